Source: an optimization exercise on an open RTL-to-GDS flow (aim: small area). Production flows keep margins and buffers that such runs may drop.
Function was checked by simulation only, so behaviour that the tests miss may differ from the original.
Runs are listed by start time; runs that overlapped did not see each other's results, and the first one shown may already differ from the original design.
The series may have gaps, and a smaller design here may also do less where the tests do not look.
No driver is modelled on the clock port, so clocking that relies on it looks cheaper here than on a real chip.

[flow/run.sh]
#!/bin/bash
# synth_recipe.tcl (not shown) runs the flow's synth.tcl, then flattens the netlist and writes it again
# the make line also repeats each setting of config.mk as NAME=value (left out here)
make -C /OpenROAD-flow-scripts/flow DESIGN_CONFIG=/design/flow/config.mk WORK_HOME=/design/flow/orfs CLKGATE_MAP_FILE= SYNTH_SCRIPT=/design/flow/synth_recipe.tcl finish
[flow/config.mk]
export PLATFORM = sky130hd
export DESIGN_NAME = uart_top
export DESIGN_NICKNAME = uart_top
export VERILOG_FILES = /design/flow/design.v
export SDC_FILE = /design/flow/constraint.sdc
export NUM_CORES = 4
export LEC_CHECK = 0
export CAP_MARGIN = 20
export CORE_MARGIN = 2
export CORE_UTILIZATION = 40
export SLEW_MARGIN = 20
[flow/constraint.sdc]
create_clock -name core_clock -period 20.0 [get_ports {clk}]
set_input_delay 4.0000 -clock core_clock [delete_from_list [all_inputs] [get_ports {clk}]]
set_output_delay 4.0000 -clock core_clock [all_outputs]
set_load 0.01 [all_outputs]
[flow/design.v]
 module clk_gen(
    input  logic clk, rst,
    input  logic [16:0] i_baud,
    output logic o_tx_tick, o_rx_tick
);
int tx_max, rx_max;
int tx_cnt, rx_cnt;
logic rx_clk, tx_clk;
always @(posedge clk) begin
    if(rst) begin
        tx_max <= 0;
        rx_max <= 0;
    end else begin
        case (i_baud)
            4800: begin 
                tx_max <= 14'd10416;  
                rx_max <= 11'd651;   
            end
            9600: begin  
                tx_max <= 14'd5208;
                rx_max <= 11'd325;
            end
            14400: begin 
                tx_max <= 14'd3472;
                rx_max <= 11'd217;
            end
            19200: begin
                tx_max <= 14'd2604;
                rx_max <= 11'd163;
            end
            38400: begin
                tx_max <= 14'd1302;
                rx_max <= 11'd81;
            end
            57600: begin 
                tx_max <= 14'd868;
                rx_max <= 11'd54;
            end
            default: begin 
                tx_max <= 14'd5208;  
                rx_max <= 11'd325;
            end 
        endcase
    end
end
always @(posedge clk) begin
    if (rst) begin
        tx_cnt <= 0;
        tx_clk <= 0;
    end else begin
        if (tx_cnt <= tx_max / 2) begin
            tx_cnt <= tx_cnt + 1;
        end else begin
            tx_cnt <= 0;
            tx_clk <= ~tx_clk;
        end
    end
end
always@(posedge clk) begin
    if (rst) begin
        rx_cnt <= 0;
        rx_clk <= 0;
    end else begin
        if(rx_cnt < rx_max / 2) begin 
            rx_cnt <= rx_cnt + 1;
        end else begin
            rx_cnt <= 0;
            rx_clk <= ~rx_clk;
        end
    end
end
assign o_tx_tick = !rst && !tx_clk && !(tx_cnt <= tx_max / 2);
assign o_rx_tick = !rst && !rx_clk && !(rx_cnt < rx_max / 2);
endmodule
 module uart_tx(
    input  logic clk, rst, i_tx_tick, i_tx_str, 
    input  logic [7:0] i_tx_data,
    input  logic [3:0] i_len,    
    input  logic i_parity_ty,      
    input  logic i_parity_en,
    input  logic i_stop2,    
    output logic o_tx, o_tx_done, o_tx_er
 );
 logic [7:0] tx_reg;
 logic parity_bit;
 integer cnt;
 typedef enum logic [2:0] {idle, start_bit, send_data, send_parity, stop1_bit, stop2_bit, done} state_ty;
 state_ty state, next_state;
 always@(posedge clk) begin
    if (rst) begin
        parity_bit <= 1'b0;
    end else if (i_tx_tick) begin
    if(i_parity_ty == 1'b1) begin    
        case(i_len)
            4'd5 : parity_bit <= ^(tx_reg[4:0]); 
            4'd6 : parity_bit <= ^(tx_reg[5:0]);
            4'd7 : parity_bit <= ^(tx_reg[6:0]);
            4'd8 : parity_bit <= ^(tx_reg[7:0]);
            default : parity_bit <= 1'b0;
        endcase
    end else begin   
        case(i_len)
            4'd5 : parity_bit <= ~^(tx_reg[4:0]); 
            4'd6 : parity_bit <= ~^(tx_reg[5:0]);
            4'd7 : parity_bit <= ~^(tx_reg[6:0]);
            4'd8 : parity_bit <= ~^(tx_reg[7:0]);
            default : parity_bit <= 1'b0; 
        endcase
    end
    end
 end
 always@(posedge clk) begin
    if (rst)
        state <= idle;
    else if (i_tx_tick)
        state <= next_state;
 end
 always@(posedge clk) begin
    if (rst)
        tx_reg <= {(8){1'b0}};
    else if (i_tx_tick) begin
        if (state == idle)
            tx_reg <= {(8){1'b0}};
        else if (state == start_bit)
            tx_reg <= i_tx_data;
    end
 end
 always@(*) begin
    o_tx_done = 1'b0;
    o_tx = 1'b1;
    o_tx_er =  1'b0;
    next_state = idle;
    case(state)
        idle: begin
            if(i_tx_str) 
                next_state = start_bit;
            else
                next_state = idle;
        end
        start_bit: begin
            o_tx = 1'b0;     
            next_state = send_data;
        end
        send_data: begin
            if (cnt < i_len - 1) begin
                next_state = send_data;
                o_tx = tx_reg[cnt];
            end else if (i_parity_en) begin
                o_tx = tx_reg[cnt];
                next_state = send_parity;
            end else begin
                o_tx = tx_reg[cnt];
                next_state = stop1_bit;
            end
        end
        send_parity: begin
            o_tx = parity_bit;
            next_state = stop1_bit;
        end
        stop1_bit: begin
            o_tx = 1'b1;
            if(i_stop2) 
                next_state = stop2_bit;
            else 
                next_state = done;
        end
        stop2_bit: begin
            o_tx = 1'b1;
            next_state = done;
        end
        done: begin
            o_tx_done = 1'b1;
            next_state = idle;
        end
        default: next_state = idle;
    endcase
 end
 always@(posedge clk) begin
    if (rst)
        cnt <= 0;
    else if (i_tx_tick) begin
    case(state)
        idle: cnt <= 0;
        start_bit: cnt <= 0;
        send_data: cnt <= cnt + 1;
        send_parity: cnt <= 0;
        stop1_bit: cnt <= 0;
        stop2_bit: cnt <= 0;
        done: cnt <= 0;
        default: cnt <= 0;
    endcase
    end
 end
 endmodule
module uart_rx(
    input  logic clk, rst, i_rx_tick, i_rx, i_rx_str,
    input  logic [3:0] i_len,
    input  logic i_parity_ty, i_parity_en,
    input  logic i_stop2,
    output logic [7:0] o_rx,
    output logic o_rx_done, 
    output logic o_rx_er     
);
logic parity;
logic rx_er;
logic [7:0] data_temp;
int cnt, bit_cnt;
typedef enum bit [2:0] {idle, start_bit, recv_data, check_parity, check_stop1, check_stop2, done} state_ty;
state_ty state, next_state;
always@(posedge clk) begin     
    if(rst)
        state <= idle;
    else if (i_rx_tick)
        state <= next_state; 
end
always@(*) begin
    if(i_parity_ty)
        parity = ^data_temp;
    else 
        parity = ~^data_temp;
end
always@(*) begin         
    next_state = state;
    case(state)
        idle: begin
            if(i_rx_str &&  !i_rx)
                next_state = start_bit;
            else
                next_state = idle;
        end
        start_bit: begin
            if (cnt == 7 && i_rx) begin      
                next_state = idle;
            end else if (cnt == 15) begin
                next_state = recv_data;
            end else begin
                next_state = start_bit;
            end
        end
        recv_data: begin
            if (cnt == 15 && bit_cnt == (i_len - 1)) begin
                if(i_parity_en)
                    next_state = check_parity;
                else 
                    next_state = check_stop1;
            end else begin
                next_state = recv_data;
            end                
        end
        check_parity: begin
            if (cnt == 15) begin
                next_state = check_stop1;
            end else begin
                next_state = check_parity;
            end
        end
        check_stop1: begin
            if (cnt == 15) begin
                if(i_stop2)
                    next_state = check_stop2;
                else 
                    next_state = done; 
            end else begin
                next_state = check_stop1;
            end
        end
        check_stop2: begin
            if (cnt == 15) begin
                next_state = done;
            end else begin
                next_state = check_stop2;
            end
        end
        done: begin
            next_state = idle;
        end
        default: next_state = idle;
    endcase
end
always@(posedge clk) begin
    if (rst) begin
        data_temp <= 8'h00;
        o_rx <= 8'h01;
        rx_er <= 1'b0;
    end else if (i_rx_tick) begin
        case(state)
            idle: begin
                data_temp <= 8'h00;
                o_rx <= 8'h01;
                rx_er <= 1'b0;
            end
            recv_data: begin
                if(cnt == 7) begin
                    data_temp <= {i_rx, data_temp[7:1]};
                end else if (cnt == 15 && bit_cnt == (i_len - 1)) begin
                    case(i_len)
                        4'd5: o_rx <= data_temp[7:3];
                        4'd6: o_rx <= data_temp[7:2];
                        4'd7: o_rx <= data_temp[7:1];
                        4'd8: o_rx <= data_temp[7:0];
                        default: o_rx <= 8'h00;
                    endcase
                end
            end
            check_parity: begin
                if(cnt == 7 && i_rx != parity)
                    rx_er <= 1'b1;   
            end
            check_stop1: begin
                if(cnt == 7 && i_rx != 1'b1)
                    rx_er <= 1'b1;   
            end
            check_stop2: begin
                if(cnt == 7 && i_rx != 1'b1)
                    rx_er <= 1'b1;   
            end
            default: ;
        endcase
    end
end
assign o_rx_done = (state == done);
assign o_rx_er = rx_er;
always@(posedge clk) begin
    if (rst) begin
        cnt <= 0;
        bit_cnt <= 0;
    end else if (i_rx_tick) begin
    case(state)
        idle: begin
            cnt <= 0;
            bit_cnt <= 0;
        end
        start_bit: begin
            if(cnt < 15) 
                cnt <= cnt + 1;
            else 
                cnt <= 0;
        end
        recv_data: begin
            if(cnt < 15) begin
                cnt <= cnt + 1;
            end else begin 
                cnt <= 0;
                bit_cnt <= bit_cnt + 1;
            end
        end
        check_parity:  begin
            if(cnt < 15) 
                cnt <= cnt + 1;
            else 
                cnt <= 0;
        end
        check_stop1:  begin
            if(cnt < 15) 
                cnt <= cnt + 1;
            else 
                cnt <= 0;
        end
        check_stop2:  begin
            if(cnt < 15) 
                cnt <= cnt + 1;
            else 
                cnt <= 0;
        end
        done: begin
            cnt <= 0;
            bit_cnt <= 0;
        end
        default: begin
            cnt <= 0;
            bit_cnt <= 0;
        end
    endcase
    end
end
endmodule
 module uart_top(
    input  logic clk, rst,
    input  logic [7:0] i_tx_data,
    input  logic [3:0] i_len,
    input  logic [16:0] i_baud,  
    input  logic i_tx_str, i_rx_str, 
    input  logic i_parity_ty, i_parity_en, i_stop2,
    input  logic i_rx,
    output logic o_tx,
    output logic o_tx_done, o_rx_done,
    output logic o_tx_er, o_rx_er,
    output logic [7:0] o_rx 
 );
 logic tx_tick, rx_tick;
 clk_gen c_gen (clk, rst, i_baud, tx_tick, rx_tick);
 uart_tx u_tx (clk, rst, tx_tick, i_tx_str, i_tx_data, i_len, i_parity_ty, i_parity_en, i_stop2, o_tx, o_tx_done, o_tx_er);
 uart_rx u_rx (clk, rst, rx_tick, i_rx, i_rx_str, i_len, i_parity_ty, i_parity_en, i_stop2, o_rx, o_rx_done, o_rx_er);
 endmodule
==> flow_summary_export.csv, run 1 <==
group,metric,value,unit
synthesis,synth_commonest_cells,"207 x dfxtp_1, 165 x nor2_1, 123 x a21oi_1",
synthesis,synth_seq_cells,207,
synthesis,synth_compound_area_frac,0.146,
run,max-cap-violations,0,
floorplanning,die_h,173,um
final_layout,layout-drive-gt1-share,0.0609,
setup_path,required,20.41,ns
synthesis,yosys.area_share.simple,0.291,
synthesis,synth_top_family_by_area,"simple AND/OR/NAND/NOR gates",
global_routing,grt_max_degree,49,
final_layout,fin_nets,1544,
synthesis,yosys.area.top_type,"dfxtp_1",
synthesis,ys_async_sr_fraction,0,
timing,setup_viol_count_final,0,
setup_path,slowest_stage,"a2111oi_0",
clock_network,clock_latency,0.52,ns
synthesis,synth.distinct_cells,75,
final_layout,n_antenna_cell,0,
synthesis,ys_seq_area_frac,0.362,
drt,first_pass_iters,5,
placed_design,hpwlAfterDp,19.2,mm
clock_network,cts_setup_buffers,0,
run_status,status,"no timing/DRC/antenna violations",
synthesis,synth.top_cell.area_share,0.362,
timing,final.min_clock_period,7.59,ns
global_routing,antenna_found_initial,0,
synthesis,synth_edf_count,0,
synthesis,synth_most_common_cell,"dfxtp_1",
final_layout,area_growth,14.6,%
synthesis,synth-main-ff-cell,"dfxtp_1",
drt,routed_wl,27.4,mm
timing,relSlewSlack,0.284,
timing,timing.final.crit_share,0.380,
setup_path,cp_max_fo,30,
final_layout,layoutNonFillerInstCount,1839,
clock_network,cts_tree,"done",
drt,post_drt_wl_per_cell,14.9,um
synthesis,synthesis.nets,1518,
timing,fmax,132,MHz
drt,met2WireLength,12.4,mm
floorplanning,num_rows,61,
floorplanning,die_area,30000,um2
timing,hold_viol_final,0,
drt,drt-vias-per-instance,5.48,
timing,drv_slew,0,
hold_path,worst_hold_path_type,"reg2reg",
clock_network,clockBufferDepth,3,
drt,top_layer,"met4",
synthesis,ys_top_cells_by_area,"dfxtp_1 36%, ha_1 6.8%, nor2_1 5.4%, a21oi_1 5.4%, xnor2_1 4.7%",
synthesis,synth.avg_cell_area,8.07,um2
setup_path,reg2reg_slack,16.75,ns
placed_design,io_buffers,48,
global_routing,grt_pass1_vias,9372,
clock_network,cts_buffers,25,
timing,finalClockSkew,0.0125,ns
floorplanning,core,28000,um2
clock_network,ctsHoldBuffers,0,
floorplanning,start_util,0.409,
drt,wl_met3,1.14,mm
timing,finalSetupTns,0,ns
setup_path,r2r-start,"u_rx.bit_cnt[5]",
final_layout,fin_area,13100,um2
final_layout,final.fill_count,2771,
setup_path,cp-startpoint,"i_len[0]",
drt,vias,10100,
floorplanning,die_w,173,um
global_routing,grt_overflow,0,
final_layout,seqCellArea,4140,um2
floorplanning,boundaryPins,50,
drt,drtIter0Drc,692,
setup_path,reg2reg_depth,7,
hold_path,hold-path-cell-count,1,
synthesis,syn_inst,1419,
setup_path,worstSetupStartpointType,"primary input",
drt,drtAntennaViolNets,0,
synthesis,synthMuxAreaShare,0.00754,
setup_path,cp.arrival,8.00,ns
synthesis,synth.cell_area,11500,um2
clock_network,root_buffer,"clkbuf_16",
drt,wl_met1,13.6,mm
timing,worst_slew_pin_slew,1.07,ns
clock_network,clkTransAtPathRegs,0.06,ns
setup_path,r2r-end,"u_rx.o_rx[0]",
global_routing,grt_first_pass_wirelength,46.2,mm
setup_path,cpPeakStageDelay,0.81,ns
synthesis,yosys.area_share.xor_xnor,0.0861,
hold_path,hold_start,"c_gen.rx_cnt[0]",
clock_network,clock-sinks,207,
hold_path,worstHoldEndpoint,"c_gen.rx_cnt[0]",
placed_design,placement.cell_area,12200,um2
clock_network,cts.htree.levels,1,
synthesis,ys_warn_count,3,
setup_path,crit_family,"compound AO/OA/AOI/OAI gates",
timing,rsz0062_at_grt,"no",
setup_path,crit_type,"in2reg",
setup_path,cp.buffers_inverters,2,
drt,drc,0,
clock_network,cts_resized,0,
global_routing,grtUsageTotal,0.179,
setup_path,crit_chain,"clkdlybuf4s50_1 > inv_1 > ha_1 > or3b_2 > ha_1 > and4_1 > o21ai_0 > a21oi_1 > o311ai_0 > a2111oi_0 > o21ai_0 > o311a_1",
final_layout,multiInputGateArea,6880,um2
setup_path,end_kind,"register",
placed_design,dp.cells,1796,
synthesis,synth_fa_ha_area_frac,0.0677,
placed_design,gp_congestion,0.837,
## final cells by class
| cell class | count | share of cell area |
|---|---|---|
| Timing Repair Buffer | 59 | 0.0425 |
| Multi-Input combinational cell | 1101 | 0.524 |
| Sequential cell | 207 | 0.316 |
| Clock inverter | 9 | 0.0116 |
| Inverter | 51 | 0.0146 |
| Tap cell | 378 | 0.0360 |
| Clock buffer | 34 | 0.0556 |
## worst max path at each step
stage / endpoint / cells past startpoint
2_1_floorplan: u_tx.state[1] / 11
3_3_place_gp: u_rx.o_rx[0] / 10
3_5_place_dp: u_rx.o_rx[0] / 10
4_1_cts: u_rx.o_rx[0] / 10
5_1_grt: u_tx.state[1] / 12
6_report: u_tx.state[1] / 12
## per-layer routing
layer  track usage  up-vias
met5             0        -
li1              -     5150
met1         0.254     4727
met3        0.0224       22
met4        0.0385        0
met2         0.293      186
## through the flow
stage	setup WS, ns	hold WS (ns)	utilization
6_report	12.41	0.466	0.469
5_1_grt	12.08	0.491	0.469
4_1_cts	12.19	0.468	0.469
3_5_place_dp	11.65	0.452	0.437
3_3_place_gp	11.84	0.446	0.437
2_1_floorplan	12.99	0.425	-
## layout by cell type (no fill, tap or decap), types with 4 or more instances in the layout
cell,synthesis,final
nand3b_1,10,10
nand4_1,53,53
nor2b_1,6,6
a31oi_1,7,7
xor2_1,49,49
nand2_1,98,98
o22ai_1,4,4
nand3_1,82,82
and3b_1,5,5
bufinv_16,0,4
nor3_1,20,20
ha_1,62,62
dfxtp_1,207,207
clkbuf_16,0,25
a21o_1,5,5
inv_1,51,51
or4_1,12,12
clkbuf_8,0,7
or3_1,47,47
o2111ai_1,5,5
a21oi_1,123,122
nand2_2,5,5
nand2b_1,17,16
a22oi_1,11,11
and3_1,28,28
xnor2_1,61,61
o211ai_1,4,4
or2_1,5,5
o21ai_1,13,13
or2_2,6,6
and4_1,8,8
o21ai_2,5,6
nor4_1,36,36
buf_4,1,11
o31ai_1,8,8
nor2_1,165,165
and2_1,13,13
o21a_1,5,5
o21ai_0,69,68
clkdlybuf4s50_1,0,47
## kinds of logic after synthesis
group           count (synthesis)
buf+inv                       111
xor+xnor                      111
compound gates                284
mux                             6
fa+ha+maj                      62
other cells                     1
flops                         207
simple gates                  637
## worst register-to-register path, delay by kind of cell, from the launching register on
| family | cells | cell delay, ns |
|---|---|---|
| simple gates | 4 | 1.11 |
| flops | 1 | 0.42 |
| compound gates | 3 | 1.59 |
Power of run 1 is not shown: the default activity estimate is doubtful for this run.
==> run 2: changes to the inputs <==
==> flow/design.v (replaced) <==
module clk_gen(
    input  logic clk, rst,
    input  logic [16:0] i_baud,
    output logic o_tx_tick, o_rx_tick
);
logic b48, b14, b19, b38, b57;
assign b48 = (i_baud == 17'd4800);
assign b14 = (i_baud == 17'd14400);
assign b19 = (i_baud == 17'd19200);
assign b38 = (i_baud == 17'd38400);
assign b57 = (i_baud == 17'd57600);
logic [12:0] tx_rl;
logic [8:0]  rx_rl;
always_comb begin
    if (b48)      begin tx_rl = 13'd5209; rx_rl = 9'd325; end
    else if (b14) begin tx_rl = 13'd1737; rx_rl = 9'd108; end
    else if (b19) begin tx_rl = 13'd1303; rx_rl = 9'd81;  end
    else if (b38) begin tx_rl = 13'd652;  rx_rl = 9'd40;  end
    else if (b57) begin tx_rl = 13'd435;  rx_rl = 9'd27;  end
    else          begin tx_rl = 13'd2605; rx_rl = 9'd162; end
end
logic [12:0] tx_cnt;
logic [8:0]  rx_cnt;
logic tx_ph, rx_ph;
logic tx_tc, rx_tc;
assign tx_tc = (tx_cnt == 13'd0);
assign rx_tc = (rx_cnt == 9'd0);
always_ff @(posedge clk) begin
    if (rst || tx_tc) tx_cnt <= tx_rl;
    else              tx_cnt <= tx_cnt - 13'd1;
    if (rst)          tx_ph <= 1'b0;
    else if (tx_tc)   tx_ph <= ~tx_ph;
end
always_ff @(posedge clk) begin
    if (rst)        rx_cnt <= 9'd0;
    else if (rx_tc) rx_cnt <= rx_rl;
    else            rx_cnt <= rx_cnt - 9'd1;
    if (rst)        rx_ph <= 1'b0;
    else if (rx_tc) rx_ph <= ~rx_ph;
end
assign o_tx_tick = tx_tc & ~tx_ph;
assign o_rx_tick = rx_tc & ~rx_ph;
endmodule
module uart_tx(
    input  logic clk, rst, i_tx_tick, i_tx_str,
    input  logic [7:0] i_tx_data,
    input  logic [3:0] i_len,
    input  logic i_parity_ty,
    input  logic i_parity_en,
    input  logic i_stop2,
    output logic o_tx, o_tx_done, o_tx_er
);
localparam logic [3:0] IDLE = 4'b0000, START = 4'b0001, PAR = 4'b0010,
                       STOP1 = 4'b0011, STOP2 = 4'b0100, DONE = 4'b0101;
logic [3:0] st, nx;
logic [7:0] tx_reg;
logic par;
logic last;
assign last = st[2] & (st[1:0] + 2'd1 == i_len[1:0]);
always_comb begin
    nx = st;
    o_tx = 1'b1;
    if (st[3]) begin
        o_tx = tx_reg[st[2:0]];
        if (last) nx = i_parity_en ? PAR : STOP1;
        else      nx = st + 4'd1;
    end else begin
        case (st)
            IDLE:  nx = i_tx_str ? START : IDLE;
            START: begin o_tx = 1'b0; nx = 4'b1000; end
            PAR:   begin o_tx = par; nx = STOP1; end
            STOP1: nx = i_stop2 ? STOP2 : DONE;
            STOP2: nx = DONE;
            default: nx = IDLE;
        endcase
    end
end
assign o_tx_done = (st == DONE);
assign o_tx_er = 1'b0;
always_ff @(posedge clk) begin
    if (rst)            st <= IDLE;
    else if (i_tx_tick) st <= nx;
end
always_ff @(posedge clk) begin
    if (i_tx_tick) begin
        if (st == START) tx_reg <= i_tx_data;
        if (st[3]) par <= par ^ o_tx;
        else       par <= ~i_parity_ty;
    end
end
endmodule
module uart_rx(
    input  logic clk, rst, i_rx_tick, i_rx, i_rx_str,
    input  logic [3:0] i_len,
    input  logic i_parity_ty, i_parity_en,
    input  logic i_stop2,
    output logic [7:0] o_rx,
    output logic o_rx_done,
    output logic o_rx_er
);
localparam logic [3:0] IDLE = 4'b0000, START = 4'b0001, PAR = 4'b0010,
                       STOP1 = 4'b0011, STOP2 = 4'b0100, DONE = 4'b0101;
logic [3:0] st, nx;
logic [3:0] cnt;
logic [7:0] dt;
logic acc;
logic mid, fin;
assign mid = (cnt == 4'd7);
assign fin = (cnt == 4'd15);
always_comb begin
    nx = st;
    if (st[3]) begin
        if (fin) begin
            if (st[2:0] == 3'd7) nx = i_parity_en ? PAR : STOP1;
            else                 nx = st + 4'd1;
        end
    end else begin
        case (st)
            IDLE:  nx = (i_rx_str && !i_rx) ? START : IDLE;
            START: if (mid && i_rx) nx = IDLE;
                   else if (fin) nx = {2'b10, i_len[1] ^ i_len[0], i_len[0]};
            PAR:   if (fin) nx = STOP1;
            STOP1: if (fin) nx = i_stop2 ? STOP2 : DONE;
            STOP2: if (fin) nx = DONE;
            default: nx = IDLE;
        endcase
    end
end
always_ff @(posedge clk) begin
    if (rst)            st <= IDLE;
    else if (i_rx_tick) st <= nx;
end
always_ff @(posedge clk) begin
    if (i_rx_tick) begin
        if (st == IDLE) cnt <= 4'd0;
        else            cnt <= cnt + 4'd1;
    end
end
always_ff @(posedge clk) begin
    if (i_rx_tick && mid && st[3]) begin
        dt[3:0] <= dt[4:1];
        dt[4] <= (i_len[1:0] == 2'b01) ? i_rx : dt[5];
        dt[5] <= (i_len[1:0] == 2'b10) ? i_rx : dt[6];
        dt[6] <= (i_len[1:0] == 2'b11) ? i_rx : dt[7];
        dt[7] <= (i_len[1:0] == 2'b00) ? i_rx : 1'b0;
    end
end
always_ff @(posedge clk) begin
    if (i_rx_tick) begin
        if (st == IDLE) acc <= ~i_parity_ty;
        else if (mid) begin
            if (st[3])         acc <= i_parity_en & (acc ^ i_rx);
            else if (st == PAR) acc <= acc ^ i_rx;
            else if (st == STOP1 || st == STOP2) acc <= acc | ~i_rx;
        end
    end
end
assign o_rx = dt;
assign o_rx_done = (st == DONE);
assign o_rx_er = acc;
endmodule
 module uart_top(
    input  logic clk, rst,
    input  logic [7:0] i_tx_data,
    input  logic [3:0] i_len,
    input  logic [16:0] i_baud,  
    input  logic i_tx_str, i_rx_str, 
    input  logic i_parity_ty, i_parity_en, i_stop2,
    input  logic i_rx,
    output logic o_tx,
    output logic o_tx_done, o_rx_done,
    output logic o_tx_er, o_rx_er,
    output logic [7:0] o_rx 
 );
 logic tx_tick, rx_tick;
 clk_gen c_gen (clk, rst, i_baud, tx_tick, rx_tick);
 uart_tx u_tx (clk, rst, tx_tick, i_tx_str, i_tx_data, i_len, i_parity_ty, i_parity_en, i_stop2, o_tx, o_tx_done, o_tx_er);
 uart_rx u_rx (clk, rst, rx_tick, i_rx, i_rx_str, i_len, i_parity_ty, i_parity_en, i_stop2, o_rx, o_rx_done, o_rx_er);
 endmodule
==> flow_summary_export.csv, run 2 <==
group,metric,value,unit
clock_network,clock-sinks,54,
floorplanning,num_rows,31,
timing,setup_ws,13.76,ns
clock_network,cts.htree.levels,2,
timing,fmax,160,MHz
timing,worst_slew_pin_slew,0.888,ns
setup_path,cp.arrival,2.24,ns
global_routing,antenna_found_initial,0,
clock_network,cts_buffers,5,
timing,relSlewSlack,0.407,
placed_design,gp_congestion,0.804,
drt,drt-vias-per-instance,5.31,
floorplanning,boundaryPins,50,
synthesis,yosys.area.top_type,"edfxtp_1",
timing,timing.final.crit_share,0.312,
setup_path,r2r-end,"u_tx.tx_reg[1]",
synthesis,synthesis.nets,371,
final_layout,reg_top3,"c_gen.tx_cnt x13, c_gen.rx_cnt x9",
final_layout,layout_common_cells,"46 x clkdlybuf4s50_1, 32 x dfxtp_1, 26 x nor2_1, 25 x nand2_1",
synthesis,synth.top_cell.area_share,0.217,
timing,hold_viol_final,0,
setup_path,r2r-start,"c_gen.tx_cnt[0]",
timing,finalClockSkew,0.00740,ns
drt,routed_wl,6.06,mm
global_routing,grt_overflow,0,
synthesis,synth_seq_cells,54,
placed_design,placement.cell_area,3600,um2
drt,drc,0,
timing,drv_slew,0,
hold_path,hold-path-cell-count,2,
final_layout,fin_nets,416,
setup_path,reg2reg_slack,17.12,ns
synthesis,synth_most_common_cell,"dfxtp_1",
clock_network,clkTransAtPathRegs,0.09,ns
run_status,status,"no timing/DRC/antenna violations",
drt,vias,2455,
setup_path,crit_family,"multiplexers",
final_layout,largest_register_ffs,13,
timing,finalSetupTns,0,ns
synthesis,synth_edf_count,22,
final_layout,n_antenna_cell,0,
setup_path,cp-startpoint,"u_tx.st[0]",
setup_path,cp_max_fo,8,
drt,drtIter0Drc,96,
global_routing,grt_max_degree,22,
final_layout,fin_area,3690,um2
setup_path,crit_chain,"mux4_2 > mux2i_1 > a21oi_1 > clkdlybuf4s50_1",
setup_path,slowest_stage,"dfxtp_1",
clock_network,clockBufferDepth,2,
drt,first_pass_iters,4,
setup_path,cp_num_cells,4,
clock_network,cts_resized,0,
synthesis,synth.cell_area,3050,um2
global_routing,grt_pass1_vias,2290,
clock_network,cts_setup_buffers,0,
final_layout,regMostFlops,"c_gen.tx_cnt",
synthesis,synth.avg_cell_area,9.61,um2
floorplanning,core,7330,um2
placed_design,dp_slack,13.99,ns
timing,setup_viol_count_final,0,
synthesis,synth.distinct_cells,57,
floorplanning,die_h,91.3,um
placed_design,io_buffers,46,
synthesis,ys_warn_count,3,
timing,hold_ws,0.458,ns
drt,post_drt_wl_per_cell,13.1,um
floorplanning,die_area,8330,um2
synthesis,syn_inst,317,
timing,rsz0062_at_grt,"no",
synthesis,synth-main-ff-cell,"dfxtp_1",
setup_path,reg2reg_depth,6,
setup_path,cp-endpoint,"o_tx",
run,max-cap-violations,0,
timing,final.min_clock_period,6.24,ns
synthesis,synth_commonest_cells,"32 x dfxtp_1, 26 x nor2_1, 25 x nand2_1",
synthesis,ys_top_cells_by_area,"edfxtp_1 22%, dfxtp_1 21%, ha_1 7.0%, xnor2_1 3.7%, a21oi_1 3.6%",
clock_network,clock_latency,0.30,ns
synthesis,ys_seq_area_frac,0.427,
final_layout,area_growth,21.3,%
setup_path,cp.buffers_inverters,1,
global_routing,grt_first_pass_wirelength,10.2,mm
floorplanning,start_util,0.415,
floorplanning,die_w,91.3,um
drt,drtAntennaViolNets,0,
setup_path,cpPeakStageDelay,0.56,ns
setup_path,end_kind,"output port",
clock_network,cts_tree,"done",
synthesis,ys_async_sr_fraction,0,
clock_network,root_buffer,"clkbuf_8",
clock_network,ctsHoldBuffers,0,
final_layout,layout-drive-gt1-share,0.0661,
setup_path,worstSetupStartpointType,"register",
setup_path,crit_type,"reg2out",
hold_path,worst_hold_path_type,"reg2reg",
placed_design,hpwlAfterDp,4.62,mm
setup_path,required,16.00,ns
global_routing,grtUsageTotal,0.147,
final_layout,final_common_cell,"clkdlybuf4s50_1",
run 2: cells by family after synthesis:
kind of cell / count (synthesis) / synth area share
simple gates: 119 / 0.225
buf+inv: 26 / 0.0333
other cells: 1 / 0.00123
mux: 10 / 0.0423
flops: 54 / 0.427
fa+ha+maj: 17 / 0.0698
xor+xnor: 18 / 0.0518
compound gates: 72 / 0.150
run 2: worst min-delay path by stage:
stage / start / to
2_1_floorplan: c_gen.rx_ph / c_gen.rx_ph
3_3_place_gp: c_gen.rx_ph / c_gen.rx_ph
3_5_place_dp: u_rx.dt[4] / u_rx.dt[3]
4_1_cts: c_gen.rx_ph / c_gen.rx_ph
5_1_grt: u_rx.dt[3] / u_rx.dt[2]
6_report: c_gen.rx_ph / c_gen.rx_ph
run 2: routing by layer:
metal / up-vias / global-route usage / routed length [um]
li1: 1257 / - / -
met1: 1140 / 0.193 / 2910
met2: 54 / 0.253 / 2870
met3: 4 / 0.0249 / 228
met4: 0 / 0.0341 / 51
met5: - / 0 / 0
run 2: worst register-to-register path, cell delays in order (launching register included):
cell and delay, ns:
dfxtp_1 0.37, inv_1 0.08, ha_1 0.22, nor3b_1 0.34
nand2_2 0.14, or4b_4 0.58, nor4b_2 0.80
run 2: cell type report:
cell class | count | area [um2]
well taps | 99 | 124
flip-flops and latches | 54 | 1300
fillers | 696 | 3640
inverters | 17 | 63.8
clock buffers | 6 | 82.6
multi-input cells | 237 | 1640
clock inverters | 2 | 12.5
repair buffers | 47 | 468
run 2: per-stage QoR:
step / std cells / util
3_5_place_dp: 454 / 0.491
6_report: 462 / 0.504
5_1_grt: 462 / 0.504
4_1_cts: 462 / 0.504
2_1_floorplan: 317 / -
3_3_place_gp: 454 / 0.491
Power of run 2 is not shown: the default activity estimate is doubtful for this run.
==> run 3: changes to the inputs <==
--- a/flow/design.v
+++ b/flow/design.v
@@ -10,31 +10,30 @@
 assign b38 = (i_baud == 17'd38400);
 assign b57 = (i_baud == 17'd57600);
 logic [12:0] tx_rl;
-logic [8:0]  rx_rl;
+logic [8:0] rx_rl;
 always_comb begin
-    if (b48)      begin tx_rl = 13'd5209; rx_rl = 9'd325; end
-    else if (b14) begin tx_rl = 13'd1737; rx_rl = 9'd108; end
-    else if (b19) begin tx_rl = 13'd1303; rx_rl = 9'd81;  end
-    else if (b38) begin tx_rl = 13'd652;  rx_rl = 9'd40;  end
-    else if (b57) begin tx_rl = 13'd435;  rx_rl = 9'd27;  end
-    else          begin tx_rl = 13'd2605; rx_rl = 9'd162; end
+    if (b48) begin tx_rl = 13'd7305; rx_rl = 9'd300; end
+    else if (b14) begin tx_rl = 13'd2776; rx_rl = 9'd395; end
+    else if (b19) begin tx_rl = 13'd4497; rx_rl = 9'd315; end
+    else if (b38) begin tx_rl = 13'd2399; rx_rl = 9'd142; end
+    else if (b57) begin tx_rl = 13'd4219; rx_rl = 9'd213; end
+    else begin tx_rl = 13'd2935; rx_rl = 9'd493; end
 end
-logic [12:0] tx_cnt;
-logic [8:0]  rx_cnt;
-logic tx_ph, rx_ph;
-logic tx_tc, rx_tc;
-assign tx_tc = (tx_cnt == 13'd0);
-assign rx_tc = (rx_cnt == 9'd0);
+logic [12:0] tx_s;
+logic [8:0] rx_s;
+logic tx_ph, rx_ph, tx_tc, rx_tc;
+assign tx_tc = (tx_s == 13'd1);
+assign rx_tc = (rx_s == 9'd1);
 always_ff @(posedge clk) begin
-    if (rst || tx_tc) tx_cnt <= tx_rl;
-    else              tx_cnt <= tx_cnt - 13'd1;
+    if (rst || tx_tc) tx_s <= tx_rl;
+    else              tx_s <= {tx_s[11:0], tx_s[0] ^ tx_s[2] ^ tx_s[3] ^ tx_s[12]};
     if (rst)          tx_ph <= 1'b0;
     else if (tx_tc)   tx_ph <= ~tx_ph;
 end
 always_ff @(posedge clk) begin
-    if (rst)        rx_cnt <= 9'd0;
-    else if (rx_tc) rx_cnt <= rx_rl;
-    else            rx_cnt <= rx_cnt - 9'd1;
+    if (rst)        rx_s <= 9'd1;
+    else if (rx_tc) rx_s <= rx_rl;
+    else            rx_s <= {rx_s[7:0], rx_s[4] ^ rx_s[8]};
     if (rst)        rx_ph <= 1'b0;
     else if (rx_tc) rx_ph <= ~rx_ph;
 end
==> flow_summary_export.csv, run 3 <==
group,metric,value,unit
run_status,status,"no timing/DRC/antenna violations",
floorplanning,num_rows,30,
timing,setup_viol_count_final,0,
synthesis,synth.top_cell.area_share,0.232,
synthesis,ys_top_cells_by_area,"edfxtp_1 23%, dfxtp_1 22%, ha_1 6.6%, nor2_1 4.1%, a21oi_1 3.3%",
timing,hold_viol_final,0,
synthesis,synth_seq_cells,54,
timing,worst_slew_pin_slew,0.734,ns
placed_design,placement.cell_area,3410,um2
clock_network,clock-sinks,54,
global_routing,grtUsageTotal,0.159,
final_layout,largest_register_ffs,13,
floorplanning,die_h,88.4,um
global_routing,grt_first_pass_wirelength,9.78,mm
clock_network,cts.htree.levels,2,
drt,post_drt_wl_per_cell,13.4,um
synthesis,ys_seq_area_frac,0.457,
floorplanning,start_util,0.417,
synthesis,synth.cell_area,2850,um2
setup_path,cp-startpoint,"u_tx.st[0]",
setup_path,crit_chain,"inv_1 > ha_1 > a2111oi_0 > a21oi_1 > clkdlybuf4s50_1",
synthesis,synth-main-ff-cell,"dfxtp_1",
synthesis,synth.distinct_cells,55,
synthesis,ys_async_sr_fraction,0,
drt,drtAntennaViolNets,0,
clock_network,cts_setup_buffers,0,
final_layout,reg_top3,"c_gen.tx_s x13, c_gen.rx_s x9",
floorplanning,die_w,88.4,um
drt,drt-vias-per-instance,5.22,
setup_path,required,16.00,ns
final_layout,seqCellArea,1300,um2
setup_path,end_kind,"output port",
synthesis,synthesis.nets,342,
drt,vias,2262,
synthesis,synth.avg_cell_area,9.82,um2
placed_design,io_buffers,46,
final_layout,layout_common_cells,"46 x clkdlybuf4s50_1, 32 x dfxtp_1, 31 x nor2_1, 22 x edfxtp_1, 19 x a21oi_1",
final_layout,layoutNonFillerInstCount,433,
timing,hold_ws,0.456,ns
clock_network,clkTransAtPathRegs,0.10,ns
final_layout,fin_nets,388,
final_layout,layout-drive-gt1-share,0.0712,
synthesis,synth_edf_count,22,
floorplanning,die_area,7810,um2
final_layout,multiInputGateArea,1450,um2
hold_path,hold-path-cell-count,0,
hold_path,worstHoldEndpoint,"u_rx.dt[3]",
timing,finalClockSkew,0.00904,ns
placed_design,dp.cells,425,
setup_path,cpPeakStageDelay,0.57,ns
clock_network,clock_latency,0.31,ns
timing,timing.final.crit_share,0.315,
clock_network,ctsHoldBuffers,0,
drt,routed_wl,5.81,mm
synthesis,synth_commonest_cells,"32 x dfxtp_1, 31 x nor2_1, 22 x edfxtp_1",
floorplanning,core,6830,um2
setup_path,r2r-start,"c_gen.tx_s[3]",
timing,final.min_clock_period,6.29,ns
clock_network,clockBufferDepth,2,
global_routing,antenna_found_initial,0,
timing,relSlewSlack,0.509,
drt,drtIter0Drc,96,
synthesis,synth_most_common_cell,"dfxtp_1",
clock_network,cts_buffers,5,
setup_path,worstSetupStartpointType,"register",
drt,first_pass_iters,4,
hold_path,hold_start,"u_rx.dt[4]",
timing,fmax,159,MHz
setup_path,r2r-end,"u_tx.tx_reg[7]",
final_layout,regMostFlops,"c_gen.tx_s",
clock_network,cts_resized,0,
synthesis,syn_inst,290,
setup_path,crit_family,"buffers and inverters",
timing,finalSetupTns,0,ns
clock_network,cts_tree,"done",
final_layout,area_growth,22.7,%
timing,drv_slew,0,
clock_network,root_buffer,"clkbuf_8",
placed_design,hpwlAfterDp,4.45,mm
setup_path,cp.buffers_inverters,2,
final_layout,final_common_cell,"clkdlybuf4s50_1",
global_routing,grt_overflow,0,
placed_design,gp_congestion,0.811,
synthesis,yosys.area.top_type,"edfxtp_1",
synthesis,ys_warn_count,3,
global_routing,grt_pass1_vias,2077,
setup_path,slowest_stage,"dfxtp_1",
final_layout,n_antenna_cell,0,
final_layout,fin_area,3500,um2
setup_path,reg2reg_slack,17.70,ns
setup_path,cp.arrival,2.29,ns
setup_path,reg2reg_depth,5,
setup_path,cp_max_fo,9,
timing,rsz0062_at_grt,"no",
hold_path,worst_hold_path_type,"reg2reg",
run,max-cap-violations,0,
final_layout,final.fill_count,661,
drt,drc,0,
setup_path,crit_type,"reg2out",
global_routing,grt_max_degree,19,
floorplanning,boundaryPins,50,
-- run 3: how the worst max path moves through the flow --
stage                          to  slack (ns)  cells past startpoint
floorplan                    o_tx       14.53                      4
global placement    c_gen.tx_s[2]       13.90                      4
detailed placement  c_gen.tx_s[2]       13.94                      4
CTS                          o_tx       13.70                      4
global route                 o_tx       13.48                      5
finish                       o_tx       13.71                      5
-- run 3: per-stage QoR --
| step | setup slack [ns] | util |
|---|---|---|
| 2_1_floorplan | 14.53 | - |
| 3_3_place_gp | 13.90 | 0.499 |
| 3_5_place_dp | 13.94 | 0.499 |
| 4_1_cts | 13.70 | 0.512 |
| 5_1_grt | 13.48 | 0.512 |
| 6_report | 13.71 | 0.512 |
-- run 3: routing by layer --
layer / vias up / GRT usage / wire length [um]
met1: 1056 / 0.211 / 2760
met3: 4 / 0.0299 / 220
met5: - / 0 / 0
met4: 0 / 0.0537 / 74
met2: 51 / 0.263 / 2750
li1: 1151 / - / -
-- run 3: cells by family (layout without fill, tap and decap cells) --
family,Yosys count,in the layout,synth area share
compound gates,65,65,0.147
flops,54,54,0.457
buf+inv,25,72,0.0347
fa+ha+maj,15,15,0.0659
xor+xnor,10,10,0.0307
mux,11,11,0.0492
other cells,1,1,0.00132
simple gates,109,109,0.214
-- run 3: area by class of cell --
class,count,share of cell area
well taps,96,0.0344
repair buffers,48,0.136
multi-input cells,211,0.414
clock buffers,5,0.0197
inverters,16,0.0172
flip-flops and latches,54,0.372
clock inverters,3,0.00608
-- run 3: worst reg2reg max path, delay by kind of cell, from the launching register on --
family                 cells  cell delay (ns)
buffers and inverters      1             0.23
and+or+nand+nor            4             1.44
DFF                        1             0.35
Power of run 3 is not shown: the default activity estimate is doubtful for this run.
==> run 4: changes to the inputs <==
--- a/flow/design.v
+++ b/flow/design.v
@@ -12,28 +12,28 @@
 logic [12:0] tx_rl;
 logic [8:0] rx_rl;
 always_comb begin
-    if (b48) begin tx_rl = 13'd7305; rx_rl = 9'd300; end
-    else if (b14) begin tx_rl = 13'd2776; rx_rl = 9'd395; end
-    else if (b19) begin tx_rl = 13'd4497; rx_rl = 9'd315; end
-    else if (b38) begin tx_rl = 13'd2399; rx_rl = 9'd142; end
-    else if (b57) begin tx_rl = 13'd4219; rx_rl = 9'd213; end
-    else begin tx_rl = 13'd2935; rx_rl = 9'd493; end
+    if (b48) begin tx_rl = 13'd1543; rx_rl = 9'd110; end
+    else if (b14) begin tx_rl = 13'd751; rx_rl = 9'd35; end
+    else if (b19) begin tx_rl = 13'd2146; rx_rl = 9'd113; end
+    else if (b38) begin tx_rl = 13'd3618; rx_rl = 9'd371; end
+    else if (b57) begin tx_rl = 13'd4863; rx_rl = 9'd56; end
+    else begin tx_rl = 13'd1711; rx_rl = 9'd98; end
 end
 logic [12:0] tx_s;
 logic [8:0] rx_s;
 logic tx_ph, rx_ph, tx_tc, rx_tc;
-assign tx_tc = (tx_s == 13'd1);
-assign rx_tc = (rx_s == 9'd1);
+assign tx_tc = (tx_s == 13'd4754);
+assign rx_tc = (rx_s == 9'd20);
 always_ff @(posedge clk) begin
     if (rst || tx_tc) tx_s <= tx_rl;
-    else              tx_s <= {tx_s[11:0], tx_s[0] ^ tx_s[2] ^ tx_s[3] ^ tx_s[12]};
+    else              tx_s <= {tx_s[11:0], tx_s[9] ^ tx_s[12]};
     if (rst)          tx_ph <= 1'b0;
     else if (tx_tc)   tx_ph <= ~tx_ph;
 end
 always_ff @(posedge clk) begin
-    if (rst)        rx_s <= 9'd1;
+    if (rst)        rx_s <= 9'd20;
     else if (rx_tc) rx_s <= rx_rl;
-    else            rx_s <= {rx_s[7:0], rx_s[4] ^ rx_s[8]};
+    else            rx_s <= {rx_s[7:0], rx_s[1] ^ rx_s[8]};
     if (rst)        rx_ph <= 1'b0;
     else if (rx_tc) rx_ph <= ~rx_ph;
 end
==> flow/flow/run.sh (new file) <==
#!/bin/bash
# The standard layout (standard.sh) with three changes that leave the
# registers exactly as the standard synthesis makes them:
#  - ABC maps the combinational logic with an area-oriented script
#    (flow/abc_area.script) instead of ORFS's speed script,
#  - Yosys does not pre-map adders to half/full-adder cells (ADDER_MAP_FILE
#    empty), so ABC sees all of the logic,
#  - the port buffers use the smallest buffer, sky130_fd_sc_hd__buf_1.
set -euo pipefail
W=$(pwd)
rm -rf "$W/scripts_area"
cp -r "$FLOW_HOME/scripts" "$W/scripts_area"
cp "$W/flow/abc_area.script" "$W/scripts_area/abc_speed.script"
export SCRIPTS_DIR="$W/scripts_area"
export BUFFER_PORTS_ARGS="-buffer_cell sky130_fd_sc_hd__buf_1"
bash standard.sh ADDER_MAP_FILE= finish > "$W/standard.log" 2>&1
==> flow/flow/abc_area.script (new file) <==
strash
fraig
dch -f
map -a
amap
strash
dch -f
map -a
amap
==> flow/standard.sh (new file) <==
#!/bin/bash
# synth_recipe.tcl (not shown) runs the flow's synth.tcl, then flattens the netlist and writes it again
# the make line also repeats each setting of config.mk as NAME=value (left out here)
make -C /OpenROAD-flow-scripts/flow DESIGN_CONFIG=/design/flow/config.mk WORK_HOME=/design/flow/orfs CLKGATE_MAP_FILE= SYNTH_SCRIPT=/design/flow/synth_recipe.tcl "${@:-finish}"
removed: flow/run.sh
==> flow_summary_export.csv, run 4 <==
group,metric,value,unit
clock_network,ctsHoldBuffers,0,
hold_path,worstHoldEndpoint,"u_rx.dt[3]",
final_layout,area_growth,17.1,%
floorplanning,core,5920,um2
run_status,status,"no timing/DRC/antenna violations",
clock_network,clkTransAtPathRegs,0.09,ns
global_routing,met3_usage,0.0424,
floorplanning,start_util,0.413,
synthesis,synth_seq_cells,54,
synthesis,yosys.area.top_type,"edfxtp_1",
setup_path,cp_max_fo,5,
synthesis,synth.cell_area,2440,um2
timing,timing.final.crit_share,0.302,
global_routing,busiest_layer,"met2",
timing,rsz0062_at_grt,"no",
synthesis,synth.top_cell.area_share,0.270,
setup_path,crit_chain,"buf_1 > or4_1 > or4_1 > nor4_1 > or2_0 > nor2_1 > nor2_1 > nor2_1",
timing,finalSetupTns,0,ns
clock_network,clockBufferDepth,2,
synthesis,synth_commonest_cells,"47 x nor2_1, 42 x clkinv_1, 32 x dfxtp_1",
synthesis,ys_async_sr_fraction,0,
synthesis,synth-main-ff-cell,"dfxtp_1",
final_layout,regMostFlops,"c_gen.tx_s",
setup_path,r2r-start,"c_gen.rx_s[1]",
timing,drv_slew,0,
synthesis,syn_inst,280,
global_routing,grt_pass1_vias,1947,
setup_path,reg2reg_depth,8,
global_routing,grtUsageTotal,0.162,
clock_network,clock-sinks,54,
timing,setup_viol_count_final,0,
setup_path,cp_common_cell,"nor2_1",
run,max-cap-violations,0,
setup_path,cpPeakStageDelay,0.69,ns
global_routing,antenna_found_initial,0,
clock_network,root_buffer,"clkbuf_8",
synthesis,ys_warn_count,3,
drt,drt-vias-per-instance,5.33,
timing,finalClockSkew,0.00274,ns
hold_path,hold-path-cell-count,0,
drt,post_drt_wl_per_cell,12.5,um
clock_network,cts_setup_buffers,0,
timing,hold_viol_final,0,
drt,drtIter0Drc,138,
synthesis,ys_seq_area_frac,0.532,
synthesis,synth.distinct_cells,34,
synthesis,synth_most_common_cell,"nor2_1",
final_layout,fin_nets,372,
placed_design,dp_slack,13.65,ns
synthesis,ys_top_cells_by_area,"edfxtp_1 27%, dfxtp_1 26%, nor2_1 7.2%, clkinv_1 6.4%, o21ai_0 4.9%",
global_routing,grt_max_degree,17,
setup_path,end_kind,"register",
timing,final.min_clock_period,6.04,ns
global_routing,met1_usage,0.218,
final_layout,reg_top3,"c_gen.tx_s x13, c_gen.rx_s x9",
drt,drc,0,
drt,routed_wl,5.14,mm
drt,vias,2191,
final_layout,n_antenna_cell,0,
clock_network,cts_tree,"done",
synthesis,synthesis.nets,317,
drt,first_pass_iters,4,
global_routing,grtUsageMet2,0.251,
placed_design,gp_congestion,0.881,
placed_design,hpwlAfterDp,3.84,mm
setup_path,r2r-end,"u_rx.dt[7]",
clock_network,cts_buffers,5,
floorplanning,num_rows,28,
timing,worst_slew_pin_slew,0.880,ns
clock_network,cts.htree.levels,2,
global_routing,grt_overflow,0,
setup_path,reg2reg_slack,17.20,ns
floorplanning,die_w,82.2,um
final_layout,final_common_cell,"nor2_1",
synthesis,synth_edf_count,22,
hold_path,worst_hold_path_type,"reg2reg",
setup_path,required,20.18,ns
clock_network,cts_resized,0,
synthesis,synth.avg_cell_area,8.73,um2
setup_path,cp.arrival,6.22,ns
timing,fmax,166,MHz
floorplanning,boundaryPins,50,
timing,hold_ws,0.463,ns
final_layout,largest_register_ffs,13,
setup_path,crit_type,"in2reg",
drt,drtAntennaViolNets,0,
floorplanning,die_h,82.2,um
placed_design,io_buffers,46,
final_layout,layout-drive-gt1-share,0.0327,
clock_network,clock_latency,0.31,ns
floorplanning,die_area,6750,um2
hold_path,hold_start,"u_rx.dt[4]",
timing,relSlewSlack,0.408,
setup_path,worstSetupStartpointType,"primary input",
global_routing,grt_first_pass_wirelength,8.54,mm
setup_path,slowest_stage,"nor4_1",
timing,setup_ws,13.96,ns
setup_path,cp-startpoint,"i_baud[1]",
final_layout,layout_common_cells,"47 x nor2_1, 46 x buf_1, 42 x clkinv_1, 32 x dfxtp_1, 24 x o21ai_0",
==> run 4: worst max-delay path by stage <==
stage / cells after the start / end / slack (ns)
final: 8 / c_gen.rx_s[6] / 13.96
after global routing: 7 / c_gen.tx_s[7] / 13.74
after CTS: 7 / c_gen.tx_s[7] / 13.98
after detailed placement: 7 / c_gen.tx_s[7] / 13.65
after global placement: 7 / c_gen.tx_s[7] / 13.67
after floorplan: 6 / c_gen.tx_s[3] / 14.04
==> run 4: metal layers <==
layer  vias to the layer above  routed length (um)
li1                       1113                   -
met1                      1014                2450
met5                         -                   0
met3                         9                 259
met4                         0                  86
met2                        55                2350
==> run 4: kinds of logic after synthesis <==
kind of cell | after synthesis | share of synthesized area
and+or+nand+nor | 117 | 0.231
AOI/OAI and AO/OA | 65 | 0.167
DFF | 54 | 0.532
buffers and inverters | 43 | 0.0676
other | 1 | 0.00153
==> run 4: cell type report <==
type / count / area, um2
clock buffers: 7 / 108
flip-flops and latches: 54 / 1300
inverters: 42 / 158
well taps: 75 / 93.8
clock inverters: 1 / 30.0
repair buffers: 49 / 195
fillers: 590 / 3060
multi-input cells: 183 / 978
==> run 4: through the flow <==
step           instances  utilization  area [um2]
5_1_grt              411        0.484        2860
4_1_cts              411        0.484        2860
3_5_place_dp         403        0.460        2730
2_1_floorplan        280            -        2440
6_report             411        0.484        2860
3_3_place_gp         403        0.460        2730
==> run 4: worst max-delay path: cells and delay by family <==
| family | cells | cell delay [ns] |
|---|---|---|
| simple gates | 7 | 2.15 |
| buf+inv | 1 | 0.07 |
Power of run 4 is not shown: the default activity estimate is doubtful for this run.
==> run 5: changes to the inputs <==
--- a/flow/flow/run.sh
+++ b/flow/flow/run.sh
@@ -13,4 +13,5 @@
 cp "$W/flow/abc_area.script" "$W/scripts_area/abc_speed.script"
 export SCRIPTS_DIR="$W/scripts_area"
 export BUFFER_PORTS_ARGS="-buffer_cell sky130_fd_sc_hd__buf_1"
+export CTS_ARGS="-sink_clustering_enable -repair_clock_nets -dont_use_dummy_load -sink_clustering_size 30 -sink_clustering_max_diameter 100 -buf_list sky130_fd_sc_hd__clkbuf_8"
 bash standard.sh ADDER_MAP_FILE= finish > "$W/standard.log" 2>&1
--- a/flow/config.mk
+++ b/flow/config.mk
@@ -8,4 +8,5 @@
 export CAP_MARGIN = 20
 export CORE_MARGIN = 2
 export CORE_UTILIZATION = 40
+export GPL_TIMING_DRIVEN = 0
 export SLEW_MARGIN = 20
==> flow_summary_export.csv, run 5 <==
group,metric,value,unit
run_status,status,"no timing/DRC/antenna violations",
clock_network,clockBufferDepth,2,
synthesis,synth_most_common_cell,"nor2_1",
setup_path,crit_family,"simple AND/OR/NAND/NOR gates",
clock_network,clkTransAtPathRegs,0.09,ns
drt,drtIter0Drc,125,
timing,fmax,165,MHz
timing,finalSetupTns,0,ns
final_layout,layoutNonFillerInstCount,408,
setup_path,reg2reg_depth,8,
final_layout,area_growth,15.0,%
drt,vias,2141,
drt,drt-vias-per-instance,5.25,
timing,worst_slew_pin_slew,0.760,ns
setup_path,r2r-end,"u_rx.dt[6]",
final_layout,final_common_cell,"nor2_1",
clock_network,cts_buffers,5,
setup_path,r2r-start,"c_gen.rx_s[1]",
final_layout,regMostFlops,"c_gen.tx_s",
placed_design,hpwlAfterDp,3.86,mm
setup_path,cp_common_cell,"or4_1",
setup_path,slowest_stage,"nor4_1",
placed_design,io_buffers,46,
setup_path,cp_num_cells,7,
timing,final.min_clock_period,6.04,ns
floorplanning,start_util,0.413,
clock_network,clock-sinks,54,
floorplanning,die_w,82.2,um
drt,drtAntennaViolNets,0,
setup_path,cp-endpoint,"c_gen.tx_s[7]",
setup_path,crit_chain,"buf_1 > or4_1 > or4_1 > nor4_1 > or3_1 > or2_0 > o21ai_0",
clock_network,ctsHoldBuffers,0,
timing,finalClockSkew,0.0160,ns
setup_path,required,20.18,ns
floorplanning,die_h,82.2,um
timing,setup_viol_count_final,0,
global_routing,antenna_found_initial,0,
global_routing,grt_first_pass_wirelength,8.31,mm
global_routing,grtUsageTotal,0.157,
synthesis,synth.avg_cell_area,8.73,um2
setup_path,end_kind,"register",
placed_design,gp_congestion,0.867,
synthesis,yosys.area.top_type,"edfxtp_1",
drt,routed_wl,5.00,mm
hold_path,worst_hold_path_type,"reg2reg",
synthesis,synth.distinct_cells,34,
synthesis,synth_seq_cells,54,
synthesis,ys_top_cells_by_area,"edfxtp_1 27%, dfxtp_1 26%, nor2_1 7.2%, clkinv_1 6.4%, o21ai_0 4.9%",
synthesis,ys_seq_area_frac,0.532,
global_routing,grt_overflow,0,
setup_path,worstSetupStartpointType,"primary input",
setup_path,cp_max_fo,6,
floorplanning,die_area,6750,um2
clock_network,cts_setup_buffers,0,
clock_network,cts.htree.levels,2,
global_routing,grt_pass1_vias,1928,
final_layout,layout_common_cells,"47 x nor2_1, 46 x buf_1, 42 x clkinv_1, 32 x dfxtp_1, 24 x o21ai_0",
final_layout,final.fill_count,584,
timing,timing.final.crit_share,0.302,
synthesis,ys_async_sr_fraction,0,
synthesis,syn_inst,280,
synthesis,synth_commonest_cells,"47 x nor2_1, 42 x clkinv_1, 32 x dfxtp_1",
drt,drc,0,
run,max-cap-violations,0,
synthesis,synthesis.nets,317,
final_layout,layout-drive-gt1-share,0.0330,
clock_network,clock_latency,0.30,ns
clock_network,cts_tree,"done",
clock_network,cts_resized,0,
drt,first_pass_iters,4,
timing,hold_viol_final,0,
timing,drv_slew,0,
final_layout,reg_top3,"c_gen.tx_s x13, c_gen.rx_s x9",
setup_path,cpPeakStageDelay,0.60,ns
timing,rsz0062_at_grt,"no",
floorplanning,core,5920,um2
setup_path,cp-startpoint,"i_baud[1]",
global_routing,grt_max_degree,17,
drt,post_drt_wl_per_cell,12.3,um
synthesis,synth-main-ff-cell,"dfxtp_1",
final_layout,fin_nets,372,
timing,relSlewSlack,0.489,
synthesis,synth.top_cell.area_share,0.270,
setup_path,crit_type,"in2reg",
clock_network,root_buffer,"clkbuf_8",
floorplanning,num_rows,28,
final_layout,largest_register_ffs,13,
setup_path,reg2reg_slack,17.03,ns
floorplanning,boundaryPins,50,
final_layout,n_antenna_cell,0,
placed_design,dp.cells,403,
synthesis,ys_warn_count,3,
setup_path,cp.arrival,6.22,ns
synthesis,synth_edf_count,22,
synthesis,synth.cell_area,2440,um2
setup_path,cp.buffers_inverters,1,
-- run 5: cell count changes in the layout (fill, tap and decap cells not counted), sizes merged --
| cell | before | now |
|---|---|---|
| clkbuf | 7 | 5 |
| bufinv | 1 | 0 |
-- run 5: how the worst min path moves through the flow --
| stage | cells after the start | endpoint | start | slack (ns) |
|---|---|---|---|---|
| after floorplan | 1 | c_gen.tx_s[1] | c_gen.tx_s[0] | 0.41 |
| after global placement | 0 | u_rx.dt[2] | u_rx.dt[3] | 0.43 |
| after detailed placement | 1 | c_gen.tx_s[1] | c_gen.tx_s[0] | 0.43 |
| after CTS | 2 | c_gen.rx_s[4] | c_gen.rx_s[3] | 0.45 |
| after global routing | 0 | u_rx.dt[0] | u_rx.dt[1] | 0.47 |
| final | 2 | c_gen.rx_s[4] | c_gen.rx_s[3] | 0.45 |
-- run 5: worst register-to-register path, stage by stage (launching register included) --
cell and delay [ns]:
dfxtp_1 0.32, nor2_1 0.10, nand4_1 0.10, nor4_1 0.53
clkinv_1 0.30, nor2_1 0.56, clkinv_1 0.22, nor4_2 0.25
buf_2 0.27
-- run 5: metrics by stage --
| step | instance area, um2 | setup slack [ns] | hold WS (ns) | util |
|---|---|---|---|---|
| 3_5_place_dp | 2740 | 13.64 | 0.433 | 0.463 |
| 4_1_cts | 2810 | 13.94 | 0.449 | 0.475 |
| 5_1_grt | 2810 | 13.71 | 0.469 | 0.475 |
| 3_3_place_gp | 2710 | 13.67 | 0.432 | 0.458 |
| 2_1_floorplan | 2440 | 14.04 | 0.413 | - |
| 6_report | 2810 | 13.96 | 0.447 | 0.475 |
-- run 5: area by class of cell --
| cell class | instances | area [um2] | share of cell area |
|---|---|---|---|
| buffer | 1 | 7.51 | 0.00267 |
| multi-input combinational | 183 | 997 | 0.355 |
| clock buffer | 5 | 68.8 | 0.0245 |
| inverter | 42 | 158 | 0.0561 |
| tap | 75 | 93.8 | 0.0334 |
| timing repair buffer | 48 | 185 | 0.0659 |
| sequential | 54 | 1300 | 0.463 |
-- run 5: cell families after synthesis --
kind of cell | Yosys count | synth area share
AND/OR/NAND/NOR | 117 | 0.231
AO/OA/AOI/OAI | 65 | 0.167
flip-flops | 54 | 0.532
buffers and inverters | 43 | 0.0676
other | 1 | 0.00153
-- run 5: routing by layer --
layer	vias to the layer above	track usage	routed length, um	share of wire
met5	-	0	0	0
met4	0	0.0633	74	0.015
met2	50	0.252	2290	0.46
met3	8	0.0370	215	0.043
li1	1118	-	-	-
met1	965	0.203	2420	0.48
Power of run 5 is not shown: the default activity estimate is doubtful for this run.
==> run 6: changes to the inputs <==
--- a/flow/flow/run.sh
+++ b/flow/flow/run.sh
@@ -13,5 +13,5 @@
 cp "$W/flow/abc_area.script" "$W/scripts_area/abc_speed.script"
 export SCRIPTS_DIR="$W/scripts_area"
 export BUFFER_PORTS_ARGS="-buffer_cell sky130_fd_sc_hd__buf_1"
-export CTS_ARGS="-sink_clustering_enable -repair_clock_nets -dont_use_dummy_load -sink_clustering_size 30 -sink_clustering_max_diameter 100 -buf_list sky130_fd_sc_hd__clkbuf_8"
+export CTS_ARGS="-sink_clustering_enable -repair_clock_nets -dont_use_dummy_load"
 bash standard.sh ADDER_MAP_FILE= finish > "$W/standard.log" 2>&1
==> flow_summary_export.csv, run 6 <==
group,metric,value,unit
synthesis,ys_warn_count,3,
clock_network,clock-sinks,54,
setup_path,cp.arrival,6.22,ns
timing,fmax,165,MHz
timing,finalSetupTns,0,ns
timing,relSlewSlack,0.489,
drt,drtAntennaViolNets,0,
drt,drt-vias-per-instance,5.25,
drt,routed_wl,5.00,mm
synthesis,synth_seq_cells,54,
run_status,status,"no timing/DRC/antenna violations",
synthesis,synth_most_common_cell,"nor2_1",
clock_network,clkTransAtPathRegs,0.09,ns
synthesis,ys_async_sr_fraction,0,
timing,rsz0062_at_grt,"no",
final_layout,layout_common_cells,"47 x nor2_1, 46 x buf_1, 42 x clkinv_1, 32 x dfxtp_1, 24 x o21ai_0",
global_routing,grtUsageTotal,0.157,
clock_network,cts_setup_buffers,0,
placed_design,io_buffers,46,
setup_path,crit_type,"in2reg",
timing,setup_viol_count_final,0,
floorplanning,die_w,82.2,um
synthesis,synth.cell_area,2440,um2
setup_path,reg2reg_depth,8,
drt,drtIter0Drc,125,
global_routing,grt_first_pass_wirelength,8.31,mm
hold_path,worstHoldEndpoint,"c_gen.rx_s[4]",
setup_path,end_kind,"register",
clock_network,clockBufferDepth,2,
setup_path,required,20.18,ns
setup_path,worstSetupStartpointType,"primary input",
drt,drc,0,
setup_path,cp_max_fo,6,
synthesis,synth.avg_cell_area,8.73,um2
final_layout,fin_nets,372,
final_layout,reg_top3,"c_gen.tx_s x13, c_gen.rx_s x9",
final_layout,layout-drive-gt1-share,0.0330,
timing,finalClockSkew,0.0160,ns
final_layout,final_common_cell,"nor2_1",
timing,final.min_clock_period,6.04,ns
final_layout,seqCellArea,1300,um2
drt,post_drt_wl_per_cell,12.3,um
synthesis,yosys.area.top_type,"edfxtp_1",
final_layout,multiInputGateArea,997,um2
global_routing,grt_overflow,0,
synthesis,synth-main-ff-cell,"dfxtp_1",
hold_path,hold_start,"c_gen.rx_s[3]",
setup_path,reg2reg_slack,17.03,ns
synthesis,synth.distinct_cells,34,
global_routing,grt_pass1_vias,1928,
synthesis,ys_top_cells_by_area,"edfxtp_1 27%, dfxtp_1 26%, nor2_1 7.2%, clkinv_1 6.4%, o21ai_0 4.9%",
setup_path,r2r-start,"c_gen.rx_s[1]",
setup_path,cp-startpoint,"i_baud[1]",
floorplanning,start_util,0.413,
synthesis,synth_edf_count,22,
synthesis,syn_inst,280,
clock_network,cts_resized,0,
timing,timing.final.crit_share,0.302,
clock_network,cts_buffers,5,
clock_network,root_buffer,"clkbuf_8",
synthesis,ys_seq_area_frac,0.532,
floorplanning,die_h,82.2,um
drt,first_pass_iters,4,
run,max-cap-violations,0,
clock_network,cts.htree.levels,2,
timing,worst_slew_pin_slew,0.760,ns
final_layout,final.fill_count,584,
drt,vias,2141,
floorplanning,boundaryPins,50,
placed_design,gp_congestion,0.867,
global_routing,grt_max_degree,17,
clock_network,cts_tree,"done",
timing,drv_slew,0,
final_layout,largest_register_ffs,13,
placed_design,hpwlAfterDp,3.86,mm
floorplanning,die_area,6750,um2
final_layout,area_growth,15.0,%
clock_network,ctsHoldBuffers,0,
global_routing,antenna_found_initial,0,
synthesis,synth.top_cell.area_share,0.270,
clock_network,clock_latency,0.30,ns
final_layout,n_antenna_cell,0,
synthesis,synthesis.nets,317,
final_layout,regMostFlops,"c_gen.tx_s",
timing,hold_viol_final,0,
setup_path,r2r-end,"u_rx.dt[6]",
synthesis,synth_commonest_cells,"47 x nor2_1, 42 x clkinv_1, 32 x dfxtp_1",
hold_path,hold-path-cell-count,2,
floorplanning,core,5920,um2
hold_path,worst_hold_path_type,"reg2reg",
floorplanning,num_rows,28,
run 6: cell counts in the layout (fill, tap and decap cells not counted):
Identical to the previous run, type by type.
run 6: how the worst max path moves through the flow:
stage               depth (start not counted)  slack (ns)            end
global placement                            7       13.67  c_gen.tx_s[7]
finish                                      7       13.96  c_gen.tx_s[7]
floorplan                                   6       14.04  c_gen.tx_s[3]
CTS                                         7       13.94  c_gen.tx_s[7]
global route                                7       13.71  c_gen.tx_s[7]
detailed placement                          7       13.64  c_gen.tx_s[7]
run 6: stage by stage:
stage                     cells  hold WS, ns  utilization  setup slack (ns)  cell area [um2]
after floorplan             280        0.413            -             14.04             2440
after global placement      401        0.432        0.458             13.67             2710
after detailed placement    403        0.433        0.463             13.64             2740
after CTS                   408        0.449        0.475             13.94             2810
after global routing        408        0.469        0.475             13.71             2810
final                       408        0.447        0.475             13.96             2810
run 6: critical path, cell delays in order:
cell,delay (ns)
buf_1,0.06
or4_1,0.55
or4_1,0.48
nor4_1,0.60
or3_1,0.27
or2_0,0.16
o21ai_0,0.09
run 6: cells by family (layout without fill, tap and decap cells):
kind of cell	count (synthesis)	in the layout	synth area share
buf+inv	43	96	0.0676
flops	54	54	0.532
simple gates	117	117	0.231
other cells	1	1	0.00153
compound gates	65	65	0.167
run 6: metal layers:
layer  vias up  part of all wire  global-route usage
li1       1118                 -                   -
met1       965              0.48               0.203
met2        50              0.46               0.252
met3         8             0.043              0.0370
met4         0             0.015              0.0633
met5         -                 0                   0
run 6: cell type report:
| class | count | share of cell area |
|---|---|---|
| plain buffers | 1 | 0.00267 |
| clock buffers | 5 | 0.0245 |
| well taps | 75 | 0.0334 |
| flip-flops and latches | 54 | 0.463 |
| repair buffers | 48 | 0.0659 |
| inverters | 42 | 0.0561 |
| multi-input cells | 183 | 0.355 |
Power of run 6 is not shown: the default activity estimate is doubtful for this run.
==> run 7: changes to the inputs <==
--- a/flow/flow/run.sh
+++ b/flow/flow/run.sh
@@ -13,5 +13,5 @@
 cp "$W/flow/abc_area.script" "$W/scripts_area/abc_speed.script"
 export SCRIPTS_DIR="$W/scripts_area"
 export BUFFER_PORTS_ARGS="-buffer_cell sky130_fd_sc_hd__buf_1"
-export CTS_ARGS="-sink_clustering_enable -repair_clock_nets -dont_use_dummy_load"
+export CTS_ARGS="-sink_clustering_enable -repair_clock_nets -dont_use_dummy_load -sink_clustering_size 30 -sink_clustering_max_diameter 100 -buf_list sky130_fd_sc_hd__clkbuf_8"
 bash standard.sh ADDER_MAP_FILE= finish > "$W/standard.log" 2>&1
--- a/flow/config.mk
+++ b/flow/config.mk
@@ -5,8 +5,8 @@
 export SDC_FILE = /design/flow/constraint.sdc
 export NUM_CORES = 4
 export LEC_CHECK = 0
-export CAP_MARGIN = 20
+export CAP_MARGIN = 0
 export CORE_MARGIN = 2
 export CORE_UTILIZATION = 40
 export GPL_TIMING_DRIVEN = 0
-export SLEW_MARGIN = 20
+export SLEW_MARGIN = 0
==> flow_summary_export.csv, run 7 <==
group,metric,value,unit
run_status,status,"no timing/DRC/antenna violations",
clock_network,cts_buffers,5,
global_routing,grt_max_degree,17,
setup_path,cp.arrival,6.22,ns
clock_network,cts.htree.levels,2,
final_layout,area_growth,14.2,%
clock_network,ctsHoldBuffers,0,
run,max-cap-violations,0,
drt,met2WireLength,2.17,mm
final_layout,fin_nets,370,
synthesis,yosys.area_share.simple,0.231,
setup_path,crit_type,"in2reg",
final_layout,layout-drive-gt1-share,0.0242,
setup_path,cp_common_cell,"or4_1",
floorplanning,num_rows,28,
synthesis,synth.distinct_cells,34,
synthesis,synth.cell_area,2440,um2
final_layout,largest_register_ffs,13,
synthesis,synth-main-ff-cell,"dfxtp_1",
setup_path,cp_max_fo,6,
synthesis,yosys.area.top_type,"edfxtp_1",
timing,relSlewSlack,0.189,
floorplanning,die_w,82.2,um
synthesis,synth_most_common_cell,"nor2_1",
floorplanning,start_util,0.413,
timing,timing.final.crit_share,0.302,
final_layout,final_common_cell,"nor2_1",
clock_network,clock_latency,0.30,ns
timing,final.min_clock_period,6.04,ns
placed_design,gp_congestion,0.867,
timing,fmax,166,MHz
synthesis,ys_warn_count,3,
drt,routed_wl,4.84,mm
setup_path,worstSetupStartpointType,"primary input",
synthesis,synth_fa_ha_area_frac,0,
timing,setup_viol_count_final,0,
global_routing,grt_overflow,0,
synthesis,ys_seq_area_frac,0.532,
clock_network,clkTransAtPathRegs,0.08,ns
drt,drt-vias-per-instance,5.20,
clock_network,cts_setup_buffers,0,
drt,top_layer,"met4",
timing,rsz0062_at_grt,"no",
timing,drv_slew,0,
synthesis,synth_compound_area_frac,0.167,
setup_path,cpPeakStageDelay,0.61,ns
clock_network,clockBufferDepth,2,
drt,wl_met1,2.37,mm
synthesis,synthesis.nets,317,
final_layout,n_antenna_cell,0,
final_layout,regMostFlops,"c_gen.tx_s",
drt,post_drt_wl_per_cell,11.9,um
drt,wl_met3,246,um
synthesis,ys_top_cells_by_area,"edfxtp_1 27%, dfxtp_1 26%, nor2_1 7.2%, clkinv_1 6.4%, o21ai_0 4.9%",
timing,finalClockSkew,0.0125,ns
floorplanning,die_h,82.2,um
placed_design,hpwlAfterDp,3.74,mm
synthesis,synth.top_cell.area_share,0.270,
setup_path,required,20.18,ns
setup_path,slowest_stage,"nor4_1",
timing,hold_viol_final,0,
drt,vias,2111,
clock_network,cts_tree,"done",
synthesis,synth_commonest_cells,"47 x nor2_1, 42 x clkinv_1, 32 x dfxtp_1",
placed_design,dp.cells,401,
hold_path,worst_hold_path_type,"reg2reg",
timing,finalSetupTns,0,ns
drt,drc,0,
final_layout,reg_top3,"c_gen.tx_s x13, c_gen.rx_s x9",
global_routing,antenna_found_initial,0,
timing,worst_slew_pin_slew,1.21,ns
final_layout,layout_common_cells,"47 x nor2_1, 46 x buf_1, 42 x clkinv_1, 32 x dfxtp_1, 24 x o21ai_0",
clock_network,root_buffer,"clkbuf_8",
floorplanning,core,5920,um2
global_routing,grtUsageTotal,0.151,
placed_design,io_buffers,46,
synthesis,yosys.area_share.xor_xnor,0,
setup_path,end_kind,"register",
clock_network,cts_resized,0,
synthesis,synth.avg_cell_area,8.73,um2
synthesis,synth_edf_count,22,
drt,drtIter0Drc,127,
global_routing,grt_first_pass_wirelength,8.02,mm
synthesis,synth_seq_cells,54,
synthesis,synth_top_family_by_area,"simple AND/OR/NAND/NOR gates",
drt,drtAntennaViolNets,0,
floorplanning,boundaryPins,50,
final_layout,layoutNonFillerInstCount,406,
drt,first_pass_iters,4,
global_routing,grt_pass1_vias,1807,
setup_path,crit_chain,"buf_1 > or4_1 > or4_1 > nor4_1 > or3_1 > or2_0 > o21ai_0",
synthesis,ys_async_sr_fraction,0,
final_layout,final.fill_count,588,
synthesis,syn_inst,280,
synthesis,synthMuxAreaShare,0,
floorplanning,die_area,6750,um2
clock_network,clock-sinks,54,
-- run 7: cell count changes in the layout (fill, tap and decap cells not counted) --
| cell | before | now |
|---|---|---|
| buf_4 | 2 | 1 |
| nor4_1 | 6 | 7 |
| nor4_2 | 3 | 2 |
| buf_2 | 1 | 0 |
-- run 7: worst max-delay path, delay by kind of cell --
kind | cells | cell delay [ns]
and+or+nand+nor | 5 | 2.06
AOI/OAI and AO/OA | 1 | 0.09
buffers and inverters | 1 | 0.06
-- run 7: worst paths after layout --
| check | startpoint | endpoint | slack, ns | cells after the start |
|---|---|---|---|---|
| setup / recovery | i_baud[1] | c_gen.tx_s[7] | 13.96 | 7 |
| hold / removal | u_rx.dt[4] | u_rx.dt[3] | 0.46 | 0 |
| setup reg to reg | c_gen.rx_s[1] | u_rx.dt[6] | 16.85 | 7 |
| hold reg to reg | u_rx.dt[4] | u_rx.dt[3] | 0.46 | 0 |
-- run 7: layout make-up --
cell class	instances	area (um2)	share of cell area
sequential	54	1300	0.466
multi-input combinational	183	991	0.355
timing repair buffer	46	173	0.0618
inverter	42	158	0.0565
tap	75	93.8	0.0336
clock buffer	5	68.8	0.0246
buffer	1	7.51	0.00269
-- run 7: routing by layer --
metal,up-vias,GRT usage
li1,1115,-
met1,936,0.209
met2,52,0.231
met3,8,0.0380
met4,0,0.0483
met5,-,0
-- run 7: cells by family (layout without fill, tap and decap cells) --
kind of cell / count (synthesis) / after routing
other: 1 / 1
buffers and inverters: 43 / 94
flip-flops: 54 / 54
AO/OA/AOI/OAI: 65 / 65
AND/OR/NAND/NOR: 117 / 117
-- run 7: per-stage QoR --
stage	area [um2]	setup WS, ns	hold WS [ns]	util
CTS	2790	13.95	0.461	0.472
finish	2790	13.96	0.457	0.472
detailed placement	2720	13.66	0.436	0.460
floorplan	2440	14.04	0.413	-
global placement	2710	13.67	0.432	0.458
global route	2790	13.76	0.468	0.472
Power of run 7 is not shown: the default activity estimate is doubtful for this run.
==> run 8: changes to the inputs <==
--- a/flow/flow/run.sh
+++ b/flow/flow/run.sh
@@ -13,5 +13,5 @@
 cp "$W/flow/abc_area.script" "$W/scripts_area/abc_speed.script"
 export SCRIPTS_DIR="$W/scripts_area"
 export BUFFER_PORTS_ARGS="-buffer_cell sky130_fd_sc_hd__buf_1"
-export CTS_ARGS="-sink_clustering_enable -repair_clock_nets -dont_use_dummy_load -sink_clustering_size 30 -sink_clustering_max_diameter 100 -buf_list sky130_fd_sc_hd__clkbuf_8"
+export CTS_ARGS="-repair_clock_nets -dont_use_dummy_load -buf_list sky130_fd_sc_hd__clkbuf_8"
 bash standard.sh ADDER_MAP_FILE= finish > "$W/standard.log" 2>&1
==> flow_summary_export.csv, run 8 <==
group,metric,value,unit
timing,drv_slew,0,
synthesis,synth.cell_area,2440,um2
global_routing,grt_pass1_vias,1807,
clock_network,cts.htree.levels,2,
global_routing,antenna_found_initial,0,
drt,drt-vias-per-instance,5.20,
clock_network,cts_setup_buffers,0,
clock_network,clockBufferDepth,2,
timing,timing.final.crit_share,0.302,
setup_path,worstSetupStartpointType,"primary input",
placed_design,hpwlAfterDp,3.74,mm
setup_path,cp_common_cell,"or4_1",
drt,post_drt_wl_per_cell,11.9,um
floorplanning,num_rows,28,
final_layout,regMostFlops,"c_gen.tx_s",
setup_path,crit_chain,"buf_1 > or4_1 > or4_1 > nor4_1 > or3_1 > or2_0 > o21ai_0",
setup_path,required,20.18,ns
final_layout,final_common_cell,"nor2_1",
drt,vias,2111,
placed_design,io_buffers,46,
synthesis,synth_edf_count,22,
final_layout,final.fill_count,588,
synthesis,synth_seq_cells,54,
clock_network,clkTransAtPathRegs,0.08,ns
drt,routed_wl,4.84,mm
timing,hold_viol_final,0,
clock_network,cts_resized,0,
final_layout,final_core_util,0.472,
synthesis,ys_top_cells_by_area,"edfxtp_1 27%, dfxtp_1 26%, nor2_1 7.2%, clkinv_1 6.4%, o21ai_0 4.9%",
synthesis,synth.distinct_cells,34,
clock_network,clock-sinks,54,
final_layout,reg_top3,"c_gen.tx_s x13, c_gen.rx_s x9",
timing,rsz0062_at_grt,"no",
placed_design,gp_congestion,0.867,
floorplanning,die_area,6750,um2
timing,worst_slew_pin_slew,1.21,ns
clock_network,ctsHoldBuffers,0,
floorplanning,die_w,82.2,um
timing,finalSetupTns,0,ns
global_routing,grt_max_degree,17,
clock_network,clock_latency,0.30,ns
setup_path,cpPeakStageDelay,0.61,ns
run_status,status,"no timing/DRC/antenna violations",
clock_network,cts_tree,"done",
final_layout,n_antenna_cell,0,
run,max-cap-violations,0,
timing,fmax,166,MHz
drt,drtAntennaViolNets,0,
setup_path,slowest_stage,"nor4_1",
hold_path,worst_hold_path_type,"reg2reg",
synthesis,synth_most_common_cell,"nor2_1",
placed_design,dp.cells,401,
final_layout,fin_nets,370,
floorplanning,boundaryPins,50,
final_layout,layout-drive-gt1-share,0.0242,
synthesis,synthesis.nets,317,
timing,relSlewSlack,0.189,
drt,drc,0,
floorplanning,start_util,0.413,
synthesis,synth.top_cell.area_share,0.270,
final_layout,layout_common_cells,"47 x nor2_1, 46 x buf_1, 42 x clkinv_1, 32 x dfxtp_1, 24 x o21ai_0",
clock_network,root_buffer,"clkbuf_8",
synthesis,synth-main-ff-cell,"dfxtp_1",
synthesis,syn_inst,280,
setup_path,cp_max_fo,6,
drt,drtIter0Drc,127,
synthesis,synth.avg_cell_area,8.73,um2
final_layout,layoutNonFillerInstCount,406,
timing,finalClockSkew,0.0125,ns
synthesis,yosys.area.top_type,"edfxtp_1",
synthesis,ys_seq_area_frac,0.532,
setup_path,crit_type,"in2reg",
final_layout,largest_register_ffs,13,
synthesis,ys_async_sr_fraction,0,
final_layout,area_growth,14.2,%
synthesis,synth_commonest_cells,"47 x nor2_1, 42 x clkinv_1, 32 x dfxtp_1",
drt,first_pass_iters,4,
floorplanning,die_h,82.2,um
global_routing,grt_first_pass_wirelength,8.02,mm
timing,setup_viol_count_final,0,
synthesis,ys_warn_count,3,
setup_path,cp.arrival,6.22,ns
timing,final.min_clock_period,6.04,ns
setup_path,end_kind,"register",
floorplanning,core,5920,um2
global_routing,grt_overflow,0,
clock_network,cts_buffers,5,
global_routing,grtUsageTotal,0.151,
## run 8: critical path, delay by kind of cell
family,cells,cell delay [ns]
and+or+nand+nor,5,2.06
buffers and inverters,1,0.06
AOI/OAI and AO/OA,1,0.09
## run 8: final timing paths
path	start	end	slack (ns)	cells after the start
worst max-delay path	i_baud[1]	c_gen.tx_s[7]	13.96	7
worst min-delay path	u_rx.dt[4]	u_rx.dt[3]	0.46	0
worst max register to register	c_gen.rx_s[1]	u_rx.dt[6]	16.85	7
worst min register to register	u_rx.dt[4]	u_rx.dt[3]	0.46	0
## run 8: logic make-up (layout without fill, tap and decap cells)
group,count (synthesis),in the layout,synth area share
buffers and inverters,43,94,0.0676
other,1,1,0.00153
AND/OR/NAND/NOR,117,117,0.231
flip-flops,54,54,0.532
AO/OA/AOI/OAI,65,65,0.167
## run 8: layer usage
| layer | global-route usage | up-vias | share of wire |
|---|---|---|---|
| met5 | 0 | - | 0 |
| met4 | 0.0483 | 0 | 0.011 |
| met3 | 0.0380 | 8 | 0.051 |
| met2 | 0.231 | 52 | 0.45 |
| met1 | 0.209 | 936 | 0.49 |
| li1 | - | 1115 | - |
## run 8: stage by stage
step | area (um2) | hold WS, ns | setup WS [ns]
3_5_place_dp | 2720 | 0.436 | 13.66
4_1_cts | 2790 | 0.461 | 13.95
5_1_grt | 2790 | 0.468 | 13.76
6_report | 2790 | 0.457 | 13.96
2_1_floorplan | 2440 | 0.413 | 14.04
3_3_place_gp | 2710 | 0.432 | 13.67
## run 8: cell type report
class	instances	area, um2	share of cell area
tap	75	93.8	0.0336
timing repair buffer	46	173	0.0618
sequential	54	1300	0.466
multi-input combinational	183	991	0.355
buffer	1	7.51	0.00269
clock buffer	5	68.8	0.0246
inverter	42	158	0.0565
Power of run 8 is not shown: the default activity estimate is doubtful for this run.
==> run 9: changes to the inputs <==
--- a/flow/design.v
+++ b/flow/design.v
@@ -19,21 +19,23 @@
     else if (b57) begin tx_rl = 13'd4863; rx_rl = 9'd56; end
     else begin tx_rl = 13'd1711; rx_rl = 9'd98; end
 end
-logic [12:0] tx_s;
-logic [8:0] rx_s;
+logic [12:0] tx_q, tx_s;
+logic [8:0] rx_q, rx_s;
+assign tx_s = tx_q ^ 13'd3437;
+assign rx_s = rx_q ^ 9'd491;
 logic tx_ph, rx_ph, tx_tc, rx_tc;
 assign tx_tc = (tx_s == 13'd4754);
 assign rx_tc = (rx_s == 9'd20);
 always_ff @(posedge clk) begin
-    if (rst || tx_tc) tx_s <= tx_rl;
-    else              tx_s <= {tx_s[11:0], tx_s[9] ^ tx_s[12]};
+    if (rst || tx_tc) tx_q <= tx_rl ^ 13'd3437;
+    else              tx_q <= {tx_s[11:0], tx_s[9] ^ tx_s[12]} ^ 13'd3437;
     if (rst)          tx_ph <= 1'b0;
     else if (tx_tc)   tx_ph <= ~tx_ph;
 end
 always_ff @(posedge clk) begin
-    if (rst)        rx_s <= 9'd20;
-    else if (rx_tc) rx_s <= rx_rl;
-    else            rx_s <= {rx_s[7:0], rx_s[1] ^ rx_s[8]};
+    if (rst)        rx_q <= 9'd20 ^ 9'd491;
+    else if (rx_tc) rx_q <= rx_rl ^ 9'd491;
+    else            rx_q <= {rx_s[7:0], rx_s[1] ^ rx_s[8]} ^ 9'd491;
     if (rst)        rx_ph <= 1'b0;
     else if (rx_tc) rx_ph <= ~rx_ph;
 end
@@ -49,8 +51,8 @@
     input  logic i_stop2,
     output logic o_tx, o_tx_done, o_tx_er
 );
-localparam logic [3:0] IDLE = 4'b0000, START = 4'b0001, PAR = 4'b0010,
-                       STOP1 = 4'b0011, STOP2 = 4'b0100, DONE = 4'b0101;
+localparam logic [3:0] IDLE = 4'd2, START = 4'd7, PAR = 4'd3,
+                       STOP1 = 4'd0, STOP2 = 4'd4, DONE = 4'd5;
 logic [3:0] st, nx;
 logic [7:0] tx_reg;
 logic par;
@@ -97,33 +99,29 @@
     output logic o_rx_done,
     output logic o_rx_er
 );
-localparam logic [3:0] IDLE = 4'b0000, START = 4'b0001, PAR = 4'b0010,
-                       STOP1 = 4'b0011, STOP2 = 4'b0100, DONE = 4'b0101;
-logic [3:0] st, nx;
+localparam logic [2:0] IDLE = 3'd3, START = 3'd0, DATA = 3'd5, PAR = 3'd2,
+                       STOP1 = 3'd6, STOP2 = 3'd4, WAIT = 3'd7, DONE = 3'd1;
+logic [2:0] st, nx;
 logic [3:0] cnt;
 logic [7:0] dt;
 logic acc;
 logic mid, fin;
-assign mid = (cnt == 4'd7);
-assign fin = (cnt == 4'd15);
+logic [3:0] sel;    
+assign mid = ~cnt[3] & cnt[2] & cnt[1] & cnt[0];
+assign fin =  cnt[3] & cnt[2] & cnt[1] & cnt[0];
+assign sel = {i_len[1:0] == 2'b00, i_len[1:0] == 2'b11, i_len[1:0] == 2'b10, i_len[1:0] == 2'b01};
 always_comb begin
     nx = st;
-    if (st[3]) begin
-        if (fin) begin
-            if (st[2:0] == 3'd7) nx = i_parity_en ? PAR : STOP1;
-            else                 nx = st + 4'd1;
-        end
-    end else begin
-        case (st)
-            IDLE:  nx = (i_rx_str && !i_rx) ? START : IDLE;
-            START: if (mid && i_rx) nx = IDLE;
-                   else if (fin) nx = {2'b10, i_len[1] ^ i_len[0], i_len[0]};
-            PAR:   if (fin) nx = STOP1;
-            STOP1: if (fin) nx = i_stop2 ? STOP2 : DONE;
-            STOP2: if (fin) nx = DONE;
-            default: nx = IDLE;
-        endcase
-    end
+    case (st)
+        IDLE:  if (i_rx_str && !i_rx) nx = START;
+        START: if (mid) nx = i_rx ? IDLE : DATA;
+        DATA:  if (mid && dt[0]) nx = i_parity_en ? PAR : STOP1;
+        PAR:   if (mid) nx = STOP1;
+        STOP1: if (mid) nx = i_stop2 ? STOP2 : WAIT;
+        STOP2: if (mid) nx = WAIT;
+        WAIT:  if (fin) nx = DONE;
+        default: nx = IDLE;
+    endcase
 end
 always_ff @(posedge clk) begin
     if (rst)            st <= IDLE;
@@ -136,20 +134,25 @@
     end
 end
 always_ff @(posedge clk) begin
-    if (i_rx_tick && mid && st[3]) begin
-        dt[3:0] <= dt[4:1];
-        dt[4] <= (i_len[1:0] == 2'b01) ? i_rx : dt[5];
-        dt[5] <= (i_len[1:0] == 2'b10) ? i_rx : dt[6];
-        dt[6] <= (i_len[1:0] == 2'b11) ? i_rx : dt[7];
-        dt[7] <= (i_len[1:0] == 2'b00) ? i_rx : 1'b0;
+    if (i_rx_tick) begin
+        if (st == IDLE) begin
+            dt[3:0] <= 4'd0;
+            dt[7:4] <= sel;
+        end else if (mid && st == DATA) begin
+            dt[3:0] <= dt[4:1];
+            dt[4] <= sel[0] ? i_rx : dt[5];
+            dt[5] <= sel[1] ? i_rx : dt[6];
+            dt[6] <= sel[2] ? i_rx : dt[7];
+            dt[7] <= sel[3] & i_rx;
+        end
     end
 end
 always_ff @(posedge clk) begin
     if (i_rx_tick) begin
         if (st == IDLE) acc <= ~i_parity_ty;
         else if (mid) begin
-            if (st[3])         acc <= i_parity_en & (acc ^ i_rx);
-            else if (st == PAR) acc <= acc ^ i_rx;
+            if (st == DATA)                    acc <= i_parity_en & (acc ^ i_rx);
+            else if (st == PAR)                acc <= acc ^ i_rx;
             else if (st == STOP1 || st == STOP2) acc <= acc | ~i_rx;
         end
     end
==> flow_summary_export.csv, run 9 <==
group,metric,value,unit
synthesis,syn_inst,261,
floorplanning,die_h,80.9,um
final_layout,layout-drive-gt1-share,0.0256,
hold_path,hold_start,"c_gen.tx_q[0]",
synthesis,synth_most_common_cell,"clkinv_1",
timing,timing.final.crit_share,0.293,
clock_network,cts_setup_buffers,0,
timing,relSlewSlack,0.401,
final_layout,final_common_cell,"buf_1",
clock_network,clkTransAtPathRegs,0.09,ns
clock_network,cts_buffers,5,
clock_network,cts_tree,"done",
drt,drt-vias-per-instance,5.20,
synthesis,yosys.area_share.xor_xnor,0,
clock_network,clock-sinks,53,
floorplanning,start_util,0.407,
floorplanning,num_rows,28,
final_layout,area_growth,14.6,%
timing,rsz0062_at_grt,"no",
drt,drtIter0Drc,133,
run_status,status,"no timing/DRC/antenna violations",
clock_network,cts.htree.levels,2,
setup_path,crit_type,"reg2out",
synthesis,synth_compound_area_frac,0.186,
global_routing,grt_overflow,0,
synthesis,ys_top_cells_by_area,"edfxtp_1 28%, dfxtp_1 26%, clkinv_1 5.7%, nor2_1 5.2%, o21ai_0 4.9%",
synthesis,ys_seq_area_frac,0.542,
global_routing,grt_max_degree,16,
floorplanning,die_area,6550,um2
drt,drc,0,
final_layout,regMostFlops,"c_gen.tx_q",
setup_path,reg2reg_slack,17.23,ns
synthesis,synth.distinct_cells,35,
placed_design,io_buffers,46,
setup_path,crit_chain,"clkinv_1 > nor2_1 > a222oi_1 > nand3_1 > nand3_1 > o21ai_0 > buf_1",
synthesis,synth_edf_count,22,
synthesis,ys_warn_count,3,
global_routing,antenna_found_initial,0,
global_routing,grt_pass1_vias,1783,
floorplanning,die_w,80.9,um
synthesis,synth.top_cell.area_share,0.279,
global_routing,grtUsageTotal,0.152,
setup_path,cp.arrival,1.86,ns
timing,hold_viol_final,0,
synthesis,synth_commonest_cells,"36 x clkinv_1, 33 x nor2_1, 31 x dfxtp_1",
synthesis,synth_fa_ha_area_frac,0,
drt,post_drt_wl_per_cell,12.0,um
setup_path,worstSetupStartpointType,"register",
synthesis,synth.cell_area,2370,um2
global_routing,grt_first_pass_wirelength,7.81,mm
hold_path,worst_hold_path_type,"reg2reg",
hold_path,hold-path-cell-count,1,
synthesis,yosys.area_share.simple,0.211,
final_layout,largest_register_ffs,13,
drt,first_pass_iters,4,
setup_path,end_kind,"output port",
timing,fmax,171,MHz
synthesis,synth-main-ff-cell,"dfxtp_1",
setup_path,required,16.00,ns
drt,vias,2012,
hold_path,worstHoldEndpoint,"c_gen.tx_q[1]",
timing,final.min_clock_period,5.86,ns
clock_network,root_buffer,"clkbuf_8",
final_layout,layout_common_cells,"46 x buf_1, 36 x clkinv_1, 33 x nor2_1, 31 x dfxtp_1, 23 x o21ai_0",
setup_path,cp_common_cell,"nand3_1",
placed_design,gp_congestion,0.854,
drt,routed_wl,4.66,mm
floorplanning,boundaryPins,50,
setup_path,r2r-start,"c_gen.tx_q[5]",
clock_network,clock_latency,0.30,ns
timing,drv_slew,0,
synthesis,synth.avg_cell_area,9.07,um2
final_layout,fin_nets,351,
clock_network,clockBufferDepth,2,
timing,finalSetupTns,0,ns
synthesis,synth_seq_cells,53,
setup_path,cp_max_fo,5,
synthesis,synthesis.nets,298,
timing,worst_slew_pin_slew,0.891,ns
synthesis,synthMuxAreaShare,0,
drt,drtAntennaViolNets,0,
timing,finalClockSkew,0.0190,ns
final_layout,reg_top3,"c_gen.tx_q x13, c_gen.rx_q x9",
floorplanning,core,5820,um2
setup_path,slowest_stage,"dfxtp_1",
setup_path,r2r-end,"u_tx.tx_reg[5]",
clock_network,cts_resized,0,
synthesis,synth_top_family_by_area,"simple AND/OR/NAND/NOR gates",
run,max-cap-violations,0,
synthesis,ys_async_sr_fraction,0,
placed_design,hpwlAfterDp,3.56,mm
synthesis,yosys.area.top_type,"edfxtp_1",
setup_path,cpPeakStageDelay,0.42,ns
final_layout,n_antenna_cell,0,
setup_path,reg2reg_depth,7,
timing,setup_viol_count_final,0,
clock_network,ctsHoldBuffers,0,
run 9: cell types whose count changed after synthesis, moves of 3 or more:
cell | before | now
nor2_1 | 47 | 33
clkinv_1 | 42 | 36
o211ai_1 | 3 | 7
nand4_1 | 6 | 3
run 9: cell type report:
| type | instances | area, um2 |
|---|---|---|
| fillers | 620 | 3100 |
| inverters | 36 | 135 |
| plain buffers | 1 | 7.51 |
| flip-flops and latches | 53 | 1280 |
| multi-input cells | 171 | 953 |
| well taps | 75 | 93.8 |
| clock buffers | 5 | 68.8 |
| repair buffers | 46 | 173 |
run 9: logic make-up (layout without fill, tap and decap cells):
kind of cell	Yosys count	count (layout)
flip-flops	53	53
AO/OA/AOI/OAI	69	69
AND/OR/NAND/NOR	101	101
buffers and inverters	37	88
other	1	1
run 9: worst max path at each step:
stage | from | endpoint | slack [ns] | cells past startpoint
after floorplan | i_baud[1] | c_gen.tx_q[11] | 14.21 | 5
after global placement | i_baud[1] | c_gen.tx_q[10] | 13.86 | 7
after detailed placement | i_baud[1] | c_gen.tx_q[11] | 13.84 | 6
after CTS | u_tx.st[0] | o_tx | 14.12 | 7
after global routing | u_tx.st[0] | o_tx | 13.92 | 7
final | u_tx.st[0] | o_tx | 14.14 | 7
run 9: critical path, delay by kind of cell (launching register included):
family,cells,cell delay [ns]
AND/OR/NAND/NOR,3,0.56
flip-flops,1,0.42
buffers and inverters,2,0.35
AO/OA/AOI/OAI,2,0.23
run 9: stage by stage:
| step | util | hold slack, ns | instance area, um2 | instances | worst slack, ns |
|---|---|---|---|---|---|
| floorplan | - | 0.358 | 2370 | 261 | 14.21 |
| global placement | 0.453 | 0.362 | 2630 | 382 | 13.86 |
| finish | 0.466 | 0.390 | 2710 | 387 | 14.14 |
| CTS | 0.466 | 0.393 | 2710 | 387 | 14.12 |
| detailed placement | 0.454 | 0.374 | 2640 | 382 | 13.84 |
| global route | 0.466 | 0.409 | 2710 | 387 | 13.92 |
run 9: per-layer routing:
metal,vias up,track usage,share of wire,routed length (um)
met1,900,0.208,0.49,2280
met3,8,0.0367,0.051,236
li1,1057,-,-,-
met2,47,0.240,0.45,2090
met4,0,0.0407,0.011,53
met5,-,0,0,0
Power of run 9 is not shown: the default activity estimate is doubtful for this run.
==> run 10: changes to the inputs <==
--- a/flow/flow/run.sh
+++ b/flow/flow/run.sh
@@ -14,4 +14,6 @@
 export SCRIPTS_DIR="$W/scripts_area"
 export BUFFER_PORTS_ARGS="-buffer_cell sky130_fd_sc_hd__buf_1"
 export CTS_ARGS="-repair_clock_nets -dont_use_dummy_load -buf_list sky130_fd_sc_hd__clkbuf_8"
+export POST_CTS_TCL="$W/flow/post_cts.tcl"
+export CLK_ROOT_CELL=sky130_fd_sc_hd__clkbuf_2
 bash standard.sh ADDER_MAP_FILE= finish > "$W/standard.log" 2>&1
==> flow/flow/post_cts.tcl (new file) <==
# Trim the clock tree that CTS built. CLK_ROOT_CELL: cell for the root buffer
# (it drives only the leaf buffers). CLK_MERGE_LEAVES=1: merge the leaf buffers
# in pairs (sinks of the second move to the first). Every register still gets
# its clock through the same number of buffers.
set block [ord::get_db_block]
set clk_net [$block findNet clk]
set roots {}
foreach it [$clk_net getITerms] { lappend roots [$it getInst] }
if {[llength $roots] == 1} {
  set root [lindex $roots 0]
  set root_out [[$root findITerm X] getNet]
  set leaves {}
  foreach it [$root_out getITerms] {
    if {[$it isInputSignal]} { lappend leaves [$it getInst] }
  }
  set leaves [lsort -command {apply {{a b} {string compare [$a getName] [$b getName]}}} $leaves]
  if {[info exists ::env(CLK_MERGE_LEAVES)] && $::env(CLK_MERGE_LEAVES)} {
    foreach {keep drop} $leaves {
      if {$drop eq ""} { break }
      set knet [[$keep findITerm X] getNet]
      set dnet [[$drop findITerm X] getNet]
      set sinks {}
      foreach it [$dnet getITerms] { if {[$it isInputSignal]} { lappend sinks $it } }
      foreach it $sinks { $it disconnect; $it connect $knet }
      set dname [$drop getName]
      [$drop findITerm A] disconnect
      [$drop findITerm X] disconnect
      odb::dbInst_destroy $drop
      odb::dbNet_destroy $dnet
      puts "trim_clock_tree: moved [llength $sinks] sinks from $dname to [$keep getName]"
    }
  }
  if {[info exists ::env(CLK_ROOT_CELL)]} {
    $root swapMaster [[ord::get_db] findMaster $::env(CLK_ROOT_CELL)]
    puts "trim_clock_tree: root [$root getName] is now $::env(CLK_ROOT_CELL)"
  }
}
detailed_placement
estimate_parasitics -placement
==> flow_summary_export.csv, run 10 <==
group,metric,value,unit
drt,drtAntennaViolNets,0,
timing,relSlewSlack,0.401,
run_status,status,"no timing/DRC/antenna violations",
final_layout,largest_register_ffs,13,
floorplanning,num_rows,28,
setup_path,cp.arrival,1.94,ns
clock_network,clkTransAtPathRegs,0.09,ns
synthesis,synth.avg_cell_area,9.07,um2
setup_path,cp_max_fo,5,
synthesis,syn_inst,261,
floorplanning,boundaryPins,50,
final_layout,layout-drive-gt1-share,0.0256,
setup_path,worstSetupStartpointType,"register",
synthesis,synth_most_common_cell,"clkinv_1",
synthesis,synth_commonest_cells,"36 x clkinv_1, 33 x nor2_1, 31 x dfxtp_1",
setup_path,crit_type,"reg2out",
floorplanning,die_h,80.9,um
final_layout,fin_nets,351,
floorplanning,die_area,6550,um2
final_layout,area_growth,14.3,%
run,max-cap-violations,0,
setup_path,slowest_stage,"dfxtp_1",
placed_design,io_buffers,46,
final_layout,regMostFlops,"c_gen.tx_q",
setup_path,cp_common_cell,"nand3_1",
synthesis,yosys.area.top_type,"edfxtp_1",
final_layout,final_core_util,0.465,
timing,worst_slew_pin_slew,0.891,ns
clock_network,cts_tree,"done",
global_routing,grtUsageTotal,0.152,
synthesis,synth_seq_cells,53,
global_routing,antenna_found_initial,0,
timing,finalSetupTns,0,ns
timing,fmax,168,MHz
placed_design,gp_congestion,0.854,
synthesis,ys_seq_area_frac,0.542,
timing,finalClockSkew,0.0193,ns
setup_path,cpPeakStageDelay,0.42,ns
placed_design,hpwlAfterDp,3.56,mm
timing,hold_viol_final,0,
synthesis,synth.cell_area,2370,um2
drt,drt-vias-per-instance,5.20,
timing,drv_slew,0,
timing,setup_ws,14.06,ns
clock_network,clock_latency,0.38,ns
timing,timing.final.crit_share,0.297,
drt,vias,2013,
synthesis,synth_edf_count,22,
final_layout,layout_common_cells,"46 x buf_1, 36 x clkinv_1, 33 x nor2_1, 31 x dfxtp_1, 23 x o21ai_0",
floorplanning,start_util,0.407,
floorplanning,core,5820,um2
setup_path,required,16.00,ns
global_routing,grt_first_pass_wirelength,7.81,mm
drt,drtIter0Drc,131,
global_routing,grt_pass1_vias,1783,
synthesis,synth.top_cell.area_share,0.279,
timing,setup_viol_count_final,0,
synthesis,ys_warn_count,3,
setup_path,end_kind,"output port",
final_layout,reg_top3,"c_gen.tx_q x13, c_gen.rx_q x9",
placed_design,dp_slack,13.84,ns
final_layout,n_antenna_cell,0,
drt,post_drt_wl_per_cell,12.0,um
timing,final.min_clock_period,5.94,ns
synthesis,ys_async_sr_fraction,0,
final_layout,final.fill_count,620,
setup_path,crit_chain,"clkinv_1 > nor2_1 > a222oi_1 > nand3_1 > nand3_1 > o21ai_0 > buf_1",
global_routing,grt_overflow,0,
synthesis,ys_top_cells_by_area,"edfxtp_1 28%, dfxtp_1 26%, clkinv_1 5.7%, nor2_1 5.2%, o21ai_0 4.9%",
global_routing,grt_max_degree,16,
clock_network,clock-sinks,53,
timing,rsz0062_at_grt,"no",
synthesis,synthesis.nets,298,
hold_path,worst_hold_path_type,"reg2reg",
drt,routed_wl,4.66,mm
synthesis,synth.distinct_cells,35,
drt,first_pass_iters,4,
drt,drc,0,
synthesis,synth-main-ff-cell,"dfxtp_1",
floorplanning,die_w,80.9,um
final_layout,final_common_cell,"buf_1",
run 10: worst paths after layout:
path                                        to     startpoint  slack [ns]  cells after the start
worst max register to register  u_tx.tx_reg[5]  c_gen.tx_q[5]       17.23                      7
worst min-delay path             c_gen.tx_q[1]  c_gen.tx_q[0]        0.39                      1
worst min register to register   c_gen.tx_q[1]  c_gen.tx_q[0]        0.39                      1
worst max-delay path                      o_tx     u_tx.st[0]       14.06                      7
run 10: kinds of logic after synthesis:
kind of cell	share of synthesized area
and+or+nand+nor	0.211
other	0.00158
AOI/OAI and AO/OA	0.186
buffers and inverters	0.0603
DFF	0.542
run 10: layout make-up:
class | instances | area, um2 | area share
Clock buffer | 5 | 60.1 | 0.0222
Multi-Input combinational cell | 171 | 953 | 0.353
Buffer | 1 | 7.51 | 0.00278
Sequential cell | 53 | 1280 | 0.474
Timing Repair Buffer | 46 | 173 | 0.0639
Inverter | 36 | 135 | 0.0500
Tap cell | 75 | 93.8 | 0.0347
run 10: worst max-delay path, delay by kind of cell (launching register included):
kind / cells / cell delay, ns
buf+inv: 2 / 0.35
compound gates: 2 / 0.23
simple gates: 3 / 0.56
flops: 1 / 0.42
run 10: routing by layer:
metal | GRT usage | up-vias | wire length [um]
met3 | 0.0367 | 5 | 244
met5 | 0 | - | 0
met4 | 0.0407 | 0 | 53
li1 | - | 1057 | -
met1 | 0.208 | 903 | 2270
met2 | 0.240 | 48 | 2090
run 10: metrics by stage:
step	cells	hold slack (ns)	instance area (um2)
after detailed placement	382	0.374	2640
after global placement	382	0.362	2630
after global routing	387	0.410	2700
after floorplan	261	0.358	2370
final	387	0.391	2700
Power of run 10 is not shown: the default activity estimate is doubtful for this run.
==> run 11: changes to the inputs <==
--- a/flow/flow/run.sh
+++ b/flow/flow/run.sh
@@ -1,11 +1,16 @@
 #!/bin/bash
-# The standard layout (standard.sh) with three changes that leave the
-# registers exactly as the standard synthesis makes them:
+# The standard layout (standard.sh, all steps) with these changes; the
+# registers stay exactly as the standard synthesis makes them:
 #  - ABC maps the combinational logic with an area-oriented script
 #    (flow/abc_area.script) instead of ORFS's speed script,
 #  - Yosys does not pre-map adders to half/full-adder cells (ADDER_MAP_FILE
 #    empty), so ABC sees all of the logic,
-#  - the port buffers use the smallest buffer, sky130_fd_sc_hd__buf_1.
+#  - the port buffers use the smallest buffer, sky130_fd_sc_hd__buf_1,
+#  - CTS uses clkbuf_8 and inserts no dummy loads; afterwards the root clock
+#    buffer, which only drives the leaf buffers, becomes a clkbuf_2
+#    (flow/post_cts.tcl). Every register is still clocked through root + leaf.
+# Each tool's output goes to the ORFS logs under orfs/logs; make's own output
+# goes to standard.log in this folder.
 set -euo pipefail
 W=$(pwd)
 rm -rf "$W/scripts_area"
--- a/flow/flow/post_cts.tcl
+++ b/flow/flow/post_cts.tcl
@@ -1,7 +1,7 @@
 # Trim the clock tree that CTS built. CLK_ROOT_CELL: cell for the root buffer
-# (it drives only the leaf buffers). CLK_MERGE_LEAVES=1: merge the leaf buffers
-# in pairs (sinks of the second move to the first). Every register still gets
-# its clock through the same number of buffers.
+# (it drives only the leaf buffers). CLK_MERGE_LEAVES=1 (not used by run.sh):
+# merge the leaf buffers in pairs. Every register still gets its clock through
+# the same number of buffers.
 set block [ord::get_db_block]
 set clk_net [$block findNet clk]
 set roots {}
==> flow_summary_export.csv, run 11 <==
group,metric,value,unit
hold_path,worst_hold_path_type,"reg2reg",
setup_path,slowest_stage,"dfxtp_1",
setup_path,r2r-end,"u_tx.tx_reg[5]",
timing,relSlewSlack,0.401,
setup_path,reg2reg_depth,7,
clock_network,clock_latency,0.38,ns
placed_design,hpwlAfterDp,3.56,mm
setup_path,cp-endpoint,"o_tx",
drt,post_drt_wl_per_cell,12.0,um
final_layout,n_antenna_cell,0,
synthesis,synth.avg_cell_area,9.07,um2
setup_path,end_kind,"output port",
clock_network,clock-sinks,53,
drt,routed_wl,4.66,mm
timing,rsz0062_at_grt,"no",
setup_path,crit_type,"reg2out",
drt,drtAntennaViolNets,0,
final_layout,largest_register_ffs,13,
setup_path,crit_chain,"clkinv_1 > nor2_1 > a222oi_1 > nand3_1 > nand3_1 > o21ai_0 > buf_1",
synthesis,synth_edf_count,22,
synthesis,synth.top_cell.area_share,0.279,
synthesis,yosys.area.top_type,"edfxtp_1",
floorplanning,boundaryPins,50,
drt,vias,2013,
setup_path,cp-startpoint,"u_tx.st[0]",
synthesis,synth_commonest_cells,"36 x clkinv_1, 33 x nor2_1, 31 x dfxtp_1",
timing,finalSetupTns,0,ns
placed_design,io_buffers,46,
final_layout,final_common_cell,"buf_1",
placed_design,placement.cell_area,2640,um2
final_layout,area_growth,14.3,%
synthesis,ys_top_cells_by_area,"edfxtp_1 28%, dfxtp_1 26%, clkinv_1 5.7%, nor2_1 5.2%, o21ai_0 4.9%",
final_layout,final_core_util,0.465,
setup_path,worstSetupStartpointType,"register",
synthesis,syn_inst,261,
timing,setup_viol_count_final,0,
drt,first_pass_iters,4,
global_routing,grt_first_pass_wirelength,7.81,mm
floorplanning,die_w,80.9,um
clock_network,cts_tree,"done",
timing,hold_viol_final,0,
final_layout,final.fill_count,620,
floorplanning,start_util,0.407,
timing,final.min_clock_period,5.94,ns
run,max-cap-violations,0,
floorplanning,num_rows,28,
global_routing,antenna_found_initial,0,
floorplanning,core,5820,um2
synthesis,synth.cell_area,2370,um2
placed_design,gp_congestion,0.854,
floorplanning,die_h,80.9,um
synthesis,synth-main-ff-cell,"dfxtp_1",
timing,hold_ws,0.391,ns
global_routing,grt_overflow,0,
drt,drc,0,
final_layout,reg_top3,"c_gen.tx_q x13, c_gen.rx_q x9",
final_layout,fin_area,2700,um2
run_status,status,"no timing/DRC/antenna violations",
synthesis,synthesis.nets,298,
synthesis,synth.distinct_cells,35,
timing,worst_slew_pin_slew,0.891,ns
timing,fmax,168,MHz
final_layout,fin_nets,351,
final_layout,regMostFlops,"c_gen.tx_q",
setup_path,reg2reg_slack,17.23,ns
final_layout,layout_common_cells,"46 x buf_1, 36 x clkinv_1, 33 x nor2_1, 31 x dfxtp_1, 23 x o21ai_0",
setup_path,cp_common_cell,"nand3_1",
floorplanning,die_area,6550,um2
final_layout,layout-drive-gt1-share,0.0256,
synthesis,ys_warn_count,3,
drt,drt-vias-per-instance,5.20,
global_routing,grt_max_degree,16,
synthesis,ys_seq_area_frac,0.542,
timing,drv_slew,0,
setup_path,cp_max_fo,5,
timing,timing.final.crit_share,0.297,
setup_path,r2r-start,"c_gen.tx_q[5]",
synthesis,synth_seq_cells,53,
timing,finalClockSkew,0.0193,ns
synthesis,synth_most_common_cell,"clkinv_1",
setup_path,required,16.00,ns
setup_path,cp.arrival,1.94,ns
synthesis,ys_async_sr_fraction,0,
global_routing,grt_pass1_vias,1783,
setup_path,cpPeakStageDelay,0.42,ns
drt,drtIter0Drc,131,
global_routing,grtUsageTotal,0.152,
clock_network,clkTransAtPathRegs,0.09,ns
run 11: cell counts in the layout (fill, tap and decap cells not counted):
No cell type changed its count.
run 11: worst max-delay path, delay by kind of cell (launching register included):
kind            cells  cell delay, ns
compound gates      2            0.23
buf+inv             2            0.35
flops               1            0.42
simple gates        3            0.56
run 11: logic make-up after synthesis:
group | count (synthesis) | share of synthesized area
buffers and inverters | 37 | 0.0603
AO/OA/AOI/OAI | 69 | 0.186
AND/OR/NAND/NOR | 101 | 0.211
other | 1 | 0.00158
flip-flops | 53 | 0.542
run 11: per-layer routing:
layer / vias to the layer above / share of wire / GRT usage
met4: 0 / 0.011 / 0.0407
met1: 903 / 0.49 / 0.208
li1: 1057 / - / -
met2: 48 / 0.45 / 0.240
met5: - / 0 / 0
met3: 5 / 0.052 / 0.0367
run 11: worst min-delay path by stage:
| stage | from | depth (start not counted) | slack, ns | end |
|---|---|---|---|---|
| floorplan | c_gen.tx_q[0] | 1 | 0.36 | c_gen.tx_q[1] |
| global placement | c_gen.rx_q[4] | 1 | 0.36 | c_gen.rx_q[5] |
| detailed placement | c_gen.tx_q[0] | 1 | 0.37 | c_gen.tx_q[1] |
| global route | c_gen.tx_q[0] | 1 | 0.41 | c_gen.tx_q[1] |
| finish | c_gen.tx_q[0] | 1 | 0.39 | c_gen.tx_q[1] |
run 11: cell type report:
cell class	instances	area, um2	area share
Sequential cell	53	1280	0.474
Tap cell	75	93.8	0.0347
Buffer	1	7.51	0.00278
Clock buffer	5	60.1	0.0222
Inverter	36	135	0.0500
Multi-Input combinational cell	171	953	0.353
Timing Repair Buffer	46	173	0.0639
run 11: metrics by stage:
| step | std cells | worst slack [ns] |
|---|---|---|
| after floorplan | 261 | 14.21 |
| after global placement | 382 | 13.86 |
| after detailed placement | 382 | 13.84 |
| after global routing | 387 | 13.83 |
| final | 387 | 14.06 |
Power of run 11 is not shown: the default activity estimate is doubtful for this run.
==> run 12: changes to the inputs <==
--- a/flow/config.mk
+++ b/flow/config.mk
@@ -7,6 +7,7 @@
 export LEC_CHECK = 0
 export CAP_MARGIN = 0
 export CORE_MARGIN = 2
-export CORE_UTILIZATION = 40
+export CORE_UTILIZATION = 60
 export GPL_TIMING_DRIVEN = 0
+export PLACE_DENSITY = 0.8
 export SLEW_MARGIN = 0
==> flow_summary_export.csv, run 12 <==
group,metric,value,unit
run_status,status,"no timing/DRC/antenna violations",
synthesis,synth.top_cell.area_share,0.279,
setup_path,crit_type,"reg2out",
synthesis,ys_seq_area_frac,0.542,
synthesis,synthesis.nets,298,
global_routing,grt_first_pass_wirelength,7.40,mm
timing,timing.final.crit_share,0.294,
timing,relSlewSlack,0.178,
global_routing,grt_overflow,0,
setup_path,cpPeakStageDelay,0.43,ns
setup_path,r2r-start,"u_rx.st[1]",
final_layout,layout-drive-gt1-share,0.0224,
hold_path,hold-path-cell-count,1,
setup_path,required,16.00,ns
setup_path,worstSetupStartpointType,"register",
setup_path,crit_family,"simple AND/OR/NAND/NOR gates",
final_layout,regMostFlops,"c_gen.tx_q",
hold_path,hold_start,"c_gen.tx_q[0]",
clock_network,clock_latency,0.38,ns
timing,fmax,170,MHz
floorplanning,num_rows,22,
hold_path,worst_hold_path_type,"reg2reg",
floorplanning,die_area,4460,um2
placed_design,hpwlAfterDp,3.53,mm
drt,drc,0,
final_layout,area_growth,12.6,%
drt,first_pass_iters,4,
floorplanning,start_util,0.637,
placed_design,gp_congestion,0.863,
timing,finalSetupTns,0,ns
setup_path,cp_common_cell,"nand3_1",
timing,worst_slew_pin_slew,1.22,ns
synthesis,yosys.area.top_type,"edfxtp_1",
final_layout,final_common_cell,"buf_1",
synthesis,synth_edf_count,22,
synthesis,syn_inst,261,
final_layout,fin_nets,351,
timing,final.min_clock_period,5.89,ns
synthesis,ys_top_cells_by_area,"edfxtp_1 28%, dfxtp_1 26%, clkinv_1 5.7%, nor2_1 5.2%, o21ai_0 4.9%",
final_layout,n_antenna_cell,0,
placed_design,placement.cell_area,2610,um2
floorplanning,core,3720,um2
synthesis,ys_async_sr_fraction,0,
setup_path,reg2reg_depth,4,
global_routing,grt_pass1_vias,1774,
setup_path,end_kind,"output port",
drt,routed_wl,4.55,mm
synthesis,synth.avg_cell_area,9.07,um2
global_routing,grt_max_degree,17,
synthesis,synth_commonest_cells,"36 x clkinv_1, 33 x nor2_1, 31 x dfxtp_1",
setup_path,r2r-end,"u_rx.dt[3]",
drt,post_drt_wl_per_cell,12.6,um
final_layout,reg_top3,"c_gen.tx_q x13, c_gen.rx_q x9",
clock_network,clock-sinks,53,
floorplanning,boundaryPins,50,
synthesis,synth_most_common_cell,"clkinv_1",
global_routing,grtUsageTotal,0.217,
global_routing,antenna_found_initial,0,
setup_path,reg2reg_slack,16.87,ns
synthesis,synth-main-ff-cell,"dfxtp_1",
drt,drtIter0Drc,177,
synthesis,synth.cell_area,2370,um2
floorplanning,die_h,66.8,um
clock_network,cts_tree,"done",
timing,rsz0062_at_grt,"no",
setup_path,cp_max_fo,5,
final_layout,final.fill_count,307,
timing,drv_slew,0,
clock_network,clkTransAtPathRegs,0.08,ns
setup_path,slowest_stage,"dfxtp_1",
drt,drtAntennaViolNets,0,
run,max-cap-violations,0,
synthesis,synth_seq_cells,53,
final_layout,layout_common_cells,"46 x buf_1, 36 x clkinv_1, 33 x nor2_1, 31 x dfxtp_1, 23 x o21ai_0",
drt,drt-vias-per-instance,5.65,
timing,hold_viol_final,0,
drt,vias,2033,
setup_path,cp.buffers_inverters,2,
synthesis,ys_warn_count,3,
final_layout,fin_area,2670,um2
floorplanning,die_w,66.8,um
timing,setup_viol_count_final,0,
synthesis,synth.distinct_cells,35,
hold_path,worstHoldEndpoint,"c_gen.tx_q[1]",
final_layout,largest_register_ffs,13,
setup_path,cp.arrival,1.89,ns
timing,finalClockSkew,0.0200,ns
setup_path,crit_chain,"clkinv_1 > nor2_1 > a222oi_1 > nand3_1 > nand3_1 > o21ai_0 > buf_1",
placed_design,io_buffers,46,
-- run 12: worst max-delay path by stage --
stage	cells past startpoint	from	endpoint	slack, ns
after floorplan	5	i_baud[1]	c_gen.tx_q[11]	14.21
after detailed placement	7	i_baud[1]	c_gen.tx_q[10]	13.86
final	7	u_tx.st[0]	o_tx	14.11
after global routing	7	u_tx.st[0]	o_tx	13.94
after global placement	6	i_baud[1]	c_gen.tx_q[11]	13.90
-- run 12: through the flow --
stage	utilization	cells	setup slack (ns)	hold slack, ns
after floorplan	-	261	14.21	0.358
after global placement	0.699	355	13.90	0.361
after detailed placement	0.701	355	13.86	0.375
after global routing	0.717	360	13.94	0.398
final	0.717	360	14.11	0.390
-- run 12: cell families (layout without fill, tap and decap cells) --
family,Yosys count,in the layout,share of synthesized area
and+or+nand+nor,101,101,0.211
AOI/OAI and AO/OA,69,69,0.186
DFF,53,53,0.542
buffers and inverters,37,88,0.0603
other,1,1,0.00158
-- run 12: final cells by class --
type,count,area [um2],share of cell area
Tap cell,48,60.1,0.0225
Buffer,1,7.51,0.00282
Sequential cell,53,1280,0.481
Clock buffer,5,60.1,0.0225
Timing Repair Buffer,46,173,0.0648
Multi-Input combinational cell,171,948,0.356
Inverter,36,135,0.0507
-- run 12: metal layers --
metal | share of wire | vias to the layer above | global-route usage
li1 | - | 1064 | -
met1 | 0.46 | 910 | 0.282
met2 | 0.48 | 54 | 0.374
met3 | 0.051 | 5 | 0.0507
met4 | 0.0075 | 0 | 0.0408
met5 | 0 | - | 0
Power of run 12 is not shown: the default activity estimate is doubtful for this run.
==> run 13: changes to the inputs <==
--- a/flow/config.mk
+++ b/flow/config.mk
@@ -7,7 +7,7 @@
 export LEC_CHECK = 0
 export CAP_MARGIN = 0
 export CORE_MARGIN = 2
-export CORE_UTILIZATION = 60
+export CORE_UTILIZATION = 75
 export GPL_TIMING_DRIVEN = 0
 export PLACE_DENSITY = 0.8
 export SLEW_MARGIN = 0
==> flow_summary_export.csv, run 13 <==
group,metric,value,unit
floorplanning,num_rows,20,
drt,drt-vias-per-instance,6.06,
drt,wl_met1,2.05,mm
synthesis,synth.top_cell.area_share,0.279,
timing,final.min_clock_period,5.90,ns
global_routing,grtUsageTotal,0.293,
synthesis,yosys.area.top_type,"edfxtp_1",
setup_path,cp.arrival,1.90,ns
placed_design,hpwlAfterDp,3.72,mm
global_routing,grt_max_degree,19,
synthesis,ys_seq_area_frac,0.542,
timing,hold_ws,0.398,ns
run_status,status,"no timing/DRC/antenna violations",
timing,relSlewSlack,0.223,
drt,first_pass_iters,5,
clock_network,clock_latency,0.39,ns
synthesis,synth.cell_area,2370,um2
synthesis,ys_warn_count,3,
synthesis,synth.distinct_cells,35,
final_layout,layout_common_cells,"46 x buf_1, 36 x clkinv_1, 33 x nor2_1, 31 x dfxtp_1, 23 x o21ai_0",
synthesis,synth.avg_cell_area,9.07,um2
drt,routed_wl,5.06,mm
final_layout,seqCellArea,1280,um2
synthesis,synth_edf_count,22,
final_layout,n_antenna_cell,0,
setup_path,cp_max_fo,5,
timing,drv_slew,0,
run,max-cap-violations,0,
placed_design,gp_congestion,0.940,
timing,fmax,169,MHz
synthesis,synth_most_common_cell,"clkinv_1",
placed_design,io_buffers,46,
global_routing,antenna_found_initial,0,
floorplanning,die_h,60.2,um
final_layout,final.fill_count,158,
clock_network,cts_tree,"done",
final_layout,regMostFlops,"c_gen.tx_q",
floorplanning,die_w,60.2,um
setup_path,worstSetupStartpointType,"register",
setup_path,end_kind,"output port",
final_layout,final_common_cell,"buf_1",
timing,worst_slew_pin_slew,1.16,ns
synthesis,synth_commonest_cells,"36 x clkinv_1, 33 x nor2_1, 31 x dfxtp_1",
final_layout,largest_register_ffs,13,
global_routing,grt_first_pass_wirelength,7.85,mm
drt,vias,2163,
final_layout,fin_nets,352,
timing,rsz0062_at_grt,"no",
drt,drtIter0Drc,168,
drt,met2WireLength,2.55,mm
final_layout,area_growth,12.4,%
floorplanning,start_util,0.781,
hold_path,worst_hold_path_type,"reg2reg",
timing,finalSetupTns,0,ns
synthesis,ys_async_sr_fraction,0,
drt,wl_met3,356,um
synthesis,synth-main-ff-cell,"dfxtp_1",
drt,post_drt_wl_per_cell,14.2,um
drt,drc,0,
setup_path,required,16.00,ns
final_layout,multiInputGateArea,942,um2
floorplanning,core,3030,um2
timing,timing.final.crit_share,0.295,
final_layout,reg_top3,"c_gen.tx_q x13, c_gen.rx_q x9",
floorplanning,boundaryPins,50,
clock_network,clkTransAtPathRegs,0.10,ns
clock_network,clock-sinks,53,
synthesis,ys_top_cells_by_area,"edfxtp_1 28%, dfxtp_1 26%, clkinv_1 5.7%, nor2_1 5.2%, o21ai_0 4.9%",
synthesis,synth_seq_cells,53,
drt,top_layer,"met4",
timing,hold_viol_final,0,
timing,finalClockSkew,0.0310,ns
final_layout,layout-drive-gt1-share,0.0224,
setup_path,crit_type,"reg2out",
timing,setup_viol_count_final,0,
global_routing,grt_pass1_vias,1839,
synthesis,syn_inst,261,
global_routing,grt_overflow,0,
floorplanning,die_area,3620,um2
synthesis,synthesis.nets,298,
drt,drtAntennaViolNets,0,
[run 13: changes by cell type in the layout (fill, tap and decap cells not counted), sizes merged]
cell  delta
buf      +1
[run 13: per-layer routing]
metal	vias to the layer above	GRT usage
li1	1054	-
met1	978	0.341
met2	111	0.519
met3	20	0.0693
met4	0	0.111
met5	-	0
[run 13: cell families (layout without fill, tap and decap cells)]
| family | Yosys count | after routing | synth area share |
|---|---|---|---|
| other cells | 1 | 1 | 0.00158 |
| flops | 53 | 53 | 0.542 |
| simple gates | 101 | 101 | 0.211 |
| buf+inv | 37 | 89 | 0.0603 |
| compound gates | 69 | 69 | 0.186 |
[run 13: metrics by stage]
step	worst slack, ns	area (um2)	instances	util
floorplan	14.21	2370	261	-
global placement	13.93	2590	351	0.857
detailed placement	13.87	2600	352	0.858
finish	14.10	2660	357	0.878
global route	13.97	2660	357	0.878
[run 13: worst paths after layout]
path	startpoint	endpoint	slack (ns)	cells past startpoint
min	c_gen.rx_q[4]	c_gen.rx_q[5]	0.40	1
min reg2reg	c_gen.rx_q[4]	c_gen.rx_q[5]	0.40	1
max reg2reg	u_rx.st[0]	u_rx.st[0]	16.79	9
max	u_tx.st[0]	o_tx	14.10	7
[run 13: layout make-up]
cell class	instances	area share
Sequential cell	53	0.482
Multi-Input combinational cell	171	0.354
Timing Repair Buffer	47	0.0668
Inverter	36	0.0508
Clock buffer	5	0.0226
Tap cell	44	0.0207
Buffer	1	0.00282
[run 13: critical path, cell delays in order (launching register included)]
cell      delay, ns
dfxtp_1        0.42
clkinv_1       0.19
nor2_1         0.31
a222oi_1       0.12
nand3_1        0.10
nand3_1        0.12
o21ai_0        0.11
buf_1          0.16
Power of run 13 is not shown: the default activity estimate is doubtful for this run.
==> run 14: changes to the inputs <==
--- a/flow/flow/run.sh
+++ b/flow/flow/run.sh
@@ -5,7 +5,8 @@
 #    (flow/abc_area.script) instead of ORFS's speed script,
 #  - Yosys does not pre-map adders to half/full-adder cells (ADDER_MAP_FILE
 #    empty), so ABC sees all of the logic,
-#  - the port buffers use the smallest buffer, sky130_fd_sc_hd__buf_1,
+#  - the port buffers, and the buffer synthesis puts on the constant output
+#    o_tx_er (MIN_BUF_CELL_AND_PORTS), use the smallest buffer, buf_1,
 #  - CTS uses clkbuf_8 and inserts no dummy loads; afterwards the root clock
 #    buffer, which only drives the leaf buffers, becomes a clkbuf_2
 #    (flow/post_cts.tcl). Every register is still clocked through root + leaf.
@@ -21,4 +22,4 @@
 export CTS_ARGS="-repair_clock_nets -dont_use_dummy_load -buf_list sky130_fd_sc_hd__clkbuf_8"
 export POST_CTS_TCL="$W/flow/post_cts.tcl"
 export CLK_ROOT_CELL=sky130_fd_sc_hd__clkbuf_2
-bash standard.sh ADDER_MAP_FILE= finish > "$W/standard.log" 2>&1
+bash standard.sh ADDER_MAP_FILE= "MIN_BUF_CELL_AND_PORTS=sky130_fd_sc_hd__buf_1 A X" finish > "$W/standard.log" 2>&1
--- a/flow/config.mk
+++ b/flow/config.mk
@@ -7,7 +7,7 @@
 export LEC_CHECK = 0
 export CAP_MARGIN = 0
 export CORE_MARGIN = 2
-export CORE_UTILIZATION = 75
+export CORE_UTILIZATION = 60
 export GPL_TIMING_DRIVEN = 0
 export PLACE_DENSITY = 0.8
 export SLEW_MARGIN = 0
==> flow_summary_export.csv, run 14 <==
group,metric,value,unit
run_status,status,"no timing/DRC/antenna violations",
synthesis,ys_async_sr_fraction,0,
hold_path,worst_hold_path_type,"reg2reg",
synthesis,synth.avg_cell_area,9.05,um2
synthesis,synth-main-ff-cell,"dfxtp_1",
final_layout,multiInputGateArea,948,um2
synthesis,yosys.area.top_type,"edfxtp_1",
final_layout,regMostFlops,"c_gen.tx_q",
placed_design,placement.cell_area,2600,um2
synthesis,synth_edf_count,22,
setup_path,cp.buffers_inverters,2,
final_layout,final_common_cell,"buf_1",
synthesis,ys_seq_area_frac,0.542,
global_routing,grt_overflow,0,
setup_path,end_kind,"output port",
setup_path,crit_family,"simple AND/OR/NAND/NOR gates",
timing,hold_viol_final,0,
global_routing,grt_pass1_vias,1688,
setup_path,required,16.00,ns
setup_path,cp.arrival,1.84,ns
timing,timing.final.crit_share,0.292,
placed_design,gp_congestion,0.866,
clock_network,clkTransAtPathRegs,0.08,ns
drt,first_pass_iters,4,
setup_path,crit_type,"reg2out",
timing,finalClockSkew,0.0177,ns
floorplanning,start_util,0.636,
synthesis,ys_warn_count,3,
final_layout,fin_area,2660,um2
final_layout,largest_register_ffs,13,
timing,finalSetupTns,0,ns
drt,routed_wl,4.33,mm
final_layout,fin_nets,351,
placed_design,dp.cells,355,
final_layout,layout-drive-gt1-share,0.0192,
clock_network,clock-sinks,53,
drt,drt-vias-per-instance,5.72,
drt,drtIter0Drc,147,
synthesis,synth_most_common_cell,"clkinv_1",
drt,drtAntennaViolNets,0,
timing,fmax,171,MHz
timing,drv_slew,0,
final_layout,layoutNonFillerInstCount,360,
timing,final.min_clock_period,5.84,ns
placed_design,io_buffers,46,
floorplanning,boundaryPins,50,
global_routing,grtUsageTotal,0.208,
final_layout,reg_top3,"c_gen.tx_q x13, c_gen.rx_q x9",
global_routing,antenna_found_initial,0,
floorplanning,die_h,66.7,um
synthesis,synth.cell_area,2360,um2
placed_design,hpwlAfterDp,3.42,mm
synthesis,syn_inst,261,
floorplanning,num_rows,22,
final_layout,final.fill_count,309,
final_layout,n_antenna_cell,0,
clock_network,cts_tree,"done",
floorplanning,die_area,4450,um2
final_layout,layout_common_cells,"47 x buf_1, 36 x clkinv_1, 33 x nor2_1, 31 x dfxtp_1, 23 x o21ai_0",
final_layout,seqCellArea,1280,um2
floorplanning,die_w,66.7,um
final_layout,area_growth,12.7,%
synthesis,synth_commonest_cells,"36 x clkinv_1, 33 x nor2_1, 31 x dfxtp_1",
synthesis,synth.distinct_cells,35,
setup_path,slowest_stage,"dfxtp_1",
global_routing,grt_first_pass_wirelength,7.04,mm
setup_path,cp_max_fo,5,
synthesis,synthesis.nets,298,
timing,setup_viol_count_final,0,
drt,drc,0,
synthesis,synth_seq_cells,53,
timing,worst_slew_pin_slew,1.24,ns
run,max-cap-violations,0,
drt,vias,2058,
setup_path,worstSetupStartpointType,"register",
setup_path,crit_chain,"clkinv_1 > nor2_1 > a222oi_1 > nand3_1 > nand3_1 > o21ai_0 > buf_1",
synthesis,synth.top_cell.area_share,0.280,
setup_path,cpPeakStageDelay,0.40,ns
timing,relSlewSlack,0.165,
floorplanning,core,3720,um2
timing,rsz0062_at_grt,"no",
setup_path,cp_common_cell,"nand3_1",
drt,post_drt_wl_per_cell,12.0,um
synthesis,ys_top_cells_by_area,"edfxtp_1 28%, dfxtp_1 26%, clkinv_1 5.7%, nor2_1 5.2%, o21ai_0 4.9%",
clock_network,clock_latency,0.37,ns
global_routing,grt_max_degree,17,
## run 14: cell count changes after synthesis
cell and delta:
buf_1 +1, buf_4 -1
## run 14: worst reg2reg max path, stage by stage (launching register included)
cell and delay, ns:
dfxtp_1 0.38, clkinv_1 0.18, nor3_1 1.03, clkinv_1 0.48, a21oi_1 0.70
## run 14: layout make-up
type                    instances  area share
multi-input cells             171       0.356
clock buffers                   5      0.0226
well taps                      48      0.0226
repair buffers                 46      0.0649
plain buffers                   1     0.00141
inverters                      36      0.0508
flip-flops and latches         53       0.481
## run 14: path summary, 6_finish.rpt
kind,from,endpoint,slack [ns],cells after the start
max,u_tx.st[0],o_tx,14.16,7
min,c_gen.tx_q[0],c_gen.tx_q[1],0.39,1
max reg2reg,u_rx.st[0],u_rx.dt[4],16.87,4
min reg2reg,c_gen.tx_q[0],c_gen.tx_q[1],0.39,1
## run 14: routing by layer
| layer | share of wire | vias to the layer above | track usage |
|---|---|---|---|
| li1 | - | 1056 | - |
| met1 | 0.46 | 931 | 0.267 |
| met2 | 0.47 | 69 | 0.348 |
| met3 | 0.060 | 2 | 0.0591 |
| met4 | 0.0048 | 0 | 0.0485 |
| met5 | 0 | - | 0 |
## run 14: per-stage QoR
stage          setup WS (ns)  hold WS, ns  utilization
6_report               14.16        0.393        0.716
3_5_place_dp           13.89        0.377        0.700
2_1_floorplan          14.21        0.358            -
5_1_grt                13.96        0.416        0.716
3_3_place_gp           13.88        0.362        0.698
## run 14: cell families after synthesis
group	count (synthesis)	synth area share
AND/OR/NAND/NOR	101	0.211
AO/OA/AOI/OAI	69	0.186
other	1	0.00159
buffers and inverters	37	0.0588
flip-flops	53	0.542
Power of run 14 is not shown: the default activity estimate is doubtful for this run.
==> run 15: changes to the inputs <==
==> flow/run.sh (new file) <==
#!/bin/bash
# synth_recipe.tcl (not shown) runs the flow's synth.tcl, then flattens the netlist and writes it again
# the make line also repeats each setting of config.mk as NAME=value (left out here)
make -C /OpenROAD-flow-scripts/flow DESIGN_CONFIG=/design/flow/config.mk WORK_HOME=/design/flow/orfs CLKGATE_MAP_FILE= SYNTH_SCRIPT=/design/flow/synth_recipe.tcl finish
--- a/flow/config.mk
+++ b/flow/config.mk
@@ -8,6 +8,7 @@
 export CAP_MARGIN = 0
 export CORE_MARGIN = 2
 export CORE_UTILIZATION = 60
+export CTS_BUF_LIST = sky130_fd_sc_hd__clkbuf_8
 export GPL_TIMING_DRIVEN = 0
 export PLACE_DENSITY = 0.8
 export SLEW_MARGIN = 0
removed: flow/flow/run.sh
removed: flow/flow/abc_area.script
removed: flow/flow/post_cts.tcl
removed: flow/standard.sh
==> flow_summary_export.csv, run 15 <==
group,metric,value,unit
timing,finalClockSkew,0.0139,ns
timing,rsz0062_at_grt,"no",
hold_path,worstHoldEndpoint,"c_gen.rx_q[5]",
final_layout,n_antenna_cell,0,
synthesis,yosys.area.top_type,"edfxtp_1",
clock_network,root_buffer,"clkbuf_8",
global_routing,grt_overflow,0,
synthesis,synth-main-ff-cell,"dfxtp_1",
run_status,status,"no timing/DRC/antenna violations",
placed_design,hpwlAfterDp,4.39,mm
floorplanning,core,4320,um2
final_layout,area_growth,23.2,%
drt,vias,2282,
clock_network,cts_setup_buffers,0,
floorplanning,boundaryPins,50,
synthesis,synth.distinct_cells,57,
synthesis,ys_async_sr_fraction,0,
setup_path,reg2reg_depth,8,
drt,drc,0,
synthesis,synth_most_common_cell,"dfxtp_1",
placed_design,dp_slack,13.83,ns
floorplanning,start_util,0.619,
floorplanning,die_h,70.8,um
setup_path,cpPeakStageDelay,0.53,ns
global_routing,grt_max_degree,19,
hold_path,hold-path-cell-count,1,
drt,drtAntennaViolNets,0,
synthesis,ys_top_cells_by_area,"edfxtp_1 25%, dfxtp_1 23%, a21oi_1 3.0%, ha_1 2.8%, nand2_1 2.8%",
clock_network,cts_tree,"done",
setup_path,worstSetupStartpointType,"register",
timing,drv_slew,0,
timing,worst_slew_pin_slew,0.879,ns
drt,first_pass_iters,4,
clock_network,clockBufferDepth,2,
timing,relSlewSlack,0.408,
clock_network,clock-sinks,53,
final_layout,layout-drive-gt1-share,0.0545,
floorplanning,num_rows,24,
timing,hold_viol_final,0,
global_routing,grtUsageTotal,0.241,
synthesis,ys_warn_count,3,
final_layout,fin_nets,372,
run,max-cap-violations,0,
floorplanning,die_w,70.8,um
drt,post_drt_wl_per_cell,15.0,um
global_routing,antenna_found_initial,0,
clock_network,cts_resized,0,
drt,drtIter0Drc,161,
placed_design,placement.cell_area,3180,um2
global_routing,grt_pass1_vias,2213,
setup_path,reg2reg_slack,17.74,ns
timing,setup_ws,13.82,ns
setup_path,r2r-end,"u_tx.st[0]",
synthesis,synth.cell_area,2680,um2
setup_path,crit_chain,"mux4_2 > mux2i_1 > a21oi_1 > clkdlybuf4s50_1",
drt,routed_wl,5.73,mm
synthesis,synthesis.nets,321,
final_layout,layout_common_cells,"44 x clkdlybuf4s50_1, 31 x dfxtp_1, 22 x edfxtp_1, 20 x nand2_1, 20 x nor2_1",
setup_path,crit_type,"reg2out",
final_layout,reg_top3,"c_gen.tx_q x13, c_gen.rx_q x9",
clock_network,cts.htree.levels,2,
setup_path,cp.arrival,2.18,ns
timing,fmax,162,MHz
setup_path,r2r-start,"u_tx.st[0]",
setup_path,required,16.00,ns
placed_design,gp_congestion,0.920,
timing,finalSetupTns,0,ns
final_layout,regMostFlops,"c_gen.tx_q",
synthesis,ys_seq_area_frac,0.479,
hold_path,hold_start,"c_gen.rx_q[4]",
final_layout,fin_area,3300,um2
setup_path,cp.buffers_inverters,1,
setup_path,cp_max_fo,6,
timing,final.min_clock_period,6.18,ns
hold_path,worst_hold_path_type,"reg2reg",
synthesis,synth_seq_cells,53,
synthesis,synth_commonest_cells,"31 x dfxtp_1, 22 x edfxtp_1, 20 x nand2_1, 20 x nor2_1, 17 x inv_1",
timing,hold_ws,0.375,ns
synthesis,synth_edf_count,22,
clock_network,clock_latency,0.31,ns
clock_network,clkTransAtPathRegs,0.10,ns
timing,timing.final.crit_share,0.309,
synthesis,syn_inst,278,
setup_path,end_kind,"output port",
final_layout,largest_register_ffs,13,
setup_path,crit_family,"multiplexers",
clock_network,cts_buffers,5,
floorplanning,die_area,5010,um2
global_routing,grt_first_pass_wirelength,9.80,mm
synthesis,synth.top_cell.area_share,0.247,
timing,setup_viol_count_final,0,
placed_design,io_buffers,44,
final_layout,final_common_cell,"clkdlybuf4s50_1",
drt,drt-vias-per-instance,5.97,
clock_network,ctsHoldBuffers,0,
setup_path,slowest_stage,"mux4_2",
synthesis,synth.avg_cell_area,9.63,um2
## run 15: final cells by class
type                    count  area (um2)
inverters                  17        63.8
repair buffers             44         440
clock inverters             3        47.5
well taps                  52        65.1
multi-input cells         197        1290
flip-flops and latches     53        1280
clock buffers               5        68.8
plain buffers              11        46.3
fillers                   328        1020
## run 15: cells by family after synthesis
group,after synthesis,synth area share
simple gates,112,0.235
compound gates,66,0.165
flops,53,0.479
buf+inv,28,0.0411
xor+xnor,8,0.0262
fa+ha+maj,6,0.0280
mux,4,0.0243
other cells,1,0.00140
## run 15: worst max path at each step
stage               start             end  slack [ns]  cells after the start
6_report       u_tx.st[1]            o_tx       13.82                      4
5_1_grt        u_tx.st[1]            o_tx       13.69                      4
4_1_cts        u_tx.st[1]            o_tx       13.78                      4
3_5_place_dp   i_baud[10]   c_gen.tx_q[7]       13.83                      6
3_3_place_gp   i_baud[10]   c_gen.tx_q[7]       13.84                      6
2_1_floorplan   i_baud[1]  c_gen.tx_q[12]       14.61                      5
## run 15: stage by stage
stage	cells	utilization
floorplan	278	-
global placement	374	0.736
detailed placement	374	0.736
CTS	382	0.763
global route	382	0.763
finish	382	0.763
## run 15: routing by layer
layer | GRT usage | part of all wire | wire length, um
met5 | 0 | 0 | 0
met4 | 0.0839 | 0.015 | 84
met3 | 0.0427 | 0.047 | 269
met2 | 0.409 | 0.50 | 2890
met1 | 0.312 | 0.43 | 2490
Power of run 15 is not shown: the default activity estimate is doubtful for this run.

-- afterwards: timing with drivers on the ports --
No port has a modelled driver above. Below, the same layouts with a new extraction and two added sets of constraints. Step 1 assumes that a clkbuf_16 drives the clock port and a buf_2 every other input. Step 2 adds t to the input delays and takes it off the output delays; t is the mean of the earliest and latest rising clock arrival at the registers after step 1. Input paths then give back, and output paths get back, about the clock's delay inside the block. Slacks: ideal / step 1 / step 2; pairs: ideal / step 1.
run	shift t [ns]	slack for setup (ns)	worst hold slack (ns)	clock arrival spread, ns	cell pins on the clock port's net
run 1	0.566	12.409 / 12.437 / 11.871	0.466 / 0.466 / 0.466	0.013 / 0.012	1
run 2	0.328	13.763 / 13.733 / 14.008	0.458 / 0.458 / 0.458	0.007 / 0.007	1
run 3	0.335	13.709 / 13.677 / 13.942	0.456 / 0.456 / 0.456	0.009 / 0.009	1
run 4	0.332	13.961 / 13.968 / 13.636	0.463 / 0.463 / 0.463	0.003 / 0.003	1
run 5	0.320	13.956 / 13.962 / 13.642	0.447 / 0.447 / 0.447	0.016 / 0.016	1
run 6	0.320	13.956 / 13.962 / 13.642	0.447 / 0.447 / 0.447	0.016 / 0.016	1
run 7	0.320	13.961 / 13.967 / 13.647	0.457 / 0.457 / 0.457	0.013 / 0.012	1
run 8	0.320	13.961 / 13.967 / 13.647	0.457 / 0.457 / 0.457	0.013 / 0.012	1
run 9	0.317	14.138 / 14.111 / 13.841	0.390 / 0.390 / 0.390	0.020 / 0.020	1
run 10	0.396	14.061 / 14.037 / 13.840	0.391 / 0.391 / 0.391	0.021 / 0.020	1
run 11	0.396	14.061 / 14.037 / 13.840	0.391 / 0.391 / 0.391	0.021 / 0.020	1
run 12	0.395	14.110 / 14.090 / 13.855	0.390 / 0.390 / 0.390	0.020 / 0.020	1
run 13	0.401	14.097 / 14.074 / 13.787	0.398 / 0.398 / 0.398	0.031 / 0.031	1
run 14	0.383	14.165 / 14.144 / 13.897	0.393 / 0.393 / 0.393	0.018 / 0.018	1
run 15	0.325	13.821 / 13.795 / 13.843	0.375 / 0.375 / 0.375	0.014 / 0.014	1
After both steps every run listed still meets setup and hold. The setup slack of run 1, which loses most, moves by +0.028 ns with the drivers and by -0.538 ns with both steps.
